Source: an optimization exercise on an open RTL-to-GDS flow (aim: small area). Production flows keep margins and buffers that such runs may drop.
RTL that was checked went through simulation tests only; none was proved equivalent to the original.
Order is by start time. A run may have started before the one above it ended, and the first run may already hold edits.
Not every run is shown, and edits may drop behaviour that the tests do not exercise.
Only the layout flow was run in runs 3 and 5; the RTL was not checked for function there.

### design/flow/config.mk
export PLATFORM = sky130hd
export DESIGN_NAME = tennis
export DESIGN_NICKNAME = tennis
export VERILOG_FILES = /design/flow/design.v
export SDC_FILE = /design/flow/constraint.sdc
export NUM_CORES = 4
export LEC_CHECK = 0
export CAP_MARGIN = 20
export CORE_MARGIN = 2
export CORE_UTILIZATION = 40
export SLEW_MARGIN = 20
### design/flow/constraint.sdc
create_clock -name core_clock -period 10.0 [get_ports {glb_clk}]
set_input_delay 2.0000 -clock core_clock [delete_from_list [all_inputs] [get_ports {glb_clk}]]
set_output_delay 2.0000 -clock core_clock [all_outputs]
set_load 0.01 [all_outputs]
### design/flow/design.v
module tennis(
 input wire glb_clk,
 input wire pixtick,  
 input wire reset,
 input wire lbat_human,
 input wire [8:0] lbat_move,  
 input wire rbat_human,
 input wire [8:0] rbat_move,  
 input wire tv_mode,
 input wire scanlines,        
 input wire pause, 			   
 output wire hsync,           
 output wire vsync,          
 output wire csync,           
 output wire ball,            
 output wire left_bat,        
 output wire right_bat,      
 output wire field_and_score,
 output wire sound           
);
 reg [8:0] snd_div;
 reg [1:0] snd_sel;
 assign sound = (snd_sel[1]) ?
                 ( (snd_sel[0]) ? snd_div[2] : snd_div[3] )
                 :
                 ( (snd_sel[0]) ? snd_div[4] : 1'b0 );
 always @(posedge glb_clk)
 begin
  if (reset)
  begin
   snd_sel <= 2'd0;
   snd_div <= 9'd0;
  end
  else
  begin
   if (pixlineend)
   begin
    if (lastline)
    begin
     if ( ( (ball_xpos==7'd22) & ~ball_xdir )
          |
          ( (ball_xpos==7'd105) & ball_xdir )
        )
     begin
      snd_sel <= 2'd3;
      snd_div <= 9'd0;
     end
     else if (hcoll)
     begin
      snd_sel <= 2'd2;
      snd_div <= 9'd0;
     end
     else if (vcollonfield)
     begin
      snd_sel <= 2'd1;
      snd_div <= 9'd0;
     end
     else
      snd_div <= snd_div + 9'd1;
    end
    else  
    begin
     if (snd_div==9'h1ff)
      snd_sel <= 2'd0;
     snd_div <= snd_div + 9'd1;
    end
   end  
  end
 end
 reg [7:0] hcount;
 reg [8:0] vcount;
 reg hfield;
 reg vfield;
 wire nsync;
 wire tborder, bborder, vborder, lborder, rborder, midline, v_lbat, v_rbat;
 wire lineend, pixlineend, lastline, lastlineend, pixlastlineend;
 reg [2:0] sc_h_cnt;
 reg [2:0] sc_v_cnt;
 reg [2:0] str6_cnt;
 wire sc_img;
 assign lineend = (hcount==8'd255);
 assign pixlineend = pixtick & lineend;
 assign lastline = (vcount==9'd311);
 assign lastlineend = lastline & lineend;
 assign pixlastlineend = pixtick & lineend & lastline;
 assign v_lbat = ~(above_lbat|below_lbat);
 assign v_rbat = ~(above_rbat|below_rbat);
 assign tborder = (vcount[8:1]==8'd24);  
 assign bborder = (vcount[8:1]==8'd139);  
 assign vborder = tborder | bborder;
 assign midline = (hcount[6:0]==7'd64);
 assign nsync = (hcount[6:3]==5'he);  
 assign hsync = (hcount[6:3]!=4'hf);  
 assign vsync = (vcount[8:1]!=8'd155);  
 assign csync = nsync | ( vsync & hsync );
 assign ball = ( hcount[7] | ~scanlines ) & hfield & vfield & vb & (hcount[6:0]==ball_xpos);
 assign left_bat = ( hcount[7] | ~scanlines ) & vfield & v_lbat & (hcount[6:0]==7'd26);
 assign right_bat = ( hcount[7] | ~scanlines ) & vfield & v_rbat & (hcount[6:0]==7'd102);
 assign field_and_score = ( hcount[7] | ~scanlines )
                          &
                          ( ( hfield & vborder & ~hcount[0] )
                            |
                            ( vfield & midline & ~(vcount[2]^vcount[1]) )
                            |
                            sc_img
                          );
 score_number scnum( .value( (hcount[6]?r_score:l_score) ),
                     .x(sc_h_cnt),
                     .y(sc_v_cnt),
                     .image(sc_img)
                   );
 always @(posedge glb_clk)
 begin
  if (reset)
  begin
   hcount <= 8'd0;
  end
  else
  begin
   if (pixtick)
    hcount <= (hcount+8'd1) | { tv_mode, 7'd0 };
  end
 end
 always @(posedge glb_clk)
 begin
  if (reset)
  begin
   hfield <= 1'd0;
  end
  else
  begin
   if      (hcount[6:0]==7'd23)   hfield <= 1'b1;
   else if (hcount[6:0]==7'd105)  hfield <= 1'b0;
  end
 end
 always @(posedge glb_clk)
 begin
  if (reset)
  begin
   vcount <= 9'd0;
  end
  else
  begin
   if (pixlineend)
   begin
    if (lastline)
     vcount <= 9'd0;
    else
     vcount <= vcount+9'd1;
    end
  end
 end
 always @(posedge glb_clk)
 begin
  if (reset)
  begin
   sc_h_cnt <= 3'd7;
  end
  else
  begin
   if (pixtick)
   begin
    if      ( (hcount[6:0]==7'd48) | (hcount[6:0]==7'd70) ) sc_h_cnt <= 3'd0;
    else if ( (sc_h_cnt!=3'd7) & (~hcount[0]) )   sc_h_cnt <= sc_h_cnt + 3'd1;
   end
  end
 end
 always @(posedge glb_clk)
 begin
  if (reset)
  begin
   str6_cnt <= 3'd0;
   sc_v_cnt <= 3'd7;
  end
  else
  begin
   if (pixlineend)
   begin
    if (vfield)
    begin
     if (str6_cnt==3'd5)
     begin
      str6_cnt <= 3'd0;
      if (sc_v_cnt!=3'd7)
       sc_v_cnt <= sc_v_cnt + 3'd1;
     end
     else
      str6_cnt <= str6_cnt + 3'd1;
    end
    else
    begin
     str6_cnt <= 3'd0;
     sc_v_cnt <= 3'd0;
    end
   end
  end
 end
 always @(*)
  vfield = (vcount >= 9'd48) & (vcount <= 9'd279);
 reg [8:0] lbat_ypos;
 reg [8:0] rbat_ypos;
 reg [8:0] ball_ypos;
 reg [6:0] ball_xpos;
 reg ball_ydir;
 reg ball_xdir;
 reg ball_yspd;
 wire bs = ~(vcoll^ball_ydir);
 wire hs = ~(hcoll^ball_xdir);
 always @(posedge glb_clk)
 begin
  if (reset)
  begin
   lbat_ypos <= 9'd96;
   rbat_ypos <= 9'd224;
   ball_ypos <= 9'd192;
   ball_xpos <= 7'd64;
   ball_ydir <= 1'd0;
   ball_xdir <= 1'd0;
   ball_yspd <= 1'd1;
  end
  else if (pixlastlineend && !pause)
  begin
   if (hcoll) ball_xdir <= ~ball_xdir;
   if (hcoll)
   begin
    if (ball_ydir^(ball_xdir?rbat_ydir:lbat_ydir))
     ball_yspd <= 1'd1;
    else
     ball_yspd <= 1'd0;
   end
   if ( (l_score!=15) & (r_score!=15) )
    ball_xpos <= ball_xpos+{hs,hs,hs,hs,hs,hs,1'd1};
   if (vcoll) ball_ydir <= ~ball_ydir;
   ball_ypos <= ball_ypos+{bs,bs,bs,bs,bs,bs,bs,bs^ball_yspd,1'b1};
   if (lbat_human)
   begin
    if (lbat_move[8])
    begin
     if ((lbat_ypos-lbat_move)>9'd279)
      lbat_ypos <= 9'd279;
     else
      lbat_ypos <= lbat_ypos - lbat_move;
    end
    else
    begin
     if (lbat_move>(lbat_ypos-9'd15))
      lbat_ypos <= 9'd15;
     else
      lbat_ypos <= lbat_ypos - lbat_move;
    end
   end
   else  
   begin
    if (~ball_xdir)
    begin
     if (lbat_ydir)
      lbat_ypos <= lbat_ypos+9'd4;
     else
      lbat_ypos <= lbat_ypos-9'd3;
    end
    else
    begin
     if (lbat_ydir)
      lbat_ypos <= lbat_ypos+9'd1;
     else
      lbat_ypos <= lbat_ypos-9'd1;
    end
   end  
   if (rbat_human)
   begin
    if (rbat_move[8])
    begin
     if ((rbat_ypos-rbat_move)>9'd279)
      rbat_ypos <= 9'd279;
     else
      rbat_ypos <= rbat_ypos - rbat_move;
    end
    else
    begin
     if (rbat_move>(rbat_ypos-9'd15))
      rbat_ypos <= 9'd15;
     else
      rbat_ypos <= rbat_ypos - rbat_move;
    end
   end
   else  
   begin
    if (ball_xdir)
    begin
     if (rbat_ydir)
      rbat_ypos <= rbat_ypos+9'd3;
     else
      rbat_ypos <= rbat_ypos-9'd4;
    end
    else
    begin
     if (rbat_ydir)
      rbat_ypos <= rbat_ypos+9'd1;
     else
      rbat_ypos <= rbat_ypos-9'd1;
    end
   end  
  end  
 end
 reg [1:0] vbcnt;
 reg [4:0] vlcnt;
 reg [4:0] vrcnt;
 reg prev_ball;
 reg prev_lbat;
 reg hcoll;
 reg vcoll;
 reg vcollonfield;
 reg newline;
 reg vb;
 reg above_lbat;
 reg below_lbat;
 reg above_rbat;
 reg below_rbat;
 reg lbat_ydir;
 reg rbat_ydir;
 reg [3:0] l_score;
 reg [3:0] r_score;
 always @(posedge glb_clk)
 begin
  if (reset)
  begin
   lbat_ydir <= 1'd0;
   rbat_ydir <= 1'd0;
  end
  else
  begin
   if (vb)
   begin
    if      (above_lbat)  lbat_ydir <= 1'b0;
    else if (below_lbat)  lbat_ydir <= 1'b1;
    if      (above_rbat)  rbat_ydir <= 1'b0;
    else if (below_rbat)  rbat_ydir <= 1'b1;
   end
  end
 end
 always @(posedge glb_clk)
 begin
  if (reset)
  begin
   newline <= 1'd0;
   prev_lbat <= 1'd0;
   prev_ball <= 1'd0;
  end
  else
  begin
   if (pixtick)
   begin
    newline <= lineend;
    prev_lbat <= left_bat;
    prev_ball <= ball;
   end
  end
 end
 always @(posedge glb_clk)
 begin
  if (reset)
  begin
   hcoll <= 1'd0;
   vcoll <= 1'd0;
   vcollonfield <= 1'd0;
  end
  else
  begin
   if (pixtick)
   begin
    if (lastlineend)
    begin
     hcoll <= 1'b0;
     vcoll <= 1'b0;
     vcollonfield <= 1'b0;
    end
    else  
    begin
     if ( ( prev_lbat & ball & ~ball_xdir ) |
          ( prev_ball & right_bat & ball_xdir ) )
      hcoll <= 1'b1;
     if ( ball & vborder )
      vcollonfield <= 1'b1;
     if ( vb & ~newline &
               ( ( tborder & ~ball_ydir )
                 |
                 ( bborder & ball_ydir )
               )
        )
      vcoll <= 1'b1;
    end  
   end
  end
 end
 always @(posedge glb_clk)
 begin
  if (reset)
  begin
   above_lbat <= 1'd1;
   below_lbat <= 1'd0;
   above_rbat <= 1'd1;
   below_rbat <= 1'd0;
   vbcnt <= 2'd0;
   vlcnt <= 5'd0;
   vrcnt <= 5'd0;
   vb <= 1'd0;
  end
  else
  begin
   if (pixtick)
   begin
    if (lineend)
    begin
     if (lastline)
     begin
      above_lbat <= 1'b1;
      below_lbat <= 1'b0;
      above_rbat <= 1'b1;
      below_rbat <= 1'b0;
      vbcnt <= 2'd0;
      vlcnt <= 5'd0;
      vrcnt <= 5'd0;
     end
     else  
     begin
      if (vcount==ball_ypos)  vb <= 1'b1;
      if (vb)
      begin
       vbcnt <= vbcnt+2'd1;
       if (vbcnt==2'd3)  vb <= 1'b0;
      end
      if (vcount==lbat_ypos)  above_lbat <= 1'b0;
      if (v_lbat)
      begin
       vlcnt <= vlcnt+5'd1;
       if (vlcnt==5'd31)  below_lbat <= 1'b1;
      end
      if (vcount==rbat_ypos)  above_rbat <= 1'b0;
      if (v_rbat)
      begin
       vrcnt <= vrcnt+5'd1;
       if (vrcnt==5'd31)  below_rbat <= 1'b1;
      end
     end  
    end  
   end  
  end
 end
 always @(posedge glb_clk)
 begin
  if ( reset |
       ( ~lbat_human & ~rbat_human & ( (l_score==4'd15) | (r_score==4'd15) ) )
     )
  begin
   l_score <= 4'd0;
   r_score <= 4'd0;
  end
  else
  if (pixlastlineend)
  begin
   if ( (ball_xpos==7'd105) & ball_xdir)
    l_score <= l_score + 4'd1;
   if ( (ball_xpos==7'd22) & ~ball_xdir)
    r_score <= r_score + 4'd1;
  end
 end
endmodule
module score_number(
 input wire [3:0] value,
 input wire [2:0] x,
 input wire [2:0] y,
 output wire image
);
 reg [7:0] ss;
 reg i;
 always @(*)
 begin
  case (value)   
   4'h0: ss <= 8'b00111111;
   4'h1: ss <= 8'b00000110;
   4'h2: ss <= 8'b01011011;
   4'h3: ss <= 8'b01001111;
   4'h4: ss <= 8'b01100110;
   4'h5: ss <= 8'b01101101;
   4'h6: ss <= 8'b01111101;
   4'h7: ss <= 8'b00000111;
   4'h8: ss <= 8'b01111111;
   4'h9: ss <= 8'b01101111;
   4'ha: ss <= 8'b10111111;
   4'hb: ss <= 8'b10000110;
   4'hc: ss <= 8'b11011011;
   4'hd: ss <= 8'b11001111;
   4'he: ss <= 8'b11100110;
   4'hf: ss <= 8'b11101101;
  endcase
 end
 always @(*)
 begin
  case (y)
   3'd1: case (x)
          3'd0: i <= ss[7];
          3'd2: i <= ss[0]|ss[5];
          3'd3: i <= ss[0];
          3'd4: i <= ss[0]|ss[1];
          default: i <= 1'b0;
         endcase
   3'd2: case (x)
          3'd0: i <= ss[7];
          3'd2: i <= ss[5];
          3'd4: i <= ss[1];
          default: i <= 1'b0;
         endcase
   3'd3: case (x)
          3'd0: i <= ss[7];
          3'd2: i <= ss[6]|ss[5]|ss[4];
          3'd3: i <= ss[6];
          3'd4: i <= ss[6]|ss[1]|ss[2];
          default: i <= 1'b0;
         endcase
   3'd4: case (x)
          3'd0: i <= ss[7];
          3'd2: i <= ss[4];
          3'd4: i <= ss[2];
          default: i <= 1'b0;
         endcase
   3'd5: case (x)
          3'd0: i <= ss[7];
          3'd2: i <= ss[3]|ss[4];
          3'd3: i <= ss[3];
          3'd4: i <= ss[3]|ss[2];
          default: i <= 1'b0;
         endcase
   default: i <= 1'b0;
  endcase
 end
 assign image = i;
endmodule
### design/flow/run.sh
#!/bin/bash
# synth_recipe.tcl (not shown) runs the flow's synth.tcl, then flattens the netlist and writes it again
# the make line also repeats each setting of config.mk as NAME=value (left out here)
make -C /OpenROAD-flow-scripts/flow DESIGN_CONFIG=/design/flow/config.mk WORK_HOME=/design/flow/orfs CLKGATE_MAP_FILE= SYNTH_SCRIPT=/design/flow/synth_recipe.tcl finish
==> results of run 1 <==
worst paths after layout:
path / start / to / slack, ps / cells after the start
hold reg to reg: vcollonfield$_SDFFE_PP0P_ / vcollonfield$_SDFFE_PP0P_ / 460 / 2
hold / removal: vcollonfield$_SDFFE_PP0P_ / vcollonfield$_SDFFE_PP0P_ / 460 / 2
setup reg to reg: ball_ydir$_SDFFE_PP0P_ / ball_ypos[8]$_SDFFE_PP0P_ / 6620 / 10
setup / recovery: hcount[6]$_SDFFE_PP0P_ / field_and_score / 4110 / 9
area by class of cell:
| cell class | count | area, um^2 |
|---|---|---|
| clock buffers | 10 | 239 |
| clock inverters | 6 | 82.6 |
| fillers | 2279 | 12600 |
| inverters | 73 | 274 |
| multi-input cells | 940 | 6620 |
| flip-flops and latches | 108 | 2160 |
| well taps | 285 | 357 |
| repair buffers | 38 | 363 |
placed cells by master, fill, tap and decap left out, types with 12 or more instances in the layout:
master and instances:
nor2_1 113, dfxtp_1 108, ha_1 103, nand2_1 100
a21oi_1 73, inv_1 71, xnor2_1 66, xor2_1 57
o21ai_0 46, nand3_1 32, clkdlybuf4s50_1 32, nor3_1 30
nand4_1 29, a211oi_1 20, a31oi_1 19, mux2i_1 16
nand2b_1 16, o211ai_1 16, nor2b_1 14, and3_1 14
a21o_1 13, o21bai_1 12
kinds of logic (layout without fill, tap and decap cells):
logic type | Yosys count | in the layout | share of synthesized area [%]
and+or+nand+nor | 408 | 408 | 22.0
xor gates and xnor gates | 123 | 123 | 11.6
DFF | 108 | 108 | 23.2
adders and majority gates | 109 | 109 | 15.1
buffers and inverters | 133 | 127 | 5.69
muxes | 21 | 21 | 2.35
AOI/OAI and AO/OA | 279 | 279 | 20.0
state kept, by name, indices dropped and copies added (netlist names), 5 cells and up:
| name | flops |
|---|---|
| snd_div | 9 |
| ball_xpos | 7 |
| vrcnt | 5 |
| rbat_ypos | 9 |
| hcount | 8 |
| vcount | 9 |
| ball_ypos | 9 |
| vlcnt | 5 |
| lbat_ypos | 9 |
worst max-delay path, stage by stage, from the launching register on:
cell and delay, ps:
dfxtp_1 820, mux2i_1 560, ha_1 290, nand2_1 60
a31o_2 230, o21ai_0 360, o211ai_1 160, and3_1 180
a221oi_1 270, clkdlybuf4s50_1 580
per-stage QoR:
stage | util [%] | hold WS, ps | instances | cell area (um^2) | worst slack, ps
floorplan | - | 427 | 1181 | 9300 | 5300
global placement | 43.0 | 443 | 1444 | 9770 | 4320
detailed placement | 43.0 | 451 | 1444 | 9770 | 4260
CTS | 44.4 | 460 | 1460 | 10100 | 4160
finish | 44.5 | 457 | 1460 | 10100 | 4110
global route | 44.5 | 473 | 1460 | 10100 | 3880
routing by layer:
layer  share of wire, %  track usage [%]
met1                 51             28.7
met2                 45             31.6
met3                2.9             1.91
met4               0.88             4.63
met5                  0                0
==> impl_metrics.yaml, run 1 <==
synth:
  synth_top_area_cell: "dfxtp_1"
  synth_most_common_cell: "nor2_1"
  synth-edff-count: 0
  async_reset_ff_share_pct: 0
  ys_ff_latch: 108
  synth_area_per_cell_um2: 7.87
  syn_nets: 1316
  yosys_warnings: 2
  synth_cells: 1181
  seq_area_frac_synth_pct: 23.2
  synth-main-ff-cell: "dfxtp_1"
  ys_top_cells_by_count: "nor2_1 (113), dfxtp_1 (108), ha_1 (103)"
  synth_area_um2: 9300
  ys_types: 82
  synth.top_cells.by_area: "dfxtp_1 (23%), ha_1 (14%), xnor2_1 (6.2%)"
  synth.top_cell.area_share_pct: 23.2
critical_path:
  start_kind: "flop"
  worstPathRequired_ps: 8000
  worst-path-max-fanout: 19
  end_kind: "output pin"
  path_class: "flop to output pin"
  worst_ep_arrival_time_ps: 3890
routing:
  dr.pass1.iters: 5
  drc: 0
  drt-initial-drc-count: 537
  ant_nets: 0
  wl_per_cell_um: 16.4
  via_per_inst: 5.63
  vias: 8216
  wirelength_um: 24000
floorplan:
  die_y_um: 156
  die_width_um: 156
  pin_count: 34
  core_area_um2: 22700
  fp.dieArea_um2: 24500
  rows: 55
  initial_core_util_pct: 41.0
layout:
  diodes: 0
  synthToLayoutAreaGrowth_pct: 8.56
  drive_gt1_share_pct: 3.83
  final_nets: 1305
status:
  outcome: "no timing/DRC/antenna violations"
job:
  maxCapViolCount: 0
timing:
  rsz0062_at_grt: "false"
  min_period_over_period_pct: 58.9
  fmax_mhz: 170
  worst_pin_slew_ps: 865
  hold_viol_final: 0
  max-slew-margin-rel_pct: 42.0
  tns_ps: 0
  finClkSkew_ps: 6.86
  slew_viol_final: 0
  setup_viol: 0
  period_needed_ps: 5890
global_routing:
  gr-usage-all-layers_pct: 19.8
  grt_pass1_vias: 7645
  grt_pass1_wl_um: 39100
  grt.overflow.total: 0
  antenna_found_initial: 0
  grt_max_degree: 50
placement:
  gp_routability_congestion: 0.852
  hpwlAfterDp_um: 17600
  portBuffers: 33
clock_tree:
  clock_latency_ps: 360
  post_cts_buffers: 0
  h-tree-depth: 3
  postCtsHoldBufs: 0
  cts_resized: 0
  cts_buffers: 9
  cts.sinks: 108
  path_clk_slew_ps: 80
  cts_tree: "yes"
  clockBufferDepth: 2
  cts-root-buf: "clkbuf_16"
hold_path:
  hp-class: "flop to flop"
Power of run 1 is not shown: the default activity estimate is doubtful for this run.
==> inputs of run 2 (changes only) <==
==> design/flow/design.v (replaced) <==
module tennis(
 input wire glb_clk,
 input wire pixtick,  
 input wire reset,
 input wire lbat_human,
 input wire [8:0] lbat_move,  
 input wire rbat_human,
 input wire [8:0] rbat_move,  
 input wire tv_mode,
 input wire scanlines,        
 input wire pause,            
 output wire hsync,           
 output wire vsync,          
 output wire csync,           
 output wire ball,            
 output wire left_bat,        
 output wire right_bat,      
 output wire field_and_score,
 output wire sound           
);
 reg [7:0] hcount;
 reg [8:0] vcount;
 reg hfield;
 reg [8:0] lbat_ypos;
 reg [8:0] rbat_ypos;
 reg [8:0] ball_ypos;
 reg [6:0] ball_xpos;
 reg ball_ydir;
 reg ball_xdir;
 reg ball_yspd;
 reg [1:0] vbcnt;
 reg prev_ball;
 reg prev_lbat;
 reg hcoll;
 reg vcoll;
 reg vcollonfield;
 reg newline;
 reg vb;
 reg lbat_ydir;
 reg rbat_ydir;
 reg [3:0] l_score;
 reg [3:0] r_score;
 reg [8:0] snd_div;
 reg [1:0] snd_sel;
 wire lineend = (hcount==8'd255);
 wire pixlineend = pixtick & lineend;
 wire lastline = (vcount==9'd311);
 wire lastlineend = lastline & lineend;
 wire pixlastlineend = pixlineend & lastline;
 wire [6:0] hc = hcount[6:0];
 wire show = hcount[7] | ~scanlines;
 wire vfield = (vcount >= 9'd48) & (vcount <= 9'd279);
 wire tborder = (vcount[8:1]==8'd24);   
 wire bborder = (vcount[8:1]==8'd139);  
 wire vborder = tborder | bborder;
 wire [9:0] lrel = {1'b0, vcount} + {1'b0, ~lbat_ypos};   
 wire [9:0] rrel = {1'b0, vcount} + {1'b0, ~rbat_ypos};
 wire above_lbat = ~lrel[9];
 wire below_lbat = lrel[9] & (lrel[8:5]!=4'd0);
 wire above_rbat = ~rrel[9];
 wire below_rbat = rrel[9] & (rrel[8:5]!=4'd0);
 wire v_lbat = lrel[9] & (lrel[8:5]==4'd0);
 wire v_rbat = rrel[9] & (rrel[8:5]==4'd0);
 wire nsync = (hc[6:3]==4'he);  
 assign hsync = (hc[6:3]!=4'hf);  
 assign vsync = (vcount[8:1]!=8'd155);  
 assign csync = nsync | ( vsync & hsync );
 assign ball = show & hfield & vfield & vb & (hc==ball_xpos);
 assign left_bat = show & vfield & v_lbat & (hc==7'd26);
 assign right_bat = show & vfield & v_rbat & (hc==7'd102);
 reg [2:0] sx;
 always @(*)
 begin
  if ((hc >= 7'd49) & (hc <= 7'd63))
   sx = hc[3:1] - 3'd1 + {2'd0, hc[0]} ;
  else if ((hc >= 7'd71) & (hc <= 7'd85))
   sx = hc[3:1] - 3'd4 + {2'd0, hc[0]};
  else
   sx = 3'd7;
 end
 reg [2:0] sy;
 always @(*)
 begin
  if      ((vcount >= 9'd54) & (vcount <= 9'd59)) sy = 3'd1;
  else if ((vcount >= 9'd60) & (vcount <= 9'd65)) sy = 3'd2;
  else if ((vcount >= 9'd66) & (vcount <= 9'd71)) sy = 3'd3;
  else if ((vcount >= 9'd72) & (vcount <= 9'd77)) sy = 3'd4;
  else if ((vcount >= 9'd78) & (vcount <= 9'd83)) sy = 3'd5;
  else sy = 3'd0;
 end
 wire sc_img;
 score_number scnum( .value( (hc[6]?r_score:l_score) ),
                     .x(sx),
                     .y(sy),
                     .image(sc_img)
                   );
 assign field_and_score = show
                          &
                          ( ( hfield & vborder & ~hc[0] )
                            |
                            ( vfield & (hc==7'd64) & ~(vcount[2]^vcount[1]) )
                            |
                            sc_img
                          );
 wire lgoal = (ball_xpos==7'd105) & ball_xdir;
 wire rgoal = (ball_xpos==7'd22) & ~ball_xdir;
 assign sound = (snd_sel[1]) ?
                 ( (snd_sel[0]) ? snd_div[2] : snd_div[3] )
                 :
                 ( (snd_sel[0]) ? snd_div[4] : 1'b0 );
 always @(posedge glb_clk)
 begin
  if (reset)
  begin
   snd_sel <= 2'd0;
   snd_div <= 9'd0;
  end
  else if (pixlineend)
  begin
   if (lastline & (lgoal | rgoal))
   begin
    snd_sel <= 2'd3;
    snd_div <= 9'd0;
   end
   else if (lastline & hcoll)
   begin
    snd_sel <= 2'd2;
    snd_div <= 9'd0;
   end
   else if (lastline & vcollonfield)
   begin
    snd_sel <= 2'd1;
    snd_div <= 9'd0;
   end
   else
   begin
    if (~lastline & (snd_div==9'h1ff))
     snd_sel <= 2'd0;
    snd_div <= snd_div + 9'd1;
   end
  end
 end
 always @(posedge glb_clk)
 begin
  if (reset)
   hcount <= 8'd0;
  else if (pixtick)
   hcount <= (hcount+8'd1) | { tv_mode, 7'd0 };
 end
 always @(posedge glb_clk)
 begin
  if      (hc==7'd23)   hfield <= 1'b1;
  else if (hc==7'd105)  hfield <= 1'b0;
 end
 always @(posedge glb_clk)
 begin
  if (reset)
   vcount <= 9'd0;
  else if (pixlineend)
  begin
   if (lastline)
    vcount <= 9'd0;
   else
    vcount <= vcount+9'd1;
  end
 end
 wire bs = ~(vcoll^ball_ydir);
 wire hs = ~(hcoll^ball_xdir);
 wire lfast = ~ball_xdir;
 wire rfast = ball_xdir;
 wire [8:0] lm = lbat_human ? lbat_move :
                 { {6{lbat_ydir}}, lbat_ydir, lbat_ydir^lfast, ~(lbat_ydir&lfast) };
 wire [8:0] rm = rbat_human ? rbat_move :
                 { {6{rbat_ydir}}, rbat_ydir|rfast, rbat_ydir&~rfast, rbat_ydir|~rfast };
 wire [9:0] ld = {1'b0, lbat_ypos} - {1'b0, lm};
 wire [9:0] rd = {1'b0, rbat_ypos} - {1'b0, rm};
 wire [8:0] lnew = (lbat_human & lm[8] & (ld[8:0] > 9'd279)) ? 9'd279 :
                   (lbat_human & ~lm[8] & (lbat_ypos >= 9'd15) & (ld[9] | (ld[8:0] < 9'd15))) ? 9'd15 :
                   ld[8:0];
 wire [8:0] rnew = (rbat_human & rm[8] & (rd[8:0] > 9'd279)) ? 9'd279 :
                   (rbat_human & ~rm[8] & (rbat_ypos >= 9'd15) & (rd[9] | (rd[8:0] < 9'd15))) ? 9'd15 :
                   rd[8:0];
 always @(posedge glb_clk)
 begin
  if (reset)
  begin
   lbat_ypos <= 9'd96;
   rbat_ypos <= 9'd224;
   ball_ypos <= 9'd192;
   ball_xpos <= 7'd64;
   ball_ydir <= 1'd0;
   ball_xdir <= 1'd0;
   ball_yspd <= 1'd1;
  end
  else if (pixlastlineend && !pause)
  begin
   if (hcoll) ball_xdir <= ~ball_xdir;
   if (hcoll)
    ball_yspd <= ball_ydir^(ball_xdir?rbat_ydir:lbat_ydir);
   if ( (l_score!=4'd15) & (r_score!=4'd15) )
    ball_xpos <= ball_xpos+{hs,hs,hs,hs,hs,hs,1'd1};
   if (vcoll) ball_ydir <= ~ball_ydir;
   ball_ypos <= ball_ypos+{bs,bs,bs,bs,bs,bs,bs,bs^ball_yspd,1'b1};
   lbat_ypos <= lnew;
   rbat_ypos <= rnew;
  end
 end
 always @(posedge glb_clk)
 begin
  if (reset)
  begin
   lbat_ydir <= 1'd0;
   rbat_ydir <= 1'd0;
  end
  else if (vb)
  begin
   if      (above_lbat)  lbat_ydir <= 1'b0;
   else if (below_lbat)  lbat_ydir <= 1'b1;
   if      (above_rbat)  rbat_ydir <= 1'b0;
   else if (below_rbat)  rbat_ydir <= 1'b1;
  end
 end
 always @(posedge glb_clk)
 begin
  if (pixtick)
  begin
   newline <= lineend;
   prev_lbat <= left_bat;
   prev_ball <= ball;
  end
 end
 always @(posedge glb_clk)
 begin
  if (reset)
  begin
   hcoll <= 1'd0;
   vcoll <= 1'd0;
   vcollonfield <= 1'd0;
  end
  else if (pixtick)
  begin
   if (lastlineend)
   begin
    hcoll <= 1'b0;
    vcoll <= 1'b0;
    vcollonfield <= 1'b0;
   end
   else
   begin
    if ( ( prev_lbat & ball & ~ball_xdir ) |
         ( prev_ball & right_bat & ball_xdir ) )
     hcoll <= 1'b1;
    if ( ball & vborder )
     vcollonfield <= 1'b1;
    if ( vb & ~newline &
              ( ( tborder & ~ball_ydir )
                |
                ( bborder & ball_ydir )
              )
       )
     vcoll <= 1'b1;
   end
  end
 end
 always @(posedge glb_clk)
 begin
  if (reset)
  begin
   vbcnt <= 2'd0;
   vb <= 1'd0;
  end
  else if (pixlineend)
  begin
   if (lastline)
    vbcnt <= 2'd0;
   else
   begin
    if (vcount==ball_ypos)  vb <= 1'b1;
    if (vb)
    begin
     vbcnt <= vbcnt+2'd1;
     if (vbcnt==2'd3)  vb <= 1'b0;
    end
   end
  end
 end
 always @(posedge glb_clk)
 begin
  if ( reset |
       ( ~lbat_human & ~rbat_human & ( (l_score==4'd15) | (r_score==4'd15) ) )
     )
  begin
   l_score <= 4'd0;
   r_score <= 4'd0;
  end
  else if (pixlastlineend)
  begin
   if (lgoal)
    l_score <= l_score + 4'd1;
   if (rgoal)
    r_score <= r_score + 4'd1;
  end
 end
endmodule
module score_number(
 input wire [3:0] value,
 input wire [2:0] x,
 input wire [2:0] y,
 output wire image
);
 reg [7:0] ss;
 reg i;
 always @(*)
 begin
  case (value)   
   4'h0: ss = 8'b00111111;
   4'h1: ss = 8'b00000110;
   4'h2: ss = 8'b01011011;
   4'h3: ss = 8'b01001111;
   4'h4: ss = 8'b01100110;
   4'h5: ss = 8'b01101101;
   4'h6: ss = 8'b01111101;
   4'h7: ss = 8'b00000111;
   4'h8: ss = 8'b01111111;
   4'h9: ss = 8'b01101111;
   4'ha: ss = 8'b10111111;
   4'hb: ss = 8'b10000110;
   4'hc: ss = 8'b11011011;
   4'hd: ss = 8'b11001111;
   4'he: ss = 8'b11100110;
   4'hf: ss = 8'b11101101;
  endcase
 end
 always @(*)
 begin
  case (y)
   3'd1: case (x)
          3'd0: i = ss[7];
          3'd2: i = ss[0]|ss[5];
          3'd3: i = ss[0];
          3'd4: i = ss[0]|ss[1];
          default: i = 1'b0;
         endcase
   3'd2: case (x)
          3'd0: i = ss[7];
          3'd2: i = ss[5];
          3'd4: i = ss[1];
          default: i = 1'b0;
         endcase
   3'd3: case (x)
          3'd0: i = ss[7];
          3'd2: i = ss[6]|ss[5]|ss[4];
          3'd3: i = ss[6];
          3'd4: i = ss[6]|ss[1]|ss[2];
          default: i = 1'b0;
         endcase
   3'd4: case (x)
          3'd0: i = ss[7];
          3'd2: i = ss[4];
          3'd4: i = ss[2];
          default: i = 1'b0;
         endcase
   3'd5: case (x)
          3'd0: i = ss[7];
          3'd2: i = ss[3]|ss[4];
          3'd3: i = ss[3];
          3'd4: i = ss[3]|ss[2];
          default: i = 1'b0;
         endcase
   default: i = 1'b0;
  endcase
 end
 assign image = i;
endmodule
==> impl_metrics.yaml, run 2 <==
critical_path:
  start_kind: "flop"
  reg2reg_slack_ps: 5950
  r2r-end: "lbat_ypos[0]$_SDFFE_PP0P_"
  reg2regPathDepth: 13
  timing.rr.start: "ball_xdir$_SDFFE_PP0P_"
  path_class: "flop to output pin"
  worstSetupStartpoint: "hcount[6]$_SDFFE_PP0P_"
  worstPathRequired_ps: 8000
  worst-path-max-fanout: 13
  worst_ep_arrival_time_ps: 3940
  end_kind: "output pin"
timing:
  max-slew-margin-rel_pct: 34.2
  setup_viol: 0
  fmax_mhz: 168
  hold_viol_final: 0
  period_needed_ps: 5940
  finClkSkew_ps: 6.89
  worst_pin_slew_ps: 960
  slew_viol_final: 0
  tns_ps: 0
  min_period_over_period_pct: 59.4
  rsz0062_at_grt: "false"
synth:
  synth.top_cells.by_area: "dfxtp_1 (23%), ha_1 (13%), nor2_1 (5.4%)"
  synthAdderAreaFrac_pct: 13.9
  synth_compound_area_share_pct: 21.3
  synth-edff-count: 3
  ys_ff_latch: 85
  synth_most_common_cell: "nor2_1"
  seq_area_frac_synth_pct: 24.6
  ys_top_cells_by_count: "nor2_1 (101), dfxtp_1 (82), ha_1 (72)"
  synth-main-ff-cell: "dfxtp_1"
  synth_top_family_by_area: "simple AND/OR/NAND/NOR gates"
  syn_nets: 981
  synth_xor_area_share_pct: 8.46
  synth.top_cell.area_share_pct: 23.3
  async_reset_ff_share_pct: 0
  synth_top_area_cell: "dfxtp_1"
  ys_types: 80
  synth_cells: 879
  synth_area_um2: 7040
  yosys_warnings: 2
  yosys-mux-area-fraction_pct: 3.86
  synth_simple_gate_area_share_pct: 22.8
  synth_area_per_cell_um2: 8.01
clock_tree:
  cts_tree: "yes"
  cts_resized: 0
  post_cts_buffers: 0
  cts-root-buf: "clkbuf_16"
  cts.sinks: 85
  clockBufferDepth: 2
  cts_buffers: 9
  path_clk_slew_ps: 60
  clock_latency_ps: 350
  postCtsHoldBufs: 0
  h-tree-depth: 3
floorplan:
  fp.dieArea_um2: 18700
  initial_core_util_pct: 40.9
  rows: 48
  die_y_um: 137
  pin_count: 34
  core_area_um2: 17200
  die_width_um: 137
global_routing:
  grt_pass1_vias: 5808
  grt.overflow.total: 0
  grt_pass1_wl_um: 28700
  grt_max_degree: 65
  gr-usage-all-layers_pct: 19.2
  antenna_found_initial: 0
hold_path:
  holdPathStages: 2
  min_from: "hfield$_SDFFE_PN1N_"
  min_to: "hfield$_SDFFE_PN1N_"
  hp-class: "flop to flop"
layout:
  drive_gt1_share_pct: 4.71
  diodes: 0
  synthToLayoutAreaGrowth_pct: 10.8
  final_common_cell: "nor2_1"
  final_nets: 989
  num-fill-cells: 1756
  mostFrequentLayoutCells: "nor2_1 (101), dfxtp_1 (82), ha_1 (72)"
routing:
  wirelength_um: 17300
  ant_nets: 0
  dr.pass1.iters: 7
  drt-initial-drc-count: 300
  wl_per_cell_um: 15.5
  drc: 0
  vias: 6176
  via_per_inst: 5.53
job:
  maxCapViolCount: 0
placement:
  hpwlAfterDp_um: 12800
  gp_routability_congestion: 0.848
  portBuffers: 33
status:
  outcome: "no timing/DRC/antenna violations"
[run 2: stage by stage]
step	hold WS (ps)	worst slack, ps	instances	utilization [%]	cell area (um^2)
5_1_grt	517	3740	1117	45.3	7800
4_1_cts	493	3980	1117	45.3	7800
6_report	487	4060	1117	45.3	7800
2_1_floorplan	451	4890	879	-	7040
3_5_place_dp	479	4060	1101	43.6	7520
3_3_place_gp	477	4080	1101	43.6	7520
[run 2: layout make-up]
type / count / area, um^2 / share of cell area, %
clock inverter: 5 / 50.0 / 0.641
sequential: 85 / 1730 / 22.2
clock buffer: 11 / 233 / 2.98
tap: 225 / 282 / 3.61
multi-input combinational: 701 / 4950 / 63.5
inverter: 53 / 199 / 2.55
timing repair buffer: 37 / 355 / 4.55
[run 2: worst max-delay path by stage]
| stage | to | slack (ps) |
|---|---|---|
| after global routing | field_and_score | 3740 |
| after global placement | left_bat | 4080 |
| after detailed placement | left_bat | 4060 |
| final | field_and_score | 4060 |
| after floorplan | lbat_ypos[7]$_SDFFE_PP0P_ | 4890 |
| after CTS | field_and_score | 3980 |
[run 2: logic make-up after synthesis]
family	Yosys count
multiplexers	24
buffers and inverters	93
AND/OR/NAND/NOR	316
flip-flops	85
adder cells (fa/ha/maj)	76
AO/OA/AOI/OAI	217
XOR/XNOR	68
[run 2: routing by layer]
layer,share of wire (%),vias up,global-route usage [%]
met5,0,-,0
li1,-,3182,-
met4,1.9,0,4.63
met3,2.5,17,3.37
met2,46,78,32.4
met1,50,2899,25.4
[run 2: worst max-delay path, stage by stage (launching register included)]
cell and delay [ps]:
dfxtp_1 670, mux2i_1 700, inv_1 150, ha_1 290
mux4_2 490, o311ai_0 320, a21o_1 170, a2111oi_0 80
o22ai_1 180, clkdlybuf4s50_1 560
Power of run 2 is not shown: the default activity estimate is doubtful for this run.
==> inputs of run 3 (changes only) <==
--- a/design/flow/design.v
+++ b/design/flow/design.v
@@ -110,2 +110,10 @@
                  ( (snd_sel[0]) ? snd_div[4] : 1'b0 );
+ wire snd_start = pixlastlineend & (lgoal | rgoal | hcoll | vcollonfield);
+ always @(posedge glb_clk)
+ begin
+  if (reset | snd_start)
+   snd_div <= 9'd0;
+  else
+   snd_div <= snd_div + {8'd0, pixlineend};
+ end
  always @(posedge glb_clk)
@@ -113,6 +121,3 @@
   if (reset)
-  begin
    snd_sel <= 2'd0;
-   snd_div <= 9'd0;
-  end
   else if (pixlineend)
@@ -120,22 +125,9 @@
    if (lastline & (lgoal | rgoal))
-   begin
     snd_sel <= 2'd3;
-    snd_div <= 9'd0;
-   end
    else if (lastline & hcoll)
-   begin
     snd_sel <= 2'd2;
-    snd_div <= 9'd0;
-   end
    else if (lastline & vcollonfield)
-   begin
     snd_sel <= 2'd1;
-    snd_div <= 9'd0;
-   end
-   else
-   begin
-    if (~lastline & (snd_div==9'h1ff))
-     snd_sel <= 2'd0;
-    snd_div <= snd_div + 9'd1;
-   end
+   else if (~lastline & (snd_div==9'h1ff))
+    snd_sel <= 2'd0;
   end
@@ -146,4 +138,4 @@
    hcount <= 8'd0;
-  else if (pixtick)
-   hcount <= (hcount+8'd1) | { tv_mode, 7'd0 };
+  else
+   hcount <= (hcount+{7'd0,pixtick}) | { tv_mode&pixtick, 7'd0 };
  end
@@ -156,11 +148,6 @@
  begin
-  if (reset)
+  if (reset | pixlastlineend)
    vcount <= 9'd0;
-  else if (pixlineend)
-  begin
-   if (lastline)
-    vcount <= 9'd0;
-   else
-    vcount <= vcount+9'd1;
-  end
+  else
+   vcount <= vcount+{8'd0,pixlineend};
  end
@@ -168,7 +155,8 @@
  wire hs = ~(hcoll^ball_xdir);
+ wire frame_en = pixlastlineend & ~pause;
  wire lfast = ~ball_xdir;
  wire rfast = ball_xdir;
- wire [8:0] lm = lbat_human ? lbat_move :
+ wire [8:0] lm = ~frame_en ? 9'd0 : lbat_human ? lbat_move :
                  { {6{lbat_ydir}}, lbat_ydir, lbat_ydir^lfast, ~(lbat_ydir&lfast) };
- wire [8:0] rm = rbat_human ? rbat_move :
+ wire [8:0] rm = ~frame_en ? 9'd0 : rbat_human ? rbat_move :
                  { {6{rbat_ydir}}, rbat_ydir|rfast, rbat_ydir&~rfast, rbat_ydir|~rfast };
@@ -176,8 +164,6 @@
  wire [9:0] rd = {1'b0, rbat_ypos} - {1'b0, rm};
- wire [8:0] lnew = (lbat_human & lm[8] & (ld[8:0] > 9'd279)) ? 9'd279 :
-                   (lbat_human & ~lm[8] & (lbat_ypos >= 9'd15) & (ld[9] | (ld[8:0] < 9'd15))) ? 9'd15 :
-                   ld[8:0];
- wire [8:0] rnew = (rbat_human & rm[8] & (rd[8:0] > 9'd279)) ? 9'd279 :
-                   (rbat_human & ~rm[8] & (rbat_ypos >= 9'd15) & (rd[9] | (rd[8:0] < 9'd15))) ? 9'd15 :
-                   rd[8:0];
+ wire lc279 = frame_en & lbat_human & lm[8] & (ld[8:0] > 9'd279);
+ wire lc15  = frame_en & lbat_human & ~lm[8] & (lbat_ypos >= 9'd15) & (ld[9] | (ld[8:0] < 9'd15));
+ wire rc279 = frame_en & rbat_human & rm[8] & (rd[8:0] > 9'd279);
+ wire rc15  = frame_en & rbat_human & ~rm[8] & (rbat_ypos >= 9'd15) & (rd[9] | (rd[8:0] < 9'd15));
  always @(posedge glb_clk)
@@ -188,4 +174,27 @@
    rbat_ypos <= 9'd224;
+  end
+  else
+  begin
+   lbat_ypos <= lc279 ? 9'd279 : lc15 ? 9'd15 : ld[8:0];
+   rbat_ypos <= rc279 ? 9'd279 : rc15 ? 9'd15 : rd[8:0];
+  end
+ end
+ wire xmove = frame_en & (l_score!=4'd15) & (r_score!=4'd15);
+ always @(posedge glb_clk)
+ begin
+  if (reset)
+  begin
    ball_ypos <= 9'd192;
    ball_xpos <= 7'd64;
+  end
+  else
+  begin
+   ball_ypos <= ball_ypos + {{7{frame_en&bs}}, frame_en&(bs^ball_yspd), frame_en};
+   ball_xpos <= ball_xpos + {{6{xmove&hs}}, xmove};
+  end
+ end
+ always @(posedge glb_clk)
+ begin
+  if (reset)
+  begin
    ball_ydir <= 1'd0;
@@ -194,3 +203,3 @@
   end
-  else if (pixlastlineend && !pause)
+  else if (frame_en)
   begin
@@ -199,8 +208,3 @@
     ball_yspd <= ball_ydir^(ball_xdir?rbat_ydir:lbat_ydir);
-   if ( (l_score!=4'd15) & (r_score!=4'd15) )
-    ball_xpos <= ball_xpos+{hs,hs,hs,hs,hs,hs,1'd1};
    if (vcoll) ball_ydir <= ~ball_ydir;
-   ball_ypos <= ball_ypos+{bs,bs,bs,bs,bs,bs,bs,bs^ball_yspd,1'b1};
-   lbat_ypos <= lnew;
-   rbat_ypos <= rnew;
   end
==> design/flow/flow/run.sh (new file) <==
#!/bin/bash
# Own layout flow: the standard synthesis, then its combinational logic re-mapped
# for area with ABC (flip-flops untouched), then the standard ORFS flow from floorplan on.
set -euo pipefail
W=$(pwd)
R=$W/orfs/results/${FLOW_PLATFORM}/tennis/base
LIB=$FLOW_HOME/platforms/${FLOW_PLATFORM}/lib/sky130_fd_sc_hd__tt_025C_1v80.lib
YOSYS=$FLOW_HOME/../tools/install/yosys/bin/yosys
[ -x "$YOSYS" ] || YOSYS=yosys
DU="-dont_use *probe* -dont_use *lpflow* -dont_use *clkbuf* -dont_use *clkinv* -dont_use *dly* -dont_use *conb* -dont_use *bleeder* -dont_use *tap* -dont_use *fill* -dont_use *decap* -dont_use *diode*"

bash standard.sh synth > $W/log_1_standard_synth.txt 2>&1
cp $R/1_2_yosys.v $W/std_netlist.v

sed -e "s|@LIB@|$LIB|g" -e "s|@NET@|$W/std_netlist.v|g" -e "s|@OUT@|$W/resyn_netlist.v|g" \
    -e "s|@SCRIPT@|$W/flow/area.abc|g" -e "s|@DU@|$DU|g" $W/flow/resyn.ys > $W/resyn_run.ys
"$YOSYS" -l $W/log_2_resyn.txt -s $W/resyn_run.ys > /dev/null 2>&1

cp $W/resyn_netlist.v $R/1_2_yosys.v
rm -f $R/1_synth.odb $R/1_synth.sdc
bash standard.sh finish > $W/log_3_standard_finish.txt 2>&1
==> design/flow/flow/area.abc (new file) <==
strash
&get -n
&deepsyn -T 20
&put
dch -f
amap
==> design/flow/flow/resyn.ys (new file) <==
# Re-map the combinational logic of the standard synthesis netlist for area.
# The flip-flop instances (names, cell types, connections) are kept as they are.
read_liberty -ignore_miss_func @LIB@
read_verilog @NET@
hierarchy -top tennis
setattr -mod -set keep_hierarchy 1 sky130_fd_sc_hd__df* sky130_fd_sc_hd__edf*
select -set comb t:sky130_fd_sc_hd__* t:sky130_fd_sc_hd__df* %d t:sky130_fd_sc_hd__edf* %d
rename -hide @comb
select -clear
flatten
opt_clean
tee -o @OUT@.pre.stat stat -liberty @LIB@
abc -liberty @LIB@ @DU@ -script @SCRIPT@
opt_clean -purge
hilomap -singleton -hicell sky130_fd_sc_hd__conb_1 HI -locell sky130_fd_sc_hd__conb_1 LO
splitnets
opt_clean -purge
insbuf -buf sky130_fd_sc_hd__buf_4 A X
tee -o @OUT@.stat stat -liberty @LIB@
select -module tennis
write_verilog -noattr -nohex -nodec -selected @OUT@
==> design/flow/standard.sh (new file) <==
#!/bin/bash
# synth_recipe.tcl (not shown) runs the flow's synth.tcl, then flattens the netlist and writes it again
# the make line also repeats each setting of config.mk as NAME=value (left out here)
make -C /OpenROAD-flow-scripts/flow DESIGN_CONFIG=/design/flow/config.mk WORK_HOME=/design/flow/orfs CLKGATE_MAP_FILE= SYNTH_SCRIPT=/design/flow/synth_recipe.tcl "${@:-finish}"
removed: design/flow/run.sh
==> impl_metrics.yaml, run 3 <==
clock_tree:
  cts-root-buf: "clkbuf_16"
  clock_latency_ps: 350
  cts_resized: 0
  postCtsHoldBufs: 0
  path_clk_slew_ps: 60
  cts_buffers: 9
  clockBufferDepth: 2
  h-tree-depth: 3
  cts.sinks: 85
  cts_tree: "yes"
  post_cts_buffers: 0
layout:
  final_nets: 808
  multiInputGateArea_um2: 2940
  design_area_um2: 5860
  final_common_cell: "nor2_1"
  mostFrequentLayoutCells: "nor2_1 (163), inv_1 (93), dfxtp_1 (82)"
  num-fill-cells: 1264
  drive_gt1_share_pct: 2.29
  diodes: 0
  finish.utilization_pct: 48.4
  synthToLayoutAreaGrowth_pct: 16.7
  regArea_um2: 1730
job:
  maxCapViolCount: 0
timing:
  tns_ps: 0
  rsz0062_at_grt: "false"
  hold_viol_final: 0
  finClkSkew_ps: 6.62
  min_period_over_period_pct: 87.2
  worst_pin_slew_ps: 746
  period_needed_ps: 8720
  max-slew-margin-rel_pct: 50.2
  slew_viol_final: 0
  fmax_mhz: 115
  setup_viol: 0
  hold_ws_ps: 468
critical_path:
  path_class: "input pin to flop"
  start_kind: "input pin"
  critPathTopFamily: "simple AND/OR/NAND/NOR gates"
  cpMostUsedCell: "nand2_1"
  cpPeakStageDelay_ps: 590
  reg2regPathDepth: 39
  critPathSlowestCell: "clkdlybuf4s50_1"
  worstPathRequired_ps: 10260
  crit_buf_inv: 6
  end_kind: "flop"
  worst_ep_arrival_time_ps: 8980
  worst-path-max-fanout: 9
  cp.depth: 38
synth:
  syn_nets: 760
  synth_cells: 734
  yosys_warnings: 2
  synth_area_per_cell_um2: 6.84
  synth_area_um2: 5020
routing:
  wl_per_cell_um: 15.5
  vias: 5356
  via_per_inst: 5.61
  drc: 0
  dr.pass1.iters: 7
  drt-initial-drc-count: 325
  ant_nets: 0
  wirelength_um: 14800
floorplan:
  pin_count: 34
  rows: 40
  initial_core_util_pct: 41.5
  fp.dieArea_um2: 13500
  core_area_um2: 12100
  die_width_um: 116
  die_y_um: 116
placement:
  dpl-instance-area_um2: 5590
  gp_routability_congestion: 0.925
  portBuffers: 33
  hpwlAfterDp_um: 11400
status:
  outcome: "no timing/DRC/antenna violations"
global_routing:
  grt_max_degree: 38
  grt.overflow.total: 0
  grt_pass1_wl_um: 23800
  grt_pass1_vias: 4810
  antenna_found_initial: 0
  gr-usage-all-layers_pct: 22.6
hold_path:
  hp-class: "flop to flop"
  holdPathStages: 1
run 3: cell count changes in the layout (fill, tap and decap cells not counted), moves of 17 or more:
cell / change
ha_1: -72
nor2_1: +62
inv_1: +40
xnor2_1: -37
xor2_1: -30
nor3_1: +26
o21ai_0: +23
a211oi_1: +17
mux2i_1: -17
run 3: worst reg2reg max path: cells and delay by family, from the launching register on:
family	cells	cell delay, ps
buffers and inverters	6	720
AO/OA/AOI/OAI	12	2090
AND/OR/NAND/NOR	21	3970
flip-flops	1	440
run 3: path summary, 6_finish.rpt:
kind                        endpoint  slack (ps)               startpoint
max          lbat_ypos[7]$_SDFF_PP0_        1280                  pixtick
min reg2reg  l_score[3]$_SDFFE_PP0P_         470  l_score[3]$_SDFFE_PP0P_
min          l_score[3]$_SDFFE_PP0P_         470  l_score[3]$_SDFFE_PP0P_
max reg2reg  lbat_ypos[7]$_SDFF_PP0_        2710     hcount[1]$_SDFF_PP0_
run 3: per-stage QoR:
stage	setup slack (ps)	std cells
after floorplan	2710	734
after global placement	1320	939
after detailed placement	1100	939
after CTS	1410	955
after global routing	413	955
final	1280	955
run 3: final cells by class:
| class | instances | share of cell area, % |
|---|---|---|
| clock buffers | 10 | 3.91 |
| clock inverters | 6 | 0.641 |
| inverters | 93 | 5.96 |
| multi-input cells | 556 | 50.2 |
| flip-flops and latches | 85 | 29.6 |
| well taps | 168 | 3.59 |
| repair buffers | 37 | 6.15 |
run 3: metal layers:
metal,GRT usage [%],wire (um),vias up,part of all wire [%]
met5,0,0,-,0
met1,29.5,6920,2432,47
met4,7.14,325,0,2.2
met2,37.9,6810,160,46
met3,4.08,723,21,4.9
li1,-,-,2743,-
Power of run 3 is not shown: the default activity estimate is doubtful for this run.
==> inputs of run 4 (changes only) <==
--- a/design/flow/design.v
+++ b/design/flow/design.v
@@ -31,4 +31,2 @@
  reg [1:0] vbcnt;
- reg prev_ball;
- reg prev_lbat;
  reg hcoll;
@@ -36,3 +34,2 @@
  reg vcollonfield;
- reg newline;
  reg vb;
@@ -226,2 +223,3 @@
  end
+ reg prev_show;
  always @(posedge glb_clk)
@@ -229,8 +227,6 @@
   if (pixtick)
-  begin
-   newline <= lineend;
-   prev_lbat <= left_bat;
-   prev_ball <= ball;
-  end
+   prev_show <= show;
  end
+ wire lhit = prev_show & show & vfield & v_lbat & vb & (hc==7'd27) & (ball_xpos==7'd27) & ~ball_xdir;
+ wire rhit = prev_show & show & vfield & v_rbat & vb & (hc==7'd102) & (ball_xpos==7'd101) & ball_xdir;
  always @(posedge glb_clk)
@@ -253,4 +249,3 @@
    begin
-    if ( ( prev_lbat & ball & ~ball_xdir ) |
-         ( prev_ball & right_bat & ball_xdir ) )
+    if (lhit | rhit)
      hcoll <= 1'b1;
@@ -258,3 +253,3 @@
      vcollonfield <= 1'b1;
-    if ( vb & ~newline &
+    if ( vb &
               ( ( tborder & ~ball_ydir )
--- a/design/flow/flow/run.sh
+++ b/design/flow/flow/run.sh
@@ -20,2 +20,2 @@
 rm -f $R/1_synth.odb $R/1_synth.sdc
-bash standard.sh finish > $W/log_3_standard_finish.txt 2>&1
+bash standard.sh finish "BUFFER_PORTS_ARGS=-buffer_cell sky130_fd_sc_hd__buf_1" "CTS_ARGS=-sink_clustering_enable -repair_clock_nets -dont_use_dummy_load -buf_list sky130_fd_sc_hd__clkbuf_8" > $W/log_3_standard_finish.txt 2>&1
==> impl_metrics.yaml, run 4 <==
status:
  outcome: "no timing/DRC/antenna violations"
critical_path:
  cpMostUsedCell: "nand2_1"
  cpPeakStageDelay_ps: 390
  crit_buf_inv: 8
  path_class: "input pin to flop"
  reg2regPathDepth: 49
  critPathTopFamily: "simple AND/OR/NAND/NOR gates"
  critPathSlowestCell: "o21ai_0"
  start_kind: "input pin"
  cp.depth: 50
  worstPathRequired_ps: 10210
  worst_ep_arrival_time_ps: 9000
  end_kind: "flop"
  worst-path-max-fanout: 15
timing:
  min_period_over_period_pct: 87.9
  hold_viol_final: 0
  worst_pin_slew_ps: 928
  hold_ws_ps: 486
  tns_ps: 0
  rsz0062_at_grt: "false"
  max-slew-margin-rel_pct: 38.2
  slew_viol_final: 0
  finClkSkew_ps: 25.1
  period_needed_ps: 8790
  fmax_mhz: 114
  setup_viol: 0
synth:
  yosys_warnings: 2
  synth_area_um2: 4870
  synth_area_per_cell_um2: 6.81
  synth_cells: 716
  syn_nets: 742
floorplan:
  die_y_um: 114
  rows: 40
  die_width_um: 114
  core_area_um2: 12000
  initial_core_util_pct: 40.8
  pin_count: 34
  fp.dieArea_um2: 13100
global_routing:
  gr-usage-all-layers_pct: 23.8
  grt_pass1_vias: 4916
  grt.overflow.total: 0
  grt_max_degree: 39
  grt_pass1_wl_um: 24600
  antenna_found_initial: 0
layout:
  mostFrequentLayoutCells: "nor2_1 (145), inv_1 (88), dfxtp_1 (82)"
  diodes: 0
  drive_gt1_share_pct: 1.97
  final_common_cell: "nor2_1"
  final_nets: 788
  design_area_um2: 5340
  synthToLayoutAreaGrowth_pct: 9.55
routing:
  ant_nets: 0
  wirelength_um: 15100
  drt-initial-drc-count: 509
  wl_per_cell_um: 16.6
  drc: 0
  vias: 5395
  dr.pass1.iters: 6
  via_per_inst: 5.95
clock_tree:
  h-tree-depth: 3
  cts_buffers: 9
  cts-root-buf: "clkbuf_8"
  path_clk_slew_ps: 80
  cts_tree: "yes"
  clock_latency_ps: 380
  clockBufferDepth: 2
  postCtsHoldBufs: 0
  cts_resized: 0
  cts.sinks: 83
  post_cts_buffers: 0
hold_path:
  holdPathStages: 1
  hp-class: "flop to flop"
placement:
  dpl-instance-area_um2: 5200
  portBuffers: 33
  gp_routability_congestion: 0.947
  hpwlAfterDp_um: 11300
job:
  maxCapViolCount: 0
-- run 4: cell count changes in the layout (fill, tap and decap cells not counted), moves of 6 or more --
cell             before  now
buf_1                 0   32
o32ai_1               8    2
o21ai_0              59   65
a311oi_1              1    7
clkdlybuf4s50_1      33    0
a211oi_1             30   24
nor2_1              163  145
clkbuf_16             9    0
nand2_1              56   64
clkbuf_8              0    9
-- run 4: path summary, 6_finish.rpt --
path / from / end / slack, ps
worst max-delay path: pixtick / lbat_ypos[3]$_SDFF_PP0_ / 1210
worst min-delay path: vbcnt[1]$_SDFFE_PP0P_ / vbcnt[1]$_SDFFE_PP0P_ / 490
worst max register to register: hcount[0]$_SDFF_PP0_ / lbat_ypos[3]$_SDFF_PP0_ / 2510
worst min register to register: vbcnt[1]$_SDFFE_PP0P_ / vbcnt[1]$_SDFFE_PP0P_ / 490
-- run 4: area by class of cell --
type	count	area (um^2)
well taps	147	184
inverters	88	330
flip-flops and latches	83	1670
fillers	1244	6620
multi-input cells	545	2890
repair buffers	35	140
clock buffers	9	124
-- run 4: per-layer routing --
metal	global-route usage, %	up-vias	share of wire (%)
met5	0	-	0
met4	7.15	0	2.6
met3	5.88	28	7.5
met2	37.4	210	44
met1	32.4	2473	46
li1	-	2684	-
-- run 4: stage by stage --
stage               util (%)  cells  setup WS (ps)
CTS                     44.5    907            862
detailed placement      43.5    898            516
global route            44.6    907           37.5
finish                  44.6    907           1210
global placement        43.5    898            885
floorplan                  -    716           1900
Power of run 4 is not shown: the default activity estimate is doubtful for this run.
==> inputs of run 5 (changes only) <==
--- a/design/flow/design.v
+++ b/design/flow/design.v
@@ -23,4 +23,4 @@
  reg hfield;
- reg [8:0] lbat_ypos;
- reg [8:0] rbat_ypos;
+ reg [8:0] lbat_npos;
+ reg [8:0] rbat_npos;
  reg [8:0] ball_ypos;
@@ -52,4 +52,4 @@
  wire vborder = tborder | bborder;
- wire [9:0] lrel = {1'b0, vcount} + {1'b0, ~lbat_ypos};   
- wire [9:0] rrel = {1'b0, vcount} + {1'b0, ~rbat_ypos};
+ wire [9:0] lrel = {1'b0, vcount} + {1'b0, lbat_npos};   
+ wire [9:0] rrel = {1'b0, vcount} + {1'b0, rbat_npos};
  wire above_lbat = ~lrel[9];
@@ -159,8 +159,8 @@
                  { {6{rbat_ydir}}, rbat_ydir|rfast, rbat_ydir&~rfast, rbat_ydir|~rfast };
- wire [9:0] ld = {1'b0, lbat_ypos} - {1'b0, lm};
- wire [9:0] rd = {1'b0, rbat_ypos} - {1'b0, rm};
- wire lc279 = frame_en & lbat_human & lm[8] & (ld[8:0] > 9'd279);
- wire lc15  = frame_en & lbat_human & ~lm[8] & (lbat_ypos >= 9'd15) & (ld[9] | (ld[8:0] < 9'd15));
- wire rc279 = frame_en & rbat_human & rm[8] & (rd[8:0] > 9'd279);
- wire rc15  = frame_en & rbat_human & ~rm[8] & (rbat_ypos >= 9'd15) & (rd[9] | (rd[8:0] < 9'd15));
+ wire [9:0] ls = {1'b0, lbat_npos} + {1'b0, lm};
+ wire [9:0] rs = {1'b0, rbat_npos} + {1'b0, rm};
+ wire lc279 = frame_en & lbat_human & lm[8] & (ls[8:0] < 9'd232);
+ wire lc15  = frame_en & lbat_human & ~lm[8] & (lbat_npos <= 9'd496) & (ls[9] | (ls[8:0] > 9'd496));
+ wire rc279 = frame_en & rbat_human & rm[8] & (rs[8:0] < 9'd232);
+ wire rc15  = frame_en & rbat_human & ~rm[8] & (rbat_npos <= 9'd496) & (rs[9] | (rs[8:0] > 9'd496));
  always @(posedge glb_clk)
@@ -169,4 +169,4 @@
   begin
-   lbat_ypos <= 9'd96;
-   rbat_ypos <= 9'd224;
+   lbat_npos <= ~9'd96;
+   rbat_npos <= ~9'd224;
   end
@@ -174,4 +174,4 @@
   begin
-   lbat_ypos <= lc279 ? 9'd279 : lc15 ? 9'd15 : ld[8:0];
-   rbat_ypos <= rc279 ? 9'd279 : rc15 ? 9'd15 : rd[8:0];
+   lbat_npos <= lc279 ? ~9'd279 : lc15 ? ~9'd15 : ls[8:0];
+   rbat_npos <= rc279 ? ~9'd279 : rc15 ? ~9'd15 : rs[8:0];
   end
--- a/design/flow/flow/run.sh
+++ b/design/flow/flow/run.sh
@@ -2,3 +2,5 @@
 # Own layout flow: the standard synthesis, then its combinational logic re-mapped
-# for area with ABC (flip-flops untouched), then the standard ORFS flow from floorplan on.
+# for area with ABC (flip-flops untouched: same instances, names and cells), keeping
+# the smallest of several ABC seeds, then the standard ORFS flow from floorplan on,
+# with buf_1 port buffers and a clkbuf_8 clock tree.
 set -euo pipefail
@@ -14,7 +16,23 @@
 
-sed -e "s|@LIB@|$LIB|g" -e "s|@NET@|$W/std_netlist.v|g" -e "s|@OUT@|$W/resyn_netlist.v|g" \
-    -e "s|@SCRIPT@|$W/flow/area.abc|g" -e "s|@DU@|$DU|g" $W/flow/resyn.ys > $W/resyn_run.ys
-"$YOSYS" -l $W/log_2_resyn.txt -s $W/resyn_run.ys > /dev/null 2>&1
+resyn() {
+  local seed=$1
+  sed -e "s|@SEED@|$seed|g" $W/flow/area.abc > $W/area_$seed.abc
+  sed -e "s|@LIB@|$LIB|g" -e "s|@NET@|$W/std_netlist.v|g" -e "s|@OUT@|$W/resyn_$seed.v|g" \
+      -e "s|@SCRIPT@|$W/area_$seed.abc|g" -e "s|@DU@|$DU|g" $W/flow/resyn.ys > $W/resyn_$seed.ys
+  "$YOSYS" -l $W/log_2_resyn_$seed.txt -s $W/resyn_$seed.ys > /dev/null 2>&1 || true
+}
+for group in "0 1 2 3" "4 5 6 7"; do
+  for s in $group; do resyn $s & done
+  wait
+done
+best=""; best_area=""
+for s in 0 1 2 3 4 5 6 7; do
+  [ -f $W/resyn_$s.v.stat ] || continue
+  a=$(grep "Chip area for top module" $W/resyn_$s.v.stat | awk '{print $NF}')
+  echo "seed $s area $a" >> $W/log_2_resyn_summary.txt
+  if [ -z "$best" ] || awk -v a=$a -v b=$best_area 'BEGIN{exit !(a<b)}'; then best=$s; best_area=$a; fi
+done
+echo "best seed $best area $best_area" >> $W/log_2_resyn_summary.txt
 
-cp $W/resyn_netlist.v $R/1_2_yosys.v
+cp $W/resyn_$best.v $R/1_2_yosys.v
 rm -f $R/1_synth.odb $R/1_synth.sdc
==> design/flow/flow/area.abc (replaced) <==
strash
&get -n
&deepsyn -T 20 -S @SEED@
&put
dch -f
amap
==> impl_metrics.yaml, run 5 <==
status:
  outcome: "no timing/DRC/antenna violations"
clock_tree:
  clockBufferDepth: 2
  h-tree-depth: 3
  cts_tree: "yes"
  cts_resized: 0
  cts.sinks: 83
  path_clk_slew_ps: 70
  post_cts_buffers: 0
  clock_latency_ps: 380
  cts_buffers: 9
  postCtsHoldBufs: 0
  cts-root-buf: "clkbuf_8"
timing:
  max-slew-margin-rel_pct: 46.3
  tns_ps: 0
  rsz0062_at_grt: "false"
  min_period_over_period_pct: 81.7
  worst_pin_slew_ps: 804
  hold_ws_ps: 451
  period_needed_ps: 8170
  finClkSkew_ps: 21.2
  fmax_mhz: 122
  setup_viol: 0
  slew_viol_final: 0
  hold_viol_final: 0
placement:
  portBuffers: 33
  hpwlAfterDp_um: 11100
  gp_routability_congestion: 0.932
  dpl-instance-area_um2: 5190
routing:
  ant_nets: 0
  drt-initial-drc-count: 398
  wirelength_um: 14500
  vias: 5295
  wl_per_cell_um: 16.1
  dr.pass1.iters: 5
  via_per_inst: 5.88
  drc: 0
floorplan:
  initial_core_util_pct: 40.7
  core_area_um2: 12000
  rows: 40
  pin_count: 34
  die_width_um: 114
  fp.dieArea_um2: 13100
  die_y_um: 114
critical_path:
  cpPeakStageDelay_ps: 390
  cpMostUsedCell: "nor2_1"
  end_kind: "flop"
  critPathSlowestCell: "or3_1"
  worst_ep_arrival_time_ps: 8410
  worst-path-max-fanout: 10
  start_kind: "input pin"
  reg2reg_slack_ps: 2920
  worstPathRequired_ps: 10240
  path_class: "input pin to flop"
layout:
  final_common_cell: "nor2_1"
  num-fill-cells: 1303
  diodes: 0
  finish.utilization_pct: 44.5
  mostFrequentLayoutCells: "nor2_1 (140), inv_1 (97), dfxtp_1 (82)"
  synthToLayoutAreaGrowth_pct: 9.34
  design_area_um2: 5320
  drive_gt1_share_pct: 1.59
  final_nets: 781
global_routing:
  grt.overflow.total: 0
  grt_max_degree: 39
  gr-max-usage-layer: "met2"
  grtUsageMet1_pct: 32.0
  gr-usage-all-layers_pct: 23.1
  gr-usage-met2_pct: 36.5
  grt_pass1_wl_um: 23800
  antenna_found_initial: 0
  grt_pass1_vias: 4845
  globalRouteMet3Util_pct: 2.81
synth:
  synth_area_per_cell_um2: 6.87
  yosys_warnings: 2
  syn_nets: 734
  synth_area_um2: 4860
  synth_cells: 708
job:
  maxCapViolCount: 0
hold_path:
  hp-class: "flop to flop"
==> run 5: changes by cell type in the layout (fill, tap and decap cells not counted), moves of 5 or more <==
| cell | change |
|---|---|
| a31oi_1 | -5 |
| o2111ai_1 | +5 |
| nor2_1 | -5 |
| nor3_1 | -10 |
| inv_1 | +9 |
| nand3_1 | -5 |
| a21oi_1 | +6 |
==> run 5: worst paths after layout <==
path | from | to | cells after the start
min | snd_div[8]$_SDFF_PP0_ | snd_div[8]$_SDFF_PP0_ | 1
max reg2reg | vcount[2]$_SDFF_PP0_ | lbat_npos[7]$_SDFF_PP1_ | 41
max | pixtick | lbat_npos[7]$_SDFF_PP1_ | 45
min reg2reg | snd_div[8]$_SDFF_PP0_ | snd_div[8]$_SDFF_PP0_ | 1
==> run 5: final cells by class <==
cell class | count | area, um^2 | area share, %
multi-input cells | 528 | 2830 | 53.2
flip-flops and latches | 83 | 1670 | 31.4
inverters | 97 | 364 | 6.85
well taps | 147 | 184 | 3.46
repair buffers | 36 | 146 | 2.75
clock buffers | 9 | 124 | 2.33
==> run 5: worst max-delay path: cells and delay by family <==
kind,cells,cell delay [ps]
AND/OR/NAND/NOR,25,3190
AO/OA/AOI/OAI,14,2340
buffers and inverters,6,840
==> run 5: routing by layer <==
metal	routed length [um]	part of all wire [%]
met2	6420	44
met4	343	2.4
met5	0	0
met1	7000	48
met3	730	5.0
==> run 5: stage by stage <==
stage               setup slack [ps]  instances
floorplan                       2530        708
finish                          1830        900
global route                     873        900
CTS                             1930        900
global placement                1880        891
detailed placement              1570        891
Power of run 5 is not shown: the default activity estimate is doubtful for this run.
==> inputs of run 6 (changes only) <==
--- a/design/flow/design.v
+++ b/design/flow/design.v
@@ -39,3 +39,2 @@
  reg [3:0] r_score;
- reg [8:0] snd_div;
  reg [1:0] snd_sel;
@@ -103,13 +102,14 @@
  wire rgoal = (ball_xpos==7'd22) & ~ball_xdir;
+ reg snd_frame2;
+ wire [2:0] snd_div = snd_frame2 ? (vcount[4:2] + 3'd6) : vcount[4:2];
+ wire snd_end = snd_frame2 & (vcount==9'd199);
  assign sound = (snd_sel[1]) ?
-                 ( (snd_sel[0]) ? snd_div[2] : snd_div[3] )
+                 ( (snd_sel[0]) ? snd_div[0] : snd_div[1] )
                  :
-                 ( (snd_sel[0]) ? snd_div[4] : 1'b0 );
- wire snd_start = pixlastlineend & (lgoal | rgoal | hcoll | vcollonfield);
+                 ( (snd_sel[0]) ? snd_div[2] : 1'b0 );
+ wire snd_start = lgoal | rgoal | hcoll | vcollonfield;
  always @(posedge glb_clk)
  begin
-  if (reset | snd_start)
-   snd_div <= 9'd0;
-  else
-   snd_div <= snd_div + {8'd0, pixlineend};
+  if (pixlastlineend)
+   snd_frame2 <= ~snd_start;
  end
@@ -127,3 +127,3 @@
     snd_sel <= 2'd1;
-   else if (~lastline & (snd_div==9'h1ff))
+   else if (~lastline & snd_end)
     snd_sel <= 2'd0;
--- a/design/flow/flow/run.sh
+++ b/design/flow/flow/run.sh
@@ -38,2 +38,2 @@
 rm -f $R/1_synth.odb $R/1_synth.sdc
-bash standard.sh finish "BUFFER_PORTS_ARGS=-buffer_cell sky130_fd_sc_hd__buf_1" "CTS_ARGS=-sink_clustering_enable -repair_clock_nets -dont_use_dummy_load -buf_list sky130_fd_sc_hd__clkbuf_8" > $W/log_3_standard_finish.txt 2>&1
+bash standard.sh finish "BUFFER_PORTS_ARGS=-buffer_cell sky130_fd_sc_hd__buf_1" "CTS_ARGS=-sink_clustering_enable -repair_clock_nets -dont_use_dummy_load -sink_clustering_size 28 -sink_clustering_max_diameter 250 -buf_list sky130_fd_sc_hd__clkbuf_8" > $W/log_3_standard_finish.txt 2>&1
==> impl_metrics.yaml, run 6 <==
floorplan:
  core_area_um2: 11300
  die_width_um: 111
  pin_count: 34
  rows: 39
  fp.dieArea_um2: 12400
  die_y_um: 111
  initial_core_util_pct: 40.6
timing:
  setup_viol: 0
  max-slew-margin-rel_pct: 44.0
  rsz0062_at_grt: "false"
  setup_slack_ps: 1560
  min_period_over_period_pct: 84.4
  fmax_mhz: 118
  period_needed_ps: 8440
  hold_ws_ps: 491
  hold_viol_final: 0
  slew_viol_final: 0
  finClkSkew_ps: 23.7
  worst_pin_slew_ps: 840
  tns_ps: 0
global_routing:
  grt_pass1_vias: 4947
  grt_max_degree: 36
  grt_pass1_wl_um: 23800
  gr-max-usage-layer: "met2"
  globalRouteMet3Util_pct: 5.63
  gr-usage-met2_pct: 39.7
  grtUsageMet1_pct: 29.1
  gr-usage-all-layers_pct: 23.6
  antenna_found_initial: 0
  grt.overflow.total: 0
critical_path:
  worst_ep_arrival_time_ps: 8670
  critPathSlowestCell: "o22ai_1"
  crit_buf_inv: 7
  cpPeakStageDelay_ps: 510
  critPathTopFamily: "simple AND/OR/NAND/NOR gates"
  path_class: "input pin to flop"
  reg2reg_slack_ps: 2770
  start_kind: "input pin"
  end_kind: "flop"
  cpMostUsedCell: "nor2_1"
  worstPathRequired_ps: 10230
  worst-path-max-fanout: 15
clock_tree:
  cts_buffers: 9
  cts.sinks: 75
  clockBufferDepth: 2
  post_cts_buffers: 0
  clock_latency_ps: 370
  postCtsHoldBufs: 0
  path_clk_slew_ps: 80
  cts-root-buf: "clkbuf_8"
  cts_tree: "yes"
  h-tree-depth: 3
  cts_resized: 0
layout:
  mostFrequentLayoutCells: "nor2_1 (155), inv_1 (86), dfxtp_1 (73)"
  final_common_cell: "nor2_1"
  final_nets: 770
  drive_gt1_share_pct: 1.48
  synthToLayoutAreaGrowth_pct: 9.60
  finish.utilization_pct: 44.6
  diodes: 0
synth:
  yosys_warnings: 2
  synth_cells: 698
  syn_nets: 724
  synth_area_um2: 4600
  synth_area_per_cell_um2: 6.59
routing:
  drt-initial-drc-count: 452
  vias: 5156
  via_per_inst: 5.83
  wirelength_um: 14200
  dr.pass1.iters: 5
  drc: 0
  ant_nets: 0
  wl_per_cell_um: 16.0
placement:
  place_ws_ps: 1320
  gp_routability_congestion: 0.884
  hpwlAfterDp_um: 10600
  portBuffers: 33
job:
  maxCapViolCount: 0
hold_path:
  hp-class: "flop to flop"
status:
  outcome: "no timing/DRC/antenna violations"
-- run 6: through the flow --
stage / instances / area (um^2)
3_3_place_gp: 876 / 4920
3_5_place_dp: 876 / 4920
5_1_grt: 885 / 5040
6_report: 885 / 5040
4_1_cts: 885 / 5040
2_1_floorplan: 698 / 4600
-- run 6: worst paths after layout --
check / startpoint / endpoint / cells past startpoint
max: pixtick / lbat_npos[3]$_SDFF_PP1_ / 40
min: vbcnt[1]$_SDFFE_PP0P_ / vbcnt[1]$_SDFFE_PP0P_ / 1
max reg2reg: hcount[6]$_SDFF_PP0_ / lbat_npos[3]$_SDFF_PP1_ / 37
min reg2reg: vbcnt[1]$_SDFFE_PP0P_ / vbcnt[1]$_SDFFE_PP0P_ / 1
-- run 6: routing by layer --
layer | vias up | part of all wire, %
met4 | 0 | 3.1
met2 | 189 | 47
met5 | - | 0
li1 | 2586 | -
met3 | 34 | 6.9
met1 | 2347 | 43
-- run 6: area by class of cell --
type	instances	area, um^2
Clock buffer	9	124
Sequential cell	75	1520
Fill cell	1215	6280
Tap cell	143	179
Multi-Input combinational cell	537	2760
Timing Repair Buffer	35	139
Inverter	86	323
Power of run 6 is not shown: the default activity estimate is doubtful for this run.
==> inputs of run 7 (changes only) <==
--- a/design/flow/flow/run.sh
+++ b/design/flow/flow/run.sh
@@ -29,3 +29,3 @@
 for s in 0 1 2 3 4 5 6 7; do
-  [ -f $W/resyn_$s.v.stat ] || continue
+  [ -f $W/resyn_$s.v.stat ] && [ -s $W/resyn_$s.v ] || continue
   a=$(grep "Chip area for top module" $W/resyn_$s.v.stat | awk '{print $NF}')
@@ -36,4 +36,4 @@
 
-cp $W/resyn_$best.v $R/1_2_yosys.v
+if [ -n "$best" ]; then cp $W/resyn_$best.v $R/1_2_yosys.v; fi
 rm -f $R/1_synth.odb $R/1_synth.sdc
-bash standard.sh finish "BUFFER_PORTS_ARGS=-buffer_cell sky130_fd_sc_hd__buf_1" "CTS_ARGS=-sink_clustering_enable -repair_clock_nets -dont_use_dummy_load -sink_clustering_size 28 -sink_clustering_max_diameter 250 -buf_list sky130_fd_sc_hd__clkbuf_8" > $W/log_3_standard_finish.txt 2>&1
+bash standard.sh finish "BUFFER_PORTS_ARGS=-buffer_cell sky130_fd_sc_hd__buf_1" "CTS_ARGS=-sink_clustering_enable -repair_clock_nets -dont_use_dummy_load -buf_list sky130_fd_sc_hd__clkbuf_4 sky130_fd_sc_hd__clkbuf_8" > $W/log_3_standard_finish.txt 2>&1
==> design/flow/flow/area.abc (replaced) <==
strash
&get -n
&deepsyn -T 20 -S @SEED@
&put
dch -f
amap
topo
mfs3 -ae
strash
dch -f
amap
topo
mfs3 -ae
==> impl_metrics.yaml, run 7 <==
status:
  outcome: "did not finish"
  haltStage: "clock tree synthesis"
  firstError: "[ERROR STA-0564] clock_tree_synthesis positional arguments not supported."
synth:
  yosys_warnings: 2
  syn_nets: 706
  synth_area_um2: 4580
  synth_area_per_cell_um2: 6.74
  synth_cells: 680
floorplan:
  rows: 39
  die_width_um: 111
  die_y_um: 111
  initial_core_util_pct: 40.5
  pin_count: 34
placement:
  hpwlAfterDp_um: 10800
  gp_routability_congestion: 0.923
  dp.cells: 858
  portBuffers: 33
  place_ws_ps: 1210
-- run 7: through the flow --
step / hold slack [ps] / instance area (um^2)
floorplan: 438 / 4580
global placement: 475 / 4900
detailed placement: 490 / 4900
-- run 7: worst max-delay path by stage --
| stage | to | cells past startpoint |
|---|---|---|
| after detailed placement | lbat_npos[1]$_SDFF_PP1_ | 40 |
| after global placement | lbat_npos[0]$_SDFF_PP1_ | 40 |
| after floorplan | rbat_npos[1]$_SDFF_PP1_ | 45 |
==> inputs of run 8 (changes only) <==
--- a/design/flow/flow/run.sh
+++ b/design/flow/flow/run.sh
@@ -38,2 +38,2 @@
 rm -f $R/1_synth.odb $R/1_synth.sdc
-bash standard.sh finish "BUFFER_PORTS_ARGS=-buffer_cell sky130_fd_sc_hd__buf_1" "CTS_ARGS=-sink_clustering_enable -repair_clock_nets -dont_use_dummy_load -buf_list sky130_fd_sc_hd__clkbuf_4 sky130_fd_sc_hd__clkbuf_8" > $W/log_3_standard_finish.txt 2>&1
+bash standard.sh finish "BUFFER_PORTS_ARGS=-buffer_cell sky130_fd_sc_hd__buf_1" "CTS_ARGS=-sink_clustering_enable -repair_clock_nets -dont_use_dummy_load -sink_clustering_size 28 -sink_clustering_max_diameter 250 -buf_list sky130_fd_sc_hd__clkbuf_8" > $W/log_3_standard_finish.txt 2>&1
==> impl_metrics.yaml, run 8 <==
status:
  outcome: "no timing/DRC/antenna violations"
clock_tree:
  cts_resized: 0
  cts_tree: "yes"
  path_clk_slew_ps: 80
  h-tree-depth: 3
  post_cts_buffers: 0
  cts-root-buf: "clkbuf_8"
  cts.sinks: 75
  clock_latency_ps: 370
  clockBufferDepth: 2
  cts_buffers: 9
  postCtsHoldBufs: 0
timing:
  min_period_over_period_pct: 84.4
  hold_viol_final: 0
  slew_viol_final: 0
  setup_viol: 0
  tns_ps: 0
  max-slew-margin-rel_pct: 55.3
  worst_pin_slew_ps: 670
  period_needed_ps: 8440
  setup_slack_ps: 1560
  finClkSkew_ps: 19.2
  rsz0062_at_grt: "false"
  fmax_mhz: 119
  hold_ws_ps: 505
global_routing:
  grt_max_degree: 41
  gr-usage-all-layers_pct: 23.5
  grt_pass1_wl_um: 23500
  grt.overflow.total: 0
  grt_pass1_vias: 4783
  antenna_found_initial: 0
synth:
  synth_area_um2: 4580
  synth_area_per_cell_um2: 6.74
  synth_cells: 680
  yosys_warnings: 2
  syn_nets: 706
critical_path:
  cpMostUsedCell: "nor2_1"
  worst_ep_arrival_time_ps: 8650
  start_kind: "input pin"
  crit_buf_inv: 8
  path_class: "input pin to flop"
  worstPathRequired_ps: 10210
  critPathTopFamily: "simple AND/OR/NAND/NOR gates"
  end_kind: "flop"
  critPathSlowestCell: "a2111oi_0"
  cpPeakStageDelay_ps: 570
  worst-path-max-fanout: 13
layout:
  mostFrequentLayoutCells: "nor2_1 (159), inv_1 (82), dfxtp_1 (73)"
  diodes: 0
  final_common_cell: "nor2_1"
  synthToLayoutAreaGrowth_pct: 9.67
  drive_gt1_share_pct: 1.66
  final_nets: 752
hold_path:
  hp-class: "flop to flop"
routing:
  ant_nets: 0
  wl_per_cell_um: 16.6
  drc: 0
  vias: 5087
  dr.pass1.iters: 6
  via_per_inst: 5.87
  drt-initial-drc-count: 425
  wirelength_um: 14400
floorplan:
  pin_count: 34
  core_area_um2: 11300
  die_width_um: 111
  initial_core_util_pct: 40.5
  die_y_um: 111
  rows: 39
  fp.dieArea_um2: 12300
placement:
  place_ws_ps: 1210
  gp_routability_congestion: 0.923
  portBuffers: 33
  hpwlAfterDp_um: 10800
job:
  maxCapViolCount: 0
[run 8: final timing paths]
check	from	endpoint	slack, ps	cells after the start
worst max-delay path	pixtick	lbat_npos[1]$_SDFF_PP1_	1560	40
worst min-delay path	snd_sel[0]$_SDFFE_PP0P_	snd_sel[0]$_SDFFE_PP0P_	510	2
worst max register to register	hcount[6]$_SDFF_PP0_	lbat_npos[1]$_SDFF_PP1_	2720	37
worst min register to register	snd_sel[0]$_SDFFE_PP0P_	snd_sel[0]$_SDFFE_PP0P_	510	2
[run 8: metrics by stage]
| stage | cell area, um^2 | std cells | util (%) |
|---|---|---|---|
| after global placement | 4900 | 858 | 43.3 |
| final | 5020 | 867 | 44.4 |
| after floorplan | 4580 | 680 | - |
| after global routing | 5020 | 867 | 44.4 |
| after detailed placement | 4900 | 858 | 43.3 |
| after CTS | 5020 | 867 | 44.4 |
[run 8: worst reg2reg max path, delay by kind of cell, from the launching register on]
family,cells,cell delay [ps]
compound gates,12,2310
simple gates,19,3160
buf+inv,6,1080
flops,1,570
[run 8: area by class of cell]
class                   count  area [um^2]
fillers                  1201         6300
multi-input cells         523         2750
flip-flops and latches     75         1520
inverters                  82          308
well taps                 143          179
repair buffers             35          140
clock buffers               9          124
[run 8: per-layer routing]
layer	wire length [um]	track usage, %	vias up
met1	6630	31.7	2330
met5	0	0	-
met4	316	9.63	0
met2	6440	37.3	193
met3	989	4.21	27
li1	-	-	2537
Power of run 8 is not shown: the default activity estimate is doubtful for this run.
==> inputs of run 9 (changes only) <==
--- a/design/flow/flow/run.sh
+++ b/design/flow/flow/run.sh
@@ -38,2 +38,2 @@
 rm -f $R/1_synth.odb $R/1_synth.sdc
-bash standard.sh finish "BUFFER_PORTS_ARGS=-buffer_cell sky130_fd_sc_hd__buf_1" "CTS_ARGS=-sink_clustering_enable -repair_clock_nets -dont_use_dummy_load -sink_clustering_size 28 -sink_clustering_max_diameter 250 -buf_list sky130_fd_sc_hd__clkbuf_8" > $W/log_3_standard_finish.txt 2>&1
+bash standard.sh finish "BUFFER_PORTS_ARGS=-buffer_cell sky130_fd_sc_hd__buf_1" "CTS_ARGS=-sink_clustering_enable -repair_clock_nets -dont_use_dummy_load -buf_list {sky130_fd_sc_hd__clkbuf_4 sky130_fd_sc_hd__clkbuf_8}" > $W/log_3_standard_finish.txt 2>&1
==> impl_metrics.yaml, run 9 <==
status:
  outcome: "no timing/DRC/antenna violations"
critical_path:
  critPathSlowestCell: "a2111oi_0"
  start_kind: "input pin"
  path_class: "input pin to flop"
  worst-path-max-fanout: 13
  cpPeakStageDelay_ps: 570
  crit_buf_inv: 8
  timing.rr.start: "hcount[6]$_SDFF_PP0_"
  end_kind: "flop"
  worstPathRequired_ps: 10210
  worst_ep_arrival_time_ps: 8650
  reg2regPathDepth: 37
  reg2reg_slack_ps: 2720
  critPathTopFamily: "simple AND/OR/NAND/NOR gates"
  cpMostUsedCell: "nor2_1"
  r2r-end: "lbat_npos[1]$_SDFF_PP1_"
layout:
  synthToLayoutAreaGrowth_pct: 9.67
  final_nets: 752
  final_common_cell: "nor2_1"
  num-fill-cells: 1201
  drive_gt1_share_pct: 1.66
  mostFrequentLayoutCells: "nor2_1 (159), inv_1 (82), dfxtp_1 (73)"
  diodes: 0
routing:
  drc: 0
  via_per_inst: 5.87
  drt-initial-drc-count: 425
  ant_nets: 0
  dr.pass1.iters: 6
  vias: 5087
  wirelength_um: 14400
  wl_per_cell_um: 16.6
clock_tree:
  clockBufferDepth: 2
  cts_tree: "yes"
  postCtsHoldBufs: 0
  cts_buffers: 9
  cts-root-buf: "clkbuf_8"
  cts.sinks: 75
  clock_latency_ps: 370
  path_clk_slew_ps: 80
  post_cts_buffers: 0
  cts_resized: 0
  h-tree-depth: 3
floorplan:
  rows: 39
  fp.dieArea_um2: 12300
  pin_count: 34
  core_area_um2: 11300
  die_width_um: 111
  die_y_um: 111
  initial_core_util_pct: 40.5
hold_path:
  holdPathStages: 2
  min_to: "snd_sel[0]$_SDFFE_PP0P_"
  hp-class: "flop to flop"
  min_from: "snd_sel[0]$_SDFFE_PP0P_"
timing:
  slew_viol_final: 0
  worst_pin_slew_ps: 670
  fmax_mhz: 119
  period_needed_ps: 8440
  finClkSkew_ps: 19.2
  setup_viol: 0
  rsz0062_at_grt: "false"
  hold_viol_final: 0
  max-slew-margin-rel_pct: 55.3
  tns_ps: 0
  min_period_over_period_pct: 84.4
global_routing:
  gr-usage-all-layers_pct: 23.5
  grt_pass1_vias: 4783
  grt.overflow.total: 0
  grt_max_degree: 41
  grt_pass1_wl_um: 23500
  antenna_found_initial: 0
job:
  maxCapViolCount: 0
placement:
  gp_routability_congestion: 0.923
  hpwlAfterDp_um: 10800
  portBuffers: 33
synth:
  yosys_warnings: 2
  synth_area_per_cell_um2: 6.74
  synth_cells: 680
  synth_area_um2: 4580
  syn_nets: 706
[run 9: worst reg2reg max path: cells and delay by family, from the launching register on]
kind	cells	cell delay [ps]
and+or+nand+nor	19	3160
AOI/OAI and AO/OA	12	2310
buffers and inverters	6	1080
DFF	1	570
[run 9: metal layers]
metal / track usage [%] / vias up / wire length (um)
met1: 31.7 / 2330 / 6630
li1: - / 2537 / -
met2: 37.3 / 193 / 6440
met5: 0 / - / 0
met4: 9.63 / 0 / 316
met3: 4.21 / 27 / 989
[run 9: worst max-delay path by stage]
stage | slack, ps | cells past startpoint | end | start
global placement | 1610 | 40 | lbat_npos[0]$_SDFF_PP1_ | pixtick
finish | 1560 | 40 | lbat_npos[1]$_SDFF_PP1_ | pixtick
global route | 430 | 40 | lbat_npos[1]$_SDFF_PP1_ | pixtick
CTS | 1580 | 40 | lbat_npos[1]$_SDFF_PP1_ | pixtick
detailed placement | 1210 | 40 | lbat_npos[1]$_SDFF_PP1_ | pixtick
floorplan | 2530 | 45 | rbat_npos[1]$_SDFF_PP1_ | pixtick
[run 9: layout make-up]
class	instances	area, um^2	area share [%]
clock buffer	9	124	2.47
inverter	82	308	6.13
multi-input combinational	523	2750	54.8
sequential	75	1520	30.3
tap	143	179	3.56
timing repair buffer	35	140	2.79
[run 9: metrics by stage]
step           instances  hold slack [ps]  instance area [um^2]  worst slack (ps)  util [%]
6_report             867              505                  5020              1560      44.4
5_1_grt              867              540                  5020               429      44.4
4_1_cts              867              503                  5020              1580      44.4
3_5_place_dp         858              490                  4900              1210      43.3
3_3_place_gp         858              475                  4900              1610      43.3
2_1_floorplan        680              438                  4580              2530         -
Power of run 9 is not shown: the default activity estimate is doubtful for this run.
==> inputs of run 10 (changes only) <==
--- a/design/flow/design.v
+++ b/design/flow/design.v
@@ -30,5 +30,5 @@
  reg ball_yspd;
- reg [1:0] vbcnt;
  reg hcoll;
- reg vcoll;
+ wire vcoll = ball_ydir ? ((ball_ypos >= 9'd274) & (ball_ypos <= 9'd278))
+                        : ((ball_ypos >= 9'd44) & (ball_ypos <= 9'd48));
  reg vcollonfield;
@@ -236,3 +236,2 @@
    hcoll <= 1'd0;
-   vcoll <= 1'd0;
    vcollonfield <= 1'd0;
@@ -244,3 +243,2 @@
     hcoll <= 1'b0;
-    vcoll <= 1'b0;
     vcollonfield <= 1'b0;
@@ -253,9 +251,2 @@
      vcollonfield <= 1'b1;
-    if ( vb &
-              ( ( tborder & ~ball_ydir )
-                |
-                ( bborder & ball_ydir )
-              )
-       )
-     vcoll <= 1'b1;
    end
@@ -263,2 +254,4 @@
  end
+ reg vb_wrap;
+ wire vb_last = vb_wrap ? (vcount[1:0]==2'd3) : (vcount[1:0]==ball_ypos[1:0]);
  always @(posedge glb_clk)
@@ -267,3 +260,3 @@
   begin
-   vbcnt <= 2'd0;
+   vb_wrap <= 1'd0;
    vb <= 1'd0;
@@ -273,3 +266,3 @@
    if (lastline)
-    vbcnt <= 2'd0;
+    vb_wrap <= vb;
    else
@@ -277,6 +270,6 @@
     if (vcount==ball_ypos)  vb <= 1'b1;
-    if (vb)
+    if (vb & vb_last)
     begin
-     vbcnt <= vbcnt+2'd1;
-     if (vbcnt==2'd3)  vb <= 1'b0;
+     vb <= 1'b0;
+     vb_wrap <= 1'b0;
     end
--- a/design/flow/flow/run.sh
+++ b/design/flow/flow/run.sh
@@ -23,3 +23,3 @@
 }
-for group in "0 1 2 3" "4 5 6 7"; do
+for group in "0 1 2 3" "4 5 6 7" "8 9 10 11"; do
   for s in $group; do resyn $s & done
@@ -28,3 +28,3 @@
 best=""; best_area=""
-for s in 0 1 2 3 4 5 6 7; do
+for s in 0 1 2 3 4 5 6 7 8 9 10 11; do
   [ -f $W/resyn_$s.v.stat ] && [ -s $W/resyn_$s.v ] || continue
@@ -38,2 +38,2 @@
 rm -f $R/1_synth.odb $R/1_synth.sdc
-bash standard.sh finish "BUFFER_PORTS_ARGS=-buffer_cell sky130_fd_sc_hd__buf_1" "CTS_ARGS=-sink_clustering_enable -repair_clock_nets -dont_use_dummy_load -buf_list {sky130_fd_sc_hd__clkbuf_4 sky130_fd_sc_hd__clkbuf_8}" > $W/log_3_standard_finish.txt 2>&1
+bash standard.sh finish "BUFFER_PORTS_ARGS=-buffer_cell sky130_fd_sc_hd__buf_1" "CTS_ARGS=-sink_clustering_enable -repair_clock_nets -dont_use_dummy_load -root_buf sky130_fd_sc_hd__clkbuf_8 -buf_list sky130_fd_sc_hd__clkbuf_4" > $W/log_3_standard_finish.txt 2>&1
==> impl_metrics.yaml, run 10 <==
critical_path:
  worst_ep_arrival_time_ps: 9030
  critPathSlowestCell: "nor2_1"
  reg2reg_slack_ps: 2250
  worstPathRequired_ps: 10230
  end_kind: "flop"
  start_kind: "input pin"
  cpMostUsedCell: "nor2_1"
  path_class: "input pin to flop"
  cpPeakStageDelay_ps: 380
  worst-path-max-fanout: 10
layout:
  num-fill-cells: 1157
  regArea_um2: 1480
  diodes: 0
  synthToLayoutAreaGrowth_pct: 9.68
  multiInputGateArea_um2: 2700
  mostFrequentLayoutCells: "nor2_1 (123), inv_1 (82), o21ai_0 (77)"
  final_nets: 737
  final_common_cell: "nor2_1"
  drive_gt1_share_pct: 1.69
floorplan:
  fp.dieArea_um2: 12100
  pin_count: 34
  core_area_um2: 10900
  initial_core_util_pct: 41.2
  die_width_um: 110
  die_y_um: 110
  rows: 38
clock_tree:
  h-tree-depth: 3
  cts_tree: "yes"
  cts_buffers: 9
  path_clk_slew_ps: 60
  clock_latency_ps: 370
  cts.sinks: 73
  clockBufferDepth: 2
  cts-root-buf: "clkbuf_8"
timing:
  min_period_over_period_pct: 88.0
  max-slew-margin-rel_pct: 51.1
  period_needed_ps: 8800
  fmax_mhz: 114
  tns_ps: 0
  slew_viol_final: 0
  hold_viol_final: 0
  finClkSkew_ps: 24.0
  setup_viol: 0
  worst_pin_slew_ps: 714
  rsz0062_at_grt: "false"
routing:
  via_per_inst: 5.93
  drc: 0
  ant_nets: 0
  vias: 5038
  dr.pass1.iters: 8
  wirelength_um: 14100
  drt-initial-drc-count: 406
  wl_per_cell_um: 16.6
placement:
  gp_routability_congestion: 0.871
  portBuffers: 33
  hpwlAfterDp_um: 10500
status:
  outcome: "no timing/DRC/antenna violations"
global_routing:
  grt_pass1_vias: 4637
  gr-usage-all-layers_pct: 24.8
  grt.overflow.total: 0
  grtUsageMet1_pct: 33.3
  grt_max_degree: 40
  gr-max-usage-layer: "met2"
  grt_pass1_wl_um: 22900
  antenna_found_initial: 0
  gr-usage-met2_pct: 39.1
  globalRouteMet3Util_pct: 6.28
synth:
  synth_area_per_cell_um2: 6.73
  yosys_warnings: 2
  synth_cells: 666
  syn_nets: 692
  synth_area_um2: 4480
hold_path:
  hp-class: "flop to flop"
job:
  maxCapViolCount: 0
==> run 10: critical path, delay by kind of cell <==
| kind | cells | cell delay, ps |
|---|---|---|
| AND/OR/NAND/NOR | 22 | 3450 |
| AO/OA/AOI/OAI | 16 | 2730 |
| buffers and inverters | 5 | 850 |
==> run 10: metal layers <==
layer / vias to the layer above / share of wire (%)
li1: 2510 / -
met1: 2319 / 46
met2: 180 / 45
met3: 29 / 7.3
met4: 0 / 2.3
met5: - / 0
==> run 10: per-stage QoR <==
step,setup WS (ps),hold WS [ps],cells,instance area [um^2],util (%)
floorplan,2400,452,666,4480,-
global placement,975,492,840,4790,44.0
detailed placement,564,489,840,4790,44.0
CTS,922,503,849,4920,45.2
global route,208,539,849,4920,45.2
finish,1200,509,849,4920,45.2
==> run 10: area by class of cell <==
| cell class | count | area share (%) |
|---|---|---|
| clock buffers | 9 | 2.52 |
| inverters | 82 | 6.26 |
| multi-input cells | 511 | 54.8 |
| flip-flops and latches | 73 | 30.1 |
| well taps | 140 | 3.56 |
| repair buffers | 34 | 2.70 |
==> run 10: path summary, 6_finish.rpt <==
path,start,endpoint,cells after the start
hold reg to reg,hfield$_SDFFE_PN1N_,hfield$_SDFFE_PN1N_,1
setup / recovery,pixtick,rbat_npos[7]$_SDFF_PP0_,43
setup reg to reg,vcount[2]$_SDFF_PP0_,rbat_npos[7]$_SDFF_PP0_,40
hold / removal,hfield$_SDFFE_PN1N_,hfield$_SDFFE_PN1N_,1
==> run 10: timing repair <==
item / in CTS / in global routing
hold buffers: 0 / 0
setup buffers: 0 / 0
resized for setup: 0 / 2
setup endpoints to repair: 0 / 5
Power of run 10 is not shown: the default activity estimate is doubtful for this run.
==> inputs of run 11 (changes only) <==
--- a/design/flow/flow/run.sh
+++ b/design/flow/flow/run.sh
@@ -38,2 +38,2 @@
 rm -f $R/1_synth.odb $R/1_synth.sdc
-bash standard.sh finish "BUFFER_PORTS_ARGS=-buffer_cell sky130_fd_sc_hd__buf_1" "CTS_ARGS=-sink_clustering_enable -repair_clock_nets -dont_use_dummy_load -root_buf sky130_fd_sc_hd__clkbuf_8 -buf_list sky130_fd_sc_hd__clkbuf_4" > $W/log_3_standard_finish.txt 2>&1
+bash standard.sh finish "BUFFER_PORTS_ARGS=-buffer_cell sky130_fd_sc_hd__buf_1" "CTS_ARGS=-sink_clustering_enable -repair_clock_nets -dont_use_dummy_load -sink_clustering_size 28 -sink_clustering_max_diameter 250 -buf_list sky130_fd_sc_hd__clkbuf_8" > $W/log_3_standard_finish.txt 2>&1
==> impl_metrics.yaml, run 11 <==
routing:
  drc: 0
  ant_nets: 0
  via_per_inst: 5.97
  wirelength_um: 14300
  drt-initial-drc-count: 429
  vias: 5100
  wl_per_cell_um: 16.8
  dr.pass1.iters: 7
floorplan:
  fp.dieArea_um2: 12100
  die_y_um: 110
  initial_core_util_pct: 41.2
  rows: 38
  pin_count: 34
  die_width_um: 110
  core_area_um2: 10900
global_routing:
  grt_pass1_wl_um: 23000
  antenna_found_initial: 0
  grt_pass1_vias: 4673
  gr-usage-all-layers_pct: 24.6
  grt.overflow.total: 0
  grt_max_degree: 44
timing:
  rsz0062_at_grt: "false"
  max-slew-margin-rel_pct: 51.4
  finClkSkew_ps: 23.4
  fmax_mhz: 116
  worst_pin_slew_ps: 727
  setup_viol: 0
  tns_ps: 0
  min_period_over_period_pct: 86.5
  period_needed_ps: 8650
  slew_viol_final: 0
  hold_viol_final: 0
critical_path:
  worst-path-max-fanout: 13
  cpPeakStageDelay_ps: 460
  worstPathRequired_ps: 10220
  start_kind: "input pin"
  worst_ep_arrival_time_ps: 8860
  end_kind: "flop"
  cpMostUsedCell: "nor2_1"
  critPathSlowestCell: "nor2_1"
  path_class: "input pin to flop"
status:
  outcome: "no timing/DRC/antenna violations"
clock_tree:
  clock_latency_ps: 370
  cts_buffers: 9
  post_cts_buffers: 0
  cts_resized: 0
  postCtsHoldBufs: 0
  path_clk_slew_ps: 80
  cts.sinks: 73
  cts-root-buf: "clkbuf_8"
  h-tree-depth: 3
  cts_tree: "yes"
  clockBufferDepth: 2
synth:
  synth_cells: 671
  synth_area_um2: 4500
  yosys_warnings: 2
  synth_area_per_cell_um2: 6.71
  syn_nets: 697
placement:
  portBuffers: 33
  gp_routability_congestion: 1.00
  hpwlAfterDp_um: 10700
layout:
  drive_gt1_share_pct: 1.54
  synthToLayoutAreaGrowth_pct: 9.59
  finish.utilization_pct: 45.1
  final_common_cell: "nor2_1"
  final_nets: 742
  diodes: 0
  mostFrequentLayoutCells: "nor2_1 (139), inv_1 (88), dfxtp_1 (71)"
  num-fill-cells: 1179
hold_path:
  hp-class: "flop to flop"
job:
  maxCapViolCount: 0
run 11: cell types whose count changed in the layout (fill, tap and decap cells not counted), moves of 5 or more:
cell | previous run | this run
a211oi_1 | 21 | 26
a21oi_1 | 38 | 48
a22oi_1 | 5 | 11
inv_1 | 82 | 88
nand2_1 | 66 | 61
nand4_1 | 9 | 3
nor2_1 | 123 | 139
nor2b_1 | 3 | 9
nor3_1 | 41 | 32
o211ai_1 | 5 | 0
o21ai_0 | 77 | 61
or3_1 | 3 | 8
run 11: final cells by class:
type	instances	area, um^2	area share, %
multi-input cells	510	2690	54.5
flip-flops and latches	73	1480	30.0
repair buffers	34	133	2.69
inverters	88	330	6.69
clock buffers	9	124	2.51
well taps	140	175	3.55
run 11: worst paths after layout:
path	startpoint	end	slack (ps)	cells after the start
min reg2reg	r_score[3]$_SDFFE_PP0P_	r_score[3]$_SDFFE_PP0P_	450	1
max reg2reg	hcount[0]$_SDFF_PP0_	rbat_npos[1]$_SDFF_PP1_	2140	40
max	pixtick	rbat_npos[1]$_SDFF_PP1_	1350	39
min	r_score[3]$_SDFFE_PP0P_	r_score[3]$_SDFFE_PP0P_	450	1
run 11: stage by stage:
step | setup WS [ps] | area [um^2] | hold slack, ps | std cells
CTS | 1480 | 4930 | 453 | 854
floorplan | 2620 | 4500 | 425 | 671
detailed placement | 1100 | 4810 | 441 | 845
global placement | 1570 | 4810 | 439 | 845
global route | 233 | 4930 | 482 | 854
finish | 1350 | 4930 | 451 | 854
run 11: routing by layer:
metal	up-vias	track usage (%)	wire, um
met5	-	0	0
met4	0	10.1	364
met3	32	4.53	1120
met2	208	37.9	6180
met1	2353	33.8	6680
li1	2507	-	-
run 11: worst max-delay path, delay by kind of cell:
kind,cells,cell delay (ps)
buffers and inverters,6,940
AND/OR/NAND/NOR,19,3270
AO/OA/AOI/OAI,14,2620
Power of run 11 is not shown: the default activity estimate is doubtful for this run.
==> inputs of run 12 (changes only) <==
--- a/design/flow/flow/run.sh
+++ b/design/flow/flow/run.sh
@@ -38,2 +38,2 @@
 rm -f $R/1_synth.odb $R/1_synth.sdc
-bash standard.sh finish "BUFFER_PORTS_ARGS=-buffer_cell sky130_fd_sc_hd__buf_1" "CTS_ARGS=-sink_clustering_enable -repair_clock_nets -dont_use_dummy_load -sink_clustering_size 28 -sink_clustering_max_diameter 250 -buf_list sky130_fd_sc_hd__clkbuf_8" > $W/log_3_standard_finish.txt 2>&1
+bash standard.sh finish "BUFFER_PORTS_ARGS=-buffer_cell sky130_fd_sc_hd__buf_1" "CTS_ARGS=-sink_clustering_enable -repair_clock_nets -dont_use_dummy_load -sink_clustering_size 40 -sink_clustering_max_diameter 400 -sink_clustering_levels 1 -buf_list sky130_fd_sc_hd__clkbuf_8" > $W/log_3_standard_finish.txt 2>&1
==> impl_metrics.yaml, run 12 <==
placement:
  hpwlAfterDp_um: 10800
  portBuffers: 33
  gp_routability_congestion: 0.953
timing:
  max-slew-margin-rel_pct: 47.2
  tns_ps: 0
  slew_viol_final: 0
  fmax_mhz: 139
  worst_pin_slew_ps: 791
  hold_viol_final: 0
  setup_viol: 0
  period_needed_ps: 7210
  rsz0062_at_grt: "false"
  finClkSkew_ps: 15.7
  min_period_over_period_pct: 72.1
layout:
  mostFrequentLayoutCells: "nor2_1 (124), o21ai_0 (78), inv_1 (78)"
  diodes: 0
  drive_gt1_share_pct: 1.54
  final_common_cell: "nor2_1"
  synthToLayoutAreaGrowth_pct: 9.68
  num-fill-cells: 1187
  final_nets: 742
routing:
  wirelength_um: 14200
  vias: 5036
  drt-initial-drc-count: 283
  wl_per_cell_um: 16.6
  ant_nets: 0
  via_per_inst: 5.90
  drc: 0
  dr.pass1.iters: 6
floorplan:
  die_y_um: 110
  core_area_um2: 10900
  fp.dieArea_um2: 12200
  pin_count: 34
  initial_core_util_pct: 41.4
  rows: 38
  die_width_um: 110
clock_tree:
  post_cts_buffers: 0
  cts-root-buf: "clkbuf_8"
  path_clk_slew_ps: 80
  cts_tree: "yes"
  cts.sinks: 73
  h-tree-depth: 3
  clock_latency_ps: 360
  cts_resized: 0
  clockBufferDepth: 2
  postCtsHoldBufs: 0
  cts_buffers: 9
global_routing:
  grt_pass1_vias: 4667
  gr-usage-all-layers_pct: 25.0
  grt_max_degree: 38
  grt.overflow.total: 0
  antenna_found_initial: 0
  grt_pass1_wl_um: 23300
critical_path:
  cpPeakStageDelay_ps: 340
  end_kind: "flop"
  worst_ep_arrival_time_ps: 7410
  critPathSlowestCell: "or3_1"
  start_kind: "input pin"
  cpMostUsedCell: "nand2_1"
  worstPathRequired_ps: 10200
  worst-path-max-fanout: 12
  path_class: "input pin to flop"
synth:
  syn_nets: 696
  synth_area_um2: 4520
  synth_area_per_cell_um2: 6.75
  synth_cells: 670
  yosys_warnings: 2
status:
  outcome: "no timing/DRC/antenna violations"
hold_path:
  hp-class: "flop to flop"
job:
  maxCapViolCount: 0
-- run 12: cell type report --
type / instances / area [um^2] / share of cell area (%)
Multi-Input combinational cell: 519 / 2750 / 55.4
Inverter: 78 / 293 / 5.90
Tap cell: 140 / 175 / 3.53
Sequential cell: 73 / 1480 / 29.9
Timing Repair Buffer: 35 / 139 / 2.80
Clock buffer: 9 / 124 / 2.50
-- run 12: through the flow --
step | cells | hold slack [ps] | util [%] | area, um^2 | setup WS, ps
floorplan | 670 | 441 | - | 4520 | 3030
global placement | 845 | 454 | 44.2 | 4840 | 2730
detailed placement | 845 | 466 | 44.2 | 4840 | 2470
CTS | 854 | 484 | 45.4 | 4960 | 2830
global route | 854 | 523 | 45.4 | 4960 | 1950
finish | 854 | 477 | 45.4 | 4960 | 2790
-- run 12: path summary, 6_finish.rpt --
check	start	to	slack, ps	cells past startpoint
max	pixtick	lbat_npos[2]$_SDFF_PP1_	2790	37
min	vcollonfield$_SDFFE_PP0P_	vcollonfield$_SDFFE_PP0P_	480	2
min reg2reg	vcollonfield$_SDFFE_PP0P_	vcollonfield$_SDFFE_PP0P_	480	2
max reg2reg	hcount[1]$_SDFF_PP0_	lbat_npos[2]$_SDFF_PP1_	3640	38
-- run 12: routing by layer --
layer	global-route usage (%)	vias up	share of wire (%)
met1	32.9	2312	45
met5	0	-	0
met2	41.4	174	47
met3	5.11	21	6.3
li1	-	2529	-
met4	7.77	0	2.1
-- run 12: critical path: cells and delay by family --
| kind | cells | cell delay [ps] |
|---|---|---|
| buffers and inverters | 6 | 880 |
| AO/OA/AOI/OAI | 11 | 1600 |
| AND/OR/NAND/NOR | 20 | 2910 |
Power of run 12 is not shown: the default activity estimate is doubtful for this run.
==> inputs of run 13 (changes only) <==
--- a/design/flow/flow/run.sh
+++ b/design/flow/flow/run.sh
@@ -38,2 +38,2 @@
 rm -f $R/1_synth.odb $R/1_synth.sdc
-bash standard.sh finish "BUFFER_PORTS_ARGS=-buffer_cell sky130_fd_sc_hd__buf_1" "CTS_ARGS=-sink_clustering_enable -repair_clock_nets -dont_use_dummy_load -sink_clustering_size 40 -sink_clustering_max_diameter 400 -sink_clustering_levels 1 -buf_list sky130_fd_sc_hd__clkbuf_8" > $W/log_3_standard_finish.txt 2>&1
+bash standard.sh finish "BUFFER_PORTS_ARGS=-buffer_cell sky130_fd_sc_hd__buf_1" "CTS_ARGS=-repair_clock_nets -dont_use_dummy_load -buf_list sky130_fd_sc_hd__clkbuf_8" > $W/log_3_standard_finish.txt 2>&1
==> impl_metrics.yaml, run 13 <==
status:
  outcome: "no timing/DRC/antenna violations"
layout:
  diodes: 0
  multiInputGateArea_um2: 2750
  regArea_um2: 1480
  num-fill-cells: 1187
  synthToLayoutAreaGrowth_pct: 9.68
  mostFrequentLayoutCells: "nor2_1 (124), o21ai_0 (78), inv_1 (78)"
  final_common_cell: "nor2_1"
  final_nets: 742
  drive_gt1_share_pct: 1.54
synth:
  synth_area_per_cell_um2: 6.75
  syn_nets: 696
  synth_area_um2: 4520
  yosys_warnings: 2
  synth_cells: 670
critical_path:
  start_kind: "input pin"
  path_class: "input pin to flop"
  reg2regPathDepth: 38
  worst-path-max-fanout: 12
  end_kind: "flop"
  critPathSlowestCell: "or3_1"
  reg2reg_slack_ps: 3640
  timing.rr.start: "hcount[1]$_SDFF_PP0_"
  cpPeakStageDelay_ps: 340
  r2r-end: "lbat_npos[2]$_SDFF_PP1_"
  cpMostUsedCell: "nand2_1"
  worst_ep_arrival_time_ps: 7410
  worstPathRequired_ps: 10200
hold_path:
  hp-class: "flop to flop"
  holdPathStages: 2
  min_from: "vcollonfield$_SDFFE_PP0P_"
  min_to: "vcollonfield$_SDFFE_PP0P_"
placement:
  portBuffers: 33
  hpwlAfterDp_um: 10800
  gp_routability_congestion: 0.953
global_routing:
  grt.overflow.total: 0
  gr-usage-all-layers_pct: 25.0
  grt_max_degree: 38
  grt_pass1_wl_um: 23300
  antenna_found_initial: 0
  grt_pass1_vias: 4667
timing:
  hold_viol_final: 0
  tns_ps: 0
  rsz0062_at_grt: "false"
  fmax_mhz: 139
  worst_pin_slew_ps: 791
  finClkSkew_ps: 15.7
  max-slew-margin-rel_pct: 47.2
  min_period_over_period_pct: 72.1
  setup_viol: 0
  slew_viol_final: 0
  period_needed_ps: 7210
routing:
  drc: 0
  vias: 5036
  wl_per_cell_um: 16.6
  ant_nets: 0
  via_per_inst: 5.90
  dr.pass1.iters: 6
  wirelength_um: 14200
  drt-initial-drc-count: 283
clock_tree:
  clockBufferDepth: 2
  postCtsHoldBufs: 0
  cts_tree: "yes"
  cts.sinks: 73
  path_clk_slew_ps: 80
  h-tree-depth: 3
  cts-root-buf: "clkbuf_8"
  post_cts_buffers: 0
  cts_buffers: 9
  cts_resized: 0
  clock_latency_ps: 360
floorplan:
  rows: 38
  die_width_um: 110
  die_y_um: 110
  fp.dieArea_um2: 12200
  pin_count: 34
  initial_core_util_pct: 41.4
  core_area_um2: 10900
job:
  maxCapViolCount: 0
## run 13: how the worst max path moves through the flow
stage                        from                       to  cells after the start
after CTS                 pixtick  lbat_npos[2]$_SDFF_PP1_                     37
after global routing      pixtick  lbat_npos[1]$_SDFF_PP1_                     37
after floorplan           pixtick  lbat_npos[1]$_SDFF_PP1_                     35
after detailed placement  pixtick  lbat_npos[2]$_SDFF_PP1_                     37
final                     pixtick  lbat_npos[2]$_SDFF_PP1_                     37
after global placement    pixtick  lbat_npos[1]$_SDFF_PP1_                     37
## run 13: area by class of cell
| class | instances | area share, % |
|---|---|---|
| Inverter | 78 | 5.90 |
| Clock buffer | 9 | 2.50 |
| Tap cell | 140 | 3.53 |
| Multi-Input combinational cell | 519 | 55.4 |
| Timing Repair Buffer | 35 | 2.80 |
| Sequential cell | 73 | 29.9 |
## run 13: metrics by stage
| stage | cell area (um^2) | setup WS (ps) | std cells | util, % | hold slack, ps |
|---|---|---|---|---|---|
| 2_1_floorplan | 4520 | 3030 | 670 | - | 441 |
| 3_3_place_gp | 4840 | 2730 | 845 | 44.2 | 454 |
| 3_5_place_dp | 4840 | 2470 | 845 | 44.2 | 466 |
| 4_1_cts | 4960 | 2830 | 854 | 45.4 | 484 |
| 5_1_grt | 4960 | 1950 | 854 | 45.4 | 523 |
| 6_report | 4960 | 2790 | 854 | 45.4 | 477 |
## run 13: critical path, delay by kind of cell
family	cells	cell delay, ps
AND/OR/NAND/NOR	20	2910
buffers and inverters	6	880
AO/OA/AOI/OAI	11	1600
## run 13: routing by layer
metal | GRT usage (%) | routed length [um]
met1 | 32.9 | 6350
met2 | 41.4 | 6650
met3 | 5.11 | 893
met4 | 7.77 | 300
met5 | 0 | 0
Power of run 13 is not shown: the default activity estimate is doubtful for this run.
==> inputs of run 14 (changes only) <==
--- a/design/flow/flow/run.sh
+++ b/design/flow/flow/run.sh
@@ -18,3 +18,5 @@
   local seed=$1
-  sed -e "s|@SEED@|$seed|g" $W/flow/area.abc > $W/area_$seed.abc
+  local script=$W/flow/area.abc
+  if [ $seed -ge 12 ]; then script=$W/flow/area_long.abc; fi
+  sed -e "s|@SEED@|$((seed % 12))|g" $script > $W/area_$seed.abc
   sed -e "s|@LIB@|$LIB|g" -e "s|@NET@|$W/std_netlist.v|g" -e "s|@OUT@|$W/resyn_$seed.v|g" \
@@ -23,3 +25,3 @@
 }
-for group in "0 1 2 3" "4 5 6 7" "8 9 10 11"; do
+for group in "0 1 2 3" "4 5 6 7" "8 9 10 11" "12 13 14 15" "16 17 18 19" "20 21 22 23"; do
   for s in $group; do resyn $s & done
@@ -28,3 +30,3 @@
 best=""; best_area=""
-for s in 0 1 2 3 4 5 6 7 8 9 10 11; do
+for s in $(seq 0 23); do
   [ -f $W/resyn_$s.v.stat ] && [ -s $W/resyn_$s.v ] || continue
@@ -38,2 +40,2 @@
 rm -f $R/1_synth.odb $R/1_synth.sdc
-bash standard.sh finish "BUFFER_PORTS_ARGS=-buffer_cell sky130_fd_sc_hd__buf_1" "CTS_ARGS=-repair_clock_nets -dont_use_dummy_load -buf_list sky130_fd_sc_hd__clkbuf_8" > $W/log_3_standard_finish.txt 2>&1
+bash standard.sh finish "BUFFER_PORTS_ARGS=-buffer_cell sky130_fd_sc_hd__buf_1" "CTS_ARGS=-sink_clustering_enable -repair_clock_nets -dont_use_dummy_load -sink_clustering_size 28 -sink_clustering_max_diameter 250 -buf_list sky130_fd_sc_hd__clkbuf_8" > $W/log_3_standard_finish.txt 2>&1
==> design/flow/flow/area_long.abc (new file) <==
strash
&get -n
&deepsyn -T 40 -S @SEED@
&put
dch -f
amap
topo
mfs3 -ae
strash
dch -f
amap
topo
mfs3 -ae
==> impl_metrics.yaml, run 14 <==
routing:
  via_per_inst: 5.97
  wirelength_um: 14300
  drt-initial-drc-count: 429
  drc: 0
  wl_per_cell_um: 16.8
  ant_nets: 0
  dr.pass1.iters: 7
  vias: 5100
timing:
  max-slew-margin-rel_pct: 51.4
  hold_viol_final: 0
  setup_viol: 0
  worst_pin_slew_ps: 727
  finClkSkew_ps: 23.4
  slew_viol_final: 0
  min_period_over_period_pct: 86.5
  tns_ps: 0
  period_needed_ps: 8650
  fmax_mhz: 116
  rsz0062_at_grt: "false"
layout:
  layoutNonFillerInstCount: 854
  final_common_cell: "nor2_1"
  mostFrequentLayoutCells: "nor2_1 (139), inv_1 (88), dfxtp_1 (71)"
  synthToLayoutAreaGrowth_pct: 9.59
  diodes: 0
  num-fill-cells: 1179
  design_area_um2: 4930
  drive_gt1_share_pct: 1.54
  final_nets: 742
global_routing:
  gr-usage-all-layers_pct: 24.6
  grt.overflow.total: 0
  grt_pass1_wl_um: 23000
  antenna_found_initial: 0
  grt_max_degree: 44
  grt_pass1_vias: 4673
placement:
  gp_routability_congestion: 1.00
  dp.cells: 845
  portBuffers: 33
  dpl-instance-area_um2: 4810
  hpwlAfterDp_um: 10700
critical_path:
  r2r-end: "rbat_npos[1]$_SDFF_PP1_"
  critPathTopFamily: "simple AND/OR/NAND/NOR gates"
  reg2reg_slack_ps: 2140
  worst_ep_arrival_time_ps: 8860
  critPathSlowestCell: "nor2_1"
  path_class: "input pin to flop"
  end_kind: "flop"
  cpPeakStageDelay_ps: 460
  cpMostUsedCell: "nor2_1"
  start_kind: "input pin"
  timing.rr.start: "hcount[0]$_SDFF_PP0_"
  worst-path-max-fanout: 13
  reg2regPathDepth: 40
  crit_buf_inv: 6
  worstPathRequired_ps: 10220
floorplan:
  initial_core_util_pct: 41.2
  rows: 38
  pin_count: 34
  core_area_um2: 10900
  die_y_um: 110
  fp.dieArea_um2: 12100
  die_width_um: 110
clock_tree:
  cts.sinks: 73
  clock_latency_ps: 370
  postCtsHoldBufs: 0
  clockBufferDepth: 2
  cts_buffers: 9
  path_clk_slew_ps: 80
  cts-root-buf: "clkbuf_8"
  cts_tree: "yes"
  cts_resized: 0
  post_cts_buffers: 0
  h-tree-depth: 3
synth:
  synth_area_um2: 4500
  synth_area_per_cell_um2: 6.71
  syn_nets: 697
  yosys_warnings: 2
  synth_cells: 671
hold_path:
  holdPathStages: 1
  min_from: "r_score[3]$_SDFFE_PP0P_"
  min_to: "r_score[3]$_SDFFE_PP0P_"
  hp-class: "flop to flop"
job:
  maxCapViolCount: 0
status:
  outcome: "no timing/DRC/antenna violations"
[run 14: routing by layer]
layer	vias up	global-route usage, %	share of wire, %
met4	0	10.1	2.5
met3	32	4.53	7.8
met1	2353	33.8	47
li1	2507	-	-
met5	-	0	0
met2	208	37.9	43
[run 14: worst max-delay path by stage]
stage          cells past startpoint     from  slack [ps]                      end
2_1_floorplan                     38  pixtick        2620  rbat_npos[0]$_SDFF_PP1_
3_3_place_gp                      39  pixtick        1570  rbat_npos[0]$_SDFF_PP1_
3_5_place_dp                      39  pixtick        1100  rbat_npos[0]$_SDFF_PP1_
4_1_cts                           39  pixtick        1480  rbat_npos[0]$_SDFF_PP1_
5_1_grt                           39  pixtick         230  rbat_npos[0]$_SDFF_PP1_
6_report                          39  pixtick        1350  rbat_npos[1]$_SDFF_PP1_
[run 14: final cells by class]
| class | count | area, um^2 | area share (%) |
|---|---|---|---|
| inverter | 88 | 330 | 6.69 |
| timing repair buffer | 34 | 133 | 2.69 |
| clock buffer | 9 | 124 | 2.51 |
| sequential | 73 | 1480 | 30.0 |
| tap | 140 | 175 | 3.55 |
| multi-input combinational | 510 | 2690 | 54.5 |
[run 14: metrics by stage]
step | hold WS [ps] | util [%] | setup WS (ps)
after floorplan | 425 | - | 2620
after global placement | 439 | 44.0 | 1570
after detailed placement | 441 | 44.0 | 1100
after CTS | 453 | 45.1 | 1480
after global routing | 482 | 45.1 | 233
final | 451 | 45.1 | 1350
Power of run 14 is not shown: the default activity estimate is doubtful for this run.

[re-timing with driven ports]
How much do the figures lean on ideal ports? The routed layouts below were timed once more, with nothing changed but the port constraints.
Step 1: set_driving_cell puts a clkbuf_16 on glb_clk and a buf_2 on each other input, an assumption about the parent block.
Step 2 also shifts input and output timing later by t, the mid clock arrival at the registers, as if the neighbouring blocks saw the same clock.
Three values: ideal ports, drivers, drivers and shift; two values: the first two.
run | t, ns | setup WS [ns] | worst setup path at the end
run 1 | 0.402 | 4.115 / 4.070 / 4.218 | input to output
run 2 | 0.393 | 4.055 / 4.014 / 4.068 | input to output
run 3 | 0.385 | 1.282 / 1.296 / 0.911 | input to register
run 4 | 0.402 | 1.211 / 1.225 / 0.822 | input to register
run 5 | 0.400 | 1.827 / 1.839 / 1.439 | input to register
run 6 | 0.392 | 1.561 / 1.572 / 1.180 | input to register
run 8 | 0.392 | 1.562 / 1.576 / 1.184 | input to register
run 9 | 0.392 | 1.562 / 1.576 / 1.184 | input to register
run 10 | 0.399 | 1.196 / 1.213 / 0.814 | input to register
run 11 | 0.393 | 1.354 / 1.363 / 0.970 | input to register
run 12 | 0.386 | 2.789 / 2.800 / 2.415 | input to register
run 13 | 0.386 | 2.789 / 2.800 / 2.415 | input to register
run 14 | 0.393 | 1.354 / 1.363 / 0.970 | input to register
After both steps setup and hold are still met in every run listed. The setup slack of run 4, which loses most, moves by +0.014 ns with the drivers and by -0.389 ns with both steps.
